This is an optimization exercise on Yosys and OpenROAD, whose aim is small area, not a production implementation. In this exercise RTL edits were held to simulation tests only and were not proved equivalent to the original. Order is by start time. A run may have started before the one above it ended, and the first run may already hold edits. Some runs may be left out. An edit can pass the tests and still lose a function that they never use.

[design.v]
`timescale 1ns / 1ps
module pe #(
    parameter DATA_WIDTH = 8,
    parameter ACC_WIDTH = 32
)(
    input  logic                    clk,
    input  logic                    reset,
    input  logic                    enable,         
    input  logic signed [DATA_WIDTH-1:0]  in_a,
    input  logic signed [DATA_WIDTH-1:0]  in_b,
    output logic signed [DATA_WIDTH-1:0]  out_a,
    output logic signed [DATA_WIDTH-1:0]  out_b,
    output logic signed [ACC_WIDTH-1:0]   out_c
);
    logic signed [DATA_WIDTH-1:0] a_reg;
    logic signed [DATA_WIDTH-1:0] b_reg;
    logic signed [2*DATA_WIDTH-1:0] mult_result;
    logic signed [ACC_WIDTH-1:0] mult_extended;   
    always_ff @(posedge clk) begin
        if (reset) begin
            a_reg       <= '0;
            b_reg       <= '0;
            mult_result <= '0;
            mult_extended <= '0;
            out_a       <= '0;
            out_b       <= '0;
            out_c       <= '0;
        end else if (enable) begin
            a_reg <= in_a;
            b_reg <= in_b;
            out_a <= a_reg;
            out_b <= b_reg;
            mult_result <= a_reg * b_reg;
            mult_extended <= {{(ACC_WIDTH-2*DATA_WIDTH){mult_result[2*DATA_WIDTH-1]}}, mult_result};
            out_c <= mult_extended;
        end
    end
endmodule
`timescale 1ns / 1ps
module Systolic #(
    parameter ARRAY_SIZE = 4,
    parameter DATA_WIDTH = 8,
    parameter ACC_WIDTH = 32
)(
    input  logic clk,
    input  logic reset,
    input  logic enable,  
    input  logic signed [DATA_WIDTH-1:0] a1, a2, a3, a4,
    input  logic signed [DATA_WIDTH-1:0] b1, b2, b3, b4,
    output logic signed [ACC_WIDTH-1:0]  c1, c2, c3, c4,
    output logic signed [ACC_WIDTH-1:0]  c5, c6, c7, c8,
    output logic signed [ACC_WIDTH-1:0]  c9, c10, c11, c12,
    output logic signed [ACC_WIDTH-1:0]  c13, c14, c15, c16
);
    logic signed [DATA_WIDTH-1:0] a_bus [ARRAY_SIZE-1:0][ARRAY_SIZE-1:0];
    logic signed [DATA_WIDTH-1:0] b_bus [ARRAY_SIZE-1:0][ARRAY_SIZE-1:0];
    logic signed [ACC_WIDTH-1:0]  c_bus [ARRAY_SIZE-1:0][ARRAY_SIZE-1:0];
    logic signed [DATA_WIDTH-1:0] a_input [ARRAY_SIZE-1:0];
    logic signed [DATA_WIDTH-1:0] b_input [ARRAY_SIZE-1:0];
    logic signed [DATA_WIDTH-1:0] a_skew [ARRAY_SIZE-1:0][ARRAY_SIZE-1:0];
    logic signed [DATA_WIDTH-1:0] b_skew [ARRAY_SIZE-1:0][ARRAY_SIZE-1:0];
    logic signed [ACC_WIDTH-1:0] c_output [ARRAY_SIZE-1:0][ARRAY_SIZE-1:0];
    logic reset_sync1, reset_sync2;
    always_ff @(posedge clk) begin
        reset_sync1 <= reset;
        reset_sync2 <= reset_sync1;
    end
    always_ff @(posedge clk) begin
        if (reset_sync2) begin
            for (int i = 0; i < ARRAY_SIZE; i++) begin
                a_input[i] <= '0;
                b_input[i] <= '0;
                for (int k = 0; k < ARRAY_SIZE; k++) begin
                    a_skew[i][k] <= '0;
                    b_skew[i][k] <= '0;
                end
            end
        end else if (enable) begin
            a_input[0] <= a1;
            a_input[1] <= a2;
            a_input[2] <= a3;
            a_input[3] <= a4;
            b_input[0] <= b1;
            b_input[1] <= b2;
            b_input[2] <= b3;
            b_input[3] <= b4;
            for (int i = 0; i < ARRAY_SIZE; i++) begin
                a_skew[i][0] <= a_input[i];
                for (int k = 1; k < ARRAY_SIZE; k++) begin
                    a_skew[i][k] <= a_skew[i][k-1];
                end
            end
            for (int j = 0; j < ARRAY_SIZE; j++) begin
                b_skew[j][0] <= b_input[j];
                for (int k = 1; k < ARRAY_SIZE; k++) begin
                    b_skew[j][k] <= b_skew[j][k-1];
                end
            end
        end
    end
    always_ff @(posedge clk) begin
        if (reset_sync2) begin
            for (int i = 0; i < ARRAY_SIZE; i++)
                for (int k = 0; k < ARRAY_SIZE; k++)
                    c_output[i][k] <= '0;
        end else if (enable) begin
            for (int i = 0; i < ARRAY_SIZE; i++)
                for (int k = 0; k < ARRAY_SIZE; k++)
                    c_output[i][k] <= c_bus[i][k];
        end
    end
    assign c1  = c_output[0][0]; assign c2  = c_output[0][1]; assign c3  = c_output[0][2]; assign c4  = c_output[0][3];
    assign c5  = c_output[1][0]; assign c6  = c_output[1][1]; assign c7  = c_output[1][2]; assign c8  = c_output[1][3];
    assign c9  = c_output[2][0]; assign c10 = c_output[2][1]; assign c11 = c_output[2][2]; assign c12 = c_output[2][3];
    assign c13 = c_output[3][0]; assign c14 = c_output[3][1]; assign c15 = c_output[3][2]; assign c16 = c_output[3][3];
    genvar i, j;
    generate
        for (i = 0; i < ARRAY_SIZE; i = i + 1) begin : ROW
            for (j = 0; j < ARRAY_SIZE; j = j + 1) begin : COL
                logic signed [DATA_WIDTH-1:0] pe_in_a;
                logic signed [DATA_WIDTH-1:0] pe_in_b;
                always_comb begin
                    if (j == 0) begin
                        pe_in_a = a_skew[i][i]; 
                    end else begin
                        pe_in_a = a_bus[i][j-1];
                    end
                    if (i == 0) begin
                        pe_in_b = b_skew[j][j]; 
                    end else begin
                        pe_in_b = b_bus[i-1][j];
                    end
                end
                pe #(
                    .DATA_WIDTH(DATA_WIDTH),
                    .ACC_WIDTH(ACC_WIDTH)
                ) pe_inst (
                    .clk(clk),
                    .reset(reset_sync2),
                    .enable(enable),
                    .in_a(pe_in_a),
                    .in_b(pe_in_b),
                    .out_a(a_bus[i][j]),
                    .out_b(b_bus[i][j]),
                    .out_c(c_bus[i][j])
                );
            end
        end
    endgenerate
endmodule
`timescale 1ns / 1ps
module systolic_top #(
    parameter ARRAY_SIZE = 4,
    parameter DATA_WIDTH = 8,
    parameter ACC_WIDTH = 32
)(
    input  logic                         clk,
    input  logic                         reset,
    input  logic                         enable,         
    input  logic [ARRAY_SIZE*DATA_WIDTH-1:0] a_in,
    input  logic [ARRAY_SIZE*DATA_WIDTH-1:0] b_in,
    output logic [ARRAY_SIZE*ARRAY_SIZE*ACC_WIDTH-1:0] c_out
);
    Systolic #(
        .ARRAY_SIZE(ARRAY_SIZE),
        .DATA_WIDTH(DATA_WIDTH),
        .ACC_WIDTH(ACC_WIDTH)
    ) u_systolic (
        .clk   (clk),
        .reset (reset),
        .enable(enable),
        .a1    (a_in[0*DATA_WIDTH +: DATA_WIDTH]),
        .a2    (a_in[1*DATA_WIDTH +: DATA_WIDTH]),
        .a3    (a_in[2*DATA_WIDTH +: DATA_WIDTH]),
        .a4    (a_in[3*DATA_WIDTH +: DATA_WIDTH]),
        .b1    (b_in[0*DATA_WIDTH +: DATA_WIDTH]),
        .b2    (b_in[1*DATA_WIDTH +: DATA_WIDTH]),
        .b3    (b_in[2*DATA_WIDTH +: DATA_WIDTH]),
        .b4    (b_in[3*DATA_WIDTH +: DATA_WIDTH]),
        .c1    (c_out[0*ACC_WIDTH +: ACC_WIDTH]), .c2  (c_out[1*ACC_WIDTH +: ACC_WIDTH]), .c3  (c_out[2*ACC_WIDTH +: ACC_WIDTH]), .c4  (c_out[3*ACC_WIDTH +: ACC_WIDTH]),
        .c5    (c_out[4*ACC_WIDTH +: ACC_WIDTH]), .c6  (c_out[5*ACC_WIDTH +: ACC_WIDTH]), .c7  (c_out[6*ACC_WIDTH +: ACC_WIDTH]), .c8  (c_out[7*ACC_WIDTH +: ACC_WIDTH]),
        .c9    (c_out[8*ACC_WIDTH +: ACC_WIDTH]), .c10 (c_out[9*ACC_WIDTH +: ACC_WIDTH]), .c11 (c_out[10*ACC_WIDTH +: ACC_WIDTH]), .c12 (c_out[11*ACC_WIDTH +: ACC_WIDTH]),
        .c13   (c_out[12*ACC_WIDTH +: ACC_WIDTH]), .c14 (c_out[13*ACC_WIDTH +: ACC_WIDTH]), .c15 (c_out[14*ACC_WIDTH +: ACC_WIDTH]), .c16 (c_out[15*ACC_WIDTH +: ACC_WIDTH])
    );
endmodule
`timescale 1ns / 1ps
module accumulator_bank #(
    parameter ROWS = 4,
    parameter COLS = 4,
    parameter ACC_WIDTH = 32
)(
    input  logic clk,
    input  logic reset,
    input  logic enable,
    input  logic clear,
    input  logic [ROWS*COLS*ACC_WIDTH-1:0]  partial_sums,
    output logic [ROWS*COLS*ACC_WIDTH-1:0]  accumulated_sums,
    output logic overflow_flag
);
    logic signed [ACC_WIDTH-1:0] accum_regs [ROWS-1:0][COLS-1:0];
    logic signed [ACC_WIDTH:0] accum_temp [ROWS-1:0][COLS-1:0];
    logic overflow_detected [ROWS-1:0][COLS-1:0];
    logic any_overflow;
    always_comb begin
        for (int i = 0; i < ROWS; i++) begin
            for (int j = 0; j < COLS; j++) begin
                accum_temp[i][j] = {partial_sums[(i*COLS+j)*ACC_WIDTH+ACC_WIDTH-1], partial_sums[(i*COLS+j)*ACC_WIDTH +: ACC_WIDTH]} +
                                   {accum_regs[i][j][ACC_WIDTH-1], accum_regs[i][j]};
            end
        end
    end
    always_ff @(posedge clk) begin
        if (reset) begin
            for (int i = 0; i < ROWS; i++)
                for (int j = 0; j < COLS; j++) begin
                    accum_regs[i][j] <= '0;
                    overflow_detected[i][j] <= 1'b0;
                end
        end else if (clear) begin
            for (int i = 0; i < ROWS; i++)
                for (int j = 0; j < COLS; j++) begin
                    accum_regs[i][j] <= '0;
                    overflow_detected[i][j] <= 1'b0;
                end
        end else if (enable) begin
            for (int i = 0; i < ROWS; i++) begin
                for (int j = 0; j < COLS; j++) begin
                    if (accum_temp[i][j][ACC_WIDTH] != accum_temp[i][j][ACC_WIDTH-1]) begin
                        overflow_detected[i][j] <= 1'b1;
                        if (accum_temp[i][j][ACC_WIDTH]) begin
                            accum_regs[i][j] <= {1'b1, {(ACC_WIDTH-1){1'b0}}};
                        end else begin
                            accum_regs[i][j] <= {1'b0, {(ACC_WIDTH-1){1'b1}}};
                        end
                    end else begin
                        accum_regs[i][j] <= accum_temp[i][j][ACC_WIDTH-1:0];
                    end
                end
            end
        end
    end
    always_comb begin
        any_overflow = 1'b0;
        for (int i = 0; i < ROWS; i++) begin
            for (int j = 0; j < COLS; j++) begin
                any_overflow |= overflow_detected[i][j];
            end
        end
    end
    genvar gi, gj;
    generate
        for (gi = 0; gi < ROWS; gi = gi + 1) begin : OUT_ROW
            for (gj = 0; gj < COLS; gj = gj + 1) begin : OUT_COL
                assign accumulated_sums[(gi*COLS+gj)*ACC_WIDTH +: ACC_WIDTH] = accum_regs[gi][gj];
            end
        end
    endgenerate
    assign overflow_flag = any_overflow;
endmodule
`timescale 1ns / 1ps
module systolic_accum4 #(
    parameter ARRAY_SIZE = 4,
    parameter DATA_WIDTH = 8,
    parameter ACC_WIDTH = 32
)(
    input  logic clk,
    input  logic reset,
    input  logic enable,
    input  logic [ARRAY_SIZE*DATA_WIDTH-1:0] a_in,
    input  logic [ARRAY_SIZE*DATA_WIDTH-1:0] b_in,
    input  logic accum_clear,
    input  logic accum_enable,
    output logic [ARRAY_SIZE*ARRAY_SIZE*ACC_WIDTH-1:0] accum_out,
    output logic systolic_valid,
    output logic accum_overflow
);
    logic [ARRAY_SIZE*ARRAY_SIZE*ACC_WIDTH-1:0] systolic_out;
    logic systolic_valid_reg;
    systolic_top #(
        .ARRAY_SIZE(ARRAY_SIZE),
        .DATA_WIDTH(DATA_WIDTH),
        .ACC_WIDTH(ACC_WIDTH)
    ) u_systolic (
        .clk    (clk),
        .reset  (reset),
        .enable (enable),
        .a_in   (a_in),
        .b_in   (b_in),
        .c_out  (systolic_out)
    );
    always_ff @(posedge clk) begin
        if (reset)
            systolic_valid_reg <= 1'b0;
        else
            systolic_valid_reg <= enable;
    end
    assign systolic_valid = systolic_valid_reg;
    accumulator_bank #(
        .ROWS(ARRAY_SIZE),
        .COLS(ARRAY_SIZE),
        .ACC_WIDTH(ACC_WIDTH)
    ) u_accumulator (
        .clk             (clk),
        .reset           (reset),
        .enable          (accum_enable & systolic_valid_reg),
        .clear           (accum_clear),
        .partial_sums    (systolic_out),
        .accumulated_sums(accum_out),
        .overflow_flag   (accum_overflow)
    );
endmodule
[run.sh]
#!/bin/bash
# synth_recipe.tcl (not shown) runs the flow's synth.tcl, then flattens the netlist and writes it again
# the make line also repeats each setting of config.mk as NAME=value (left out here)
make -C /OpenROAD-flow-scripts/flow DESIGN_CONFIG=/design/flow/config.mk WORK_HOME=/design/flow/orfs CLKGATE_MAP_FILE= SYNTH_SCRIPT=/design/flow/synth_recipe.tcl finish
[config.mk]
export PLATFORM = sky130hd
export DESIGN_NAME = systolic_accum4
export DESIGN_NICKNAME = systolic_accum4
export VERILOG_FILES = /design/flow/design.v
export SDC_FILE = /design/flow/constraint.sdc
export NUM_CORES = 4
export LEC_CHECK = 0
export CAP_MARGIN = 20
export CORE_MARGIN = 2
export CORE_UTILIZATION = 40
export SLEW_MARGIN = 20
[constraint.sdc]
create_clock -name core_clock -period 5.5 [get_ports {clk}]
set_input_delay 1.1000 -clock core_clock [delete_from_list [all_inputs] [get_ports {clk}]]
set_output_delay 1.1000 -clock core_clock [all_outputs]
set_load 0.01 [all_outputs]
==> impl_metrics.py, run 1 <==
metrics = {
    "floorplanning": {
        "pin_count": 583,
        "die_area_um2": 366000,
        "initial_core_util": 0.402,
        "rows": 220,
        "die_height_um": 605,
        "die_w_um": 605,
        "coreArea_um2": 359000,
    },
    "cells_and_area": {
        "top_register": "u_accumulator.accum_regs",
        "drive_gt1_frac": 0.0454,
        "final_cell_area_um2": 164000,
        "largest_register_ffs": 512,
        "n_fill_cell": 34600,
        "nets": 18200,
        "syn_to_final_growth_pct": 13.8,
    },
    "synth": {
        "syn_nets": 18000,
        "synth.largest_area_cell": "dfxtp_1",
        "synth-edff-count": 0,
        "synth_area_leaders": "dfxtp_1 31%, fa_1 12%, mux2i_1 11%",
        "ys.flop_type": "dfxtp_1",
        "synth_top_area_frac": 0.309,
        "synth.avg_cell_area_um2": 8.99,
        "ys_async_sr_fraction": 0,
        "yosysWarnings": 20,
        "ys_ff_latch": 2227,
        "syn_inst": 16100,
        "synth.distinct_cells": 117,
        "yosysSeqAreaShare": 0.309,
        "synthesis.area_um2": 144000,
    },
    "global_route": {
        "grt_pass1_wl_mm": 588,
        "antenna_found_initial": 26,
        "grt_usage": 0.198,
        "grt_max_degree": 206,
        "grt_pass1_vias": 104000,
        "grt_overflow": 0,
    },
    "min_path": {
        "timing.hold.worst.class": "flip-flop to flip-flop",
    },
    "sta": {
        "hold_violations": 0,
        "max_freq_ghz": 0.200,
        "skew_ns": 0.0416,
        "setup_viol": 0,
        "fin_crit_ns": 5.00,
        "whs_ns": 0.323,
        "rsz0062_at_grt": "no",
        "period_share": 0.910,
        "tightest_slew_ns": 1.20,
        "drv_slew": 0,
        "max_slew_margin": 0.202,
        "tns_ns": 0,
    },
    "cts": {
        "post_cts_resized": 0,
        "cts_root_buf": "clkbuf_16",
        "h-tree-depth": 5,
        "cts_tree": "yes",
        "cts_setup_buffers": 0,
        "cts.sink_count": 2227,
        "clkSlewWorstSetupHoldPaths_ns": 0.06,
        "clk_latency_ns": 0.90,
        "clock_path_buffers": 4,
        "cts_hold_buf": 0,
        "numCtsBuffers": 275,
    },
    "placed_design": {
        "portBuffers": 582,
        "place.gp.congestion": 0.882,
        "placed_area_um2": 155000,
        "hpwl_mm": 272,
    },
    "detailed_routing": {
        "drcViolationCount": 0,
        "wl_met1_mm": 172,
        "vias": 107000,
        "met2WireLength_mm": 175,
        "firstDrtPassIters": 6,
        "ant_nets": 0,
        "post_drt_wl_per_cell_um": 17.5,
        "route.top_layer_used": "met5",
        "drt_iter0_drc": 6141,
        "wl_met3_mm": 13.4,
        "wl_mm": 371,
        "via_per_inst": 5.06,
    },
    "critical_path": {
        "cp-end-kind": "flip-flop",
        "timing.critical_path.fanout_max": 10,
        "worstSetupPathType": "flip-flop to flip-flop",
        "critPathRequiredTime_ns": 6.29,
        "cp_data_arrival_time_ns": 5.79,
        "worst_setup_path_start_kind": "flip-flop",
    },
    "status": {
        "status": "finished clean",
    },
    "run": {
        "drv_cap": 0,
    },
}
## metrics by stage
stage | setup slack, ns | std cells | utilization
3_5_place_dp | 0.522 | 20700 | 0.431
2_1_floorplan | 0.878 | 16100 | -
4_1_cts | 0.485 | 21200 | 0.457
3_3_place_gp | 0.632 | 20700 | 0.431
5_1_grt | 0.168 | 21200 | 0.457
6_report | 0.496 | 21200 | 0.457
## kinds of logic after synthesis
group           share of synthesized area
xor+xnor                           0.0439
flops                               0.309
fa+ha+maj                           0.220
simple gates                        0.128
compound gates                      0.130
mux                                 0.108
buf+inv                            0.0612
## metal layers
layer / GRT usage / vias to the layer above
met5: 0 / -
met1: 0.266 / 51200
met2: 0.331 / 1616
met3: 0.0256 / 474
li1: - / 54200
met4: 0.0573 / 2
## cells in the final DEF, fill, tap and decap left out, types with 73 or more instances in the layout
cell type,n
a211oi_1,73
a21o_1,312
a21oi_1,1275
and2_1,695
buf_4,128
clkbuf_16,279
clkdlybuf4s50_1,581
dfxtp_1,2226
fa_1,896
ha_1,976
inv_1,1471
maj3_1,167
mux2i_1,1545
nand2_1,552
nand2b_1,90
nand3_1,94
nor2_1,2047
nor2b_1,212
nor3_1,117
o21ai_0,932
o21bai_1,95
xnor2_1,507
xor2_1,196
## synthesized netlist by cell type (13+ instances only)
master / count
clkbuf_1: 667
nor2_1: 2052
mux2i_1: 1545
and3_1: 43
inv_1: 1471
o21bai_1: 95
or3_1: 18
nor4_1: 21
xnor2_1: 509
and2_1: 696
buf_1: 123
a221o_1: 17
nand2_1: 554
o21ai_0: 932
a21boi_0: 17
fa_1: 896
nor3_1: 117
nor3b_1: 13
nand3_1: 94
nor2b_1: 212
nand2b_1: 91
a21oi_1: 1277
a211oi_1: 73
dfxtp_1: 2227
buf_2: 39
a31oi_1: 46
nand4_1: 39
o31ai_1: 20
mux2_2: 16
o31a_1: 21
or2_2: 16
ha_1: 976
xor2_1: 202
o22ai_1: 39
o211ai_1: 28
a21o_1: 312
and4_1: 13
o21ai_1: 61
maj3_1: 167
o21a_1: 69
## worst paths after layout
check / startpoint / to / slack, ns / cells after the start
worst max-delay path: flip-flop / flip-flop / 0.50 / 20
worst min-delay path: u_systolic.u_systolic.reset_sync1 / u_systolic.u_systolic.reset_sync2 / 0.32 / 0
worst max register to register: flip-flop / flip-flop / 0.50 / 20
worst min register to register: u_systolic.u_systolic.reset_sync1 / u_systolic.u_systolic.reset_sync2 / 0.32 / 0
## layout make-up
cell class | instances | area [um^2] | area share
repair buffers | 744 | 7490 | 0.0456
diodes | 11 | 27.5 | 0.000168
multi-input cells | 11500 | 91200 | 0.555
flip-flops and latches | 2227 | 44600 | 0.271
well taps | 4773 | 5970 | 0.0363
clock buffers | 351 | 7660 | 0.0466
clock inverters | 132 | 1810 | 0.0110
inverters | 1474 | 5540 | 0.0337
## worst max-delay path: stages (launching register included)
cell and delay, ns:
dfxtp_1 0.43, and2_1 0.24, fa_1 0.53, inv_1 0.05, fa_1 0.54, inv_1 0.05, fa_1 0.51, inv_1 0.06
fa_1 0.48, inv_1 0.04, ha_1 0.28, inv_1 0.09, o21ai_0 0.09, a21oi_1 0.24, o21bai_1 0.09, a21oi_1 0.22
nor2b_1 0.07, o21a_1 0.18, o41ai_1 0.33, xnor2_1 0.12, a211oi_1 0.25
Power of run 1 is not shown: the default activity estimate is doubtful for this run.
==> run 2: changes to the inputs <==
==> design.v (replaced) <==
`timescale 1ns / 1ps
module systolic_accum4 #(
    parameter ARRAY_SIZE = 4,
    parameter DATA_WIDTH = 8,
    parameter ACC_WIDTH = 32
)(
    input  logic clk,
    input  logic reset,
    input  logic enable,
    input  logic [ARRAY_SIZE*DATA_WIDTH-1:0] a_in,
    input  logic [ARRAY_SIZE*DATA_WIDTH-1:0] b_in,
    input  logic accum_clear,
    input  logic accum_enable,
    output logic [ARRAY_SIZE*ARRAY_SIZE*ACC_WIDTH-1:0] accum_out,
    output logic systolic_valid,
    output logic accum_overflow
);
    logic reset_sync1, reset_sync2;
    logic systolic_valid_reg;
    logic [4:0] step_count;
    always_ff @(posedge clk) begin
        reset_sync1 <= reset;
        reset_sync2 <= reset_sync1;
        systolic_valid_reg <= reset ? 1'b0 : enable;
    end
    always_ff @(posedge clk) begin
        if (reset_sync2)
            step_count <= '0;
        else if (enable && !step_count[4])
            step_count <= step_count + 5'd1;
    end
    assign systolic_valid = systolic_valid_reg;
    wire accum_clr = reset | accum_clear;
    wire accum_go  = accum_enable & systolic_valid_reg;
    logic [15*8-1:0] a_dly [4];
    logic [15*8-1:0] b_dly [4];
    genvar k;
    generate
        for (k = 0; k < 4; k++) begin : LINE
            localparam int LEN = k + 12;
            logic [LEN*8-1:0] a_sr, b_sr;
            always_ff @(posedge clk) begin
                if (enable) begin
                    a_sr <= {a_sr[(LEN-1)*8-1:0], a_in[8*k +: 8]};
                    b_sr <= {b_sr[(LEN-1)*8-1:0], b_in[8*k +: 8]};
                end
            end
            if (LEN < 15) begin : PAD
                assign a_dly[k] = {{(15-LEN)*8{1'b0}}, a_sr};
                assign b_dly[k] = {{(15-LEN)*8{1'b0}}, b_sr};
            end else begin : NOPAD
                assign a_dly[k] = a_sr;
                assign b_dly[k] = b_sr;
            end
        end
    endgenerate
    logic [15:0] ovf_flags;
    genvar i, j;
    generate
        for (i = 0; i < 4; i++) begin : ROW
            for (j = 0; j < 4; j++) begin : COL
                localparam int DA = i + 2*j + 7;
                localparam int DB = j + 2*i + 7;
                localparam int DMAX = (DA > DB) ? DA : DB;
                logic [15:0] prod;
                wire  [15:0] prod_next;
                mul8s u_mul (
                    .a(a_dly[i][8*(DA-2) +: 8]),
                    .b(b_dly[j][8*(DB-2) +: 8]),
                    .p(prod_next)
                );
                always_ff @(posedge clk)
                    prod <= prod_next;
                acc_sat u_acc (
                    .clk  (clk),
                    .clr  (accum_clr),
                    .go   (accum_go & (step_count >= DMAX)),
                    .p    (prod),
                    .acc  (accum_out[32*(4*i+j) +: 32]),
                    .flag (ovf_flags[4*i+j])
                );
            end
        end
    endgenerate
    assign accum_overflow = |ovf_flags;
endmodule
module acc_sat (
    input  logic        clk,
    input  logic        clr,
    input  logic        go,
    input  logic [15:0] p,
    output logic [31:0] acc,
    output logic        flag
);
    wire [15:0] lo_sum;
    wire        c16;
    add16 u_add (.a(acc[15:0]), .b(p), .s(lo_sum), .co(c16));
    logic [15:0] ones_below, zeros_below;
    always_comb begin
        ones_below[0]  = 1'b1;
        zeros_below[0] = 1'b1;
        for (int k = 1; k < 16; k++) begin
            ones_below[k]  = ones_below[k-1]  &  acc[16+k-1];
            zeros_below[k] = zeros_below[k-1] & ~acc[16+k-1];
        end
    end
    wire is_max = ones_below[15]  & ~acc[31];    
    wire is_min = zeros_below[15] &  acc[31];    
    wire inc    = go &  c16 & ~p[15];
    wire dec    = go & ~c16 &  p[15];
    wire ovf_hi = inc & is_max;
    wire ovf_lo = dec & is_min;
    wire inc_ok = inc & ~is_max;
    wire dec_ok = dec & ~is_min;
    logic [31:0] acc_next;
    always_comb begin
        for (int k = 0; k < 16; k++)
            acc_next[k] = ~clr & (((go ? lo_sum[k] : acc[k]) | ovf_hi) & ~ovf_lo);
        for (int k = 0; k < 16; k++)
            acc_next[16+k] = ~clr & (acc[16+k] ^ ((inc_ok & ones_below[k]) | (dec_ok & zeros_below[k])));
    end
    always_ff @(posedge clk) begin
        acc  <= acc_next;
        flag <= ~clr & (flag | ovf_hi | ovf_lo);
    end
endmodule
module mul8s (
    input  logic [7:0]  a,
    input  logic [7:0]  b,
    output logic [15:0] p
);
    wire w0 = (a[0] & b[0]);
    wire w1 = (a[0] & b[1]);
    wire w2 = (a[0] & b[2]);
    wire w3 = (a[0] & b[3]);
    wire w4 = (a[0] & b[4]);
    wire w5 = (a[0] & b[5]);
    wire w6 = (a[0] & b[6]);
    wire w7 = ~(a[0] & b[7]);
    wire w8 = (a[1] & b[0]);
    wire w9 = (a[1] & b[1]);
    wire w10 = (a[1] & b[2]);
    wire w11 = (a[1] & b[3]);
    wire w12 = (a[1] & b[4]);
    wire w13 = (a[1] & b[5]);
    wire w14 = (a[1] & b[6]);
    wire w15 = ~(a[1] & b[7]);
    wire w16 = (a[2] & b[0]);
    wire w17 = (a[2] & b[1]);
    wire w18 = (a[2] & b[2]);
    wire w19 = (a[2] & b[3]);
    wire w20 = (a[2] & b[4]);
    wire w21 = (a[2] & b[5]);
    wire w22 = (a[2] & b[6]);
    wire w23 = ~(a[2] & b[7]);
    wire w24 = (a[3] & b[0]);
    wire w25 = (a[3] & b[1]);
    wire w26 = (a[3] & b[2]);
    wire w27 = (a[3] & b[3]);
    wire w28 = (a[3] & b[4]);
    wire w29 = (a[3] & b[5]);
    wire w30 = (a[3] & b[6]);
    wire w31 = ~(a[3] & b[7]);
    wire w32 = (a[4] & b[0]);
    wire w33 = (a[4] & b[1]);
    wire w34 = (a[4] & b[2]);
    wire w35 = (a[4] & b[3]);
    wire w36 = (a[4] & b[4]);
    wire w37 = (a[4] & b[5]);
    wire w38 = (a[4] & b[6]);
    wire w39 = ~(a[4] & b[7]);
    wire w40 = (a[5] & b[0]);
    wire w41 = (a[5] & b[1]);
    wire w42 = (a[5] & b[2]);
    wire w43 = (a[5] & b[3]);
    wire w44 = (a[5] & b[4]);
    wire w45 = (a[5] & b[5]);
    wire w46 = (a[5] & b[6]);
    wire w47 = ~(a[5] & b[7]);
    wire w48 = (a[6] & b[0]);
    wire w49 = (a[6] & b[1]);
    wire w50 = (a[6] & b[2]);
    wire w51 = (a[6] & b[3]);
    wire w52 = (a[6] & b[4]);
    wire w53 = (a[6] & b[5]);
    wire w54 = (a[6] & b[6]);
    wire w55 = ~(a[6] & b[7]);
    wire w56 = ~(a[7] & b[0]);
    wire w57 = ~(a[7] & b[1]);
    wire w58 = ~(a[7] & b[2]);
    wire w59 = ~(a[7] & b[3]);
    wire w60 = ~(a[7] & b[4]);
    wire w61 = ~(a[7] & b[5]);
    wire w62 = ~(a[7] & b[6]);
    wire w63 = (a[7] & b[7]);
    wire w64 = w16 ^ w2 ^ w9;
    wire w65 = (w16 & w2) | (w16 & w9) | (w2 & w9);
    wire w66 = w10 ^ w17 ^ w24;
    wire w67 = (w10 & w17) | (w10 & w24) | (w17 & w24);
    wire w68 = w3 ^ w65 ^ w66;
    wire w69 = (w3 & w65) | (w3 & w66) | (w65 & w66);
    wire w70 = w11 ^ w18 ^ w25;
    wire w71 = (w11 & w18) | (w11 & w25) | (w18 & w25);
    wire w72 = w32 ^ w4 ^ w67;
    wire w73 = (w32 & w4) | (w32 & w67) | (w4 & w67);
    wire w74 = w70 ^ w69 ^ w72;
    wire w75 = (w70 & w69) | (w70 & w72) | (w69 & w72);
    wire w76 = w12 ^ w19 ^ w26;
    wire w77 = (w12 & w19) | (w12 & w26) | (w19 & w26);
    wire w78 = w33 ^ w40 ^ w5;
    wire w79 = (w33 & w40) | (w33 & w5) | (w40 & w5);
    wire w80 = w71 ^ w76 ^ w78;
    wire w81 = (w71 & w76) | (w71 & w78) | (w76 & w78);
    wire w82 = w73 ^ w80 ^ w75;
    wire w83 = (w73 & w80) | (w73 & w75) | (w80 & w75);
    wire w84 = w13 ^ w20 ^ w27;
    wire w85 = (w13 & w20) | (w13 & w27) | (w20 & w27);
    wire w86 = w34 ^ w41 ^ w48;
    wire w87 = (w34 & w41) | (w34 & w48) | (w41 & w48);
    wire w88 = w6 ^ w77 ^ w79;
    wire w89 = (w6 & w77) | (w6 & w79) | (w77 & w79);
    wire w90 = w84 ^ w86 ^ w81;
    wire w91 = (w84 & w86) | (w84 & w81) | (w86 & w81);
    wire w92 = w88 ^ w90 ^ w83;
    wire w93 = (w88 & w90) | (w88 & w83) | (w90 & w83);
    wire w94 = w14 ^ w21 ^ w28;
    wire w95 = (w14 & w21) | (w14 & w28) | (w21 & w28);
    wire w96 = w35 ^ w42 ^ w49;
    wire w97 = (w35 & w42) | (w35 & w49) | (w42 & w49);
    wire w98 = w56 ^ w7 ^ w85;
    wire w99 = (w56 & w7) | (w56 & w85) | (w7 & w85);
    wire w100 = w87 ^ w94 ^ w96;
    wire w101 = (w87 & w94) | (w87 & w96) | (w94 & w96);
    wire w102 = w89 ^ w98 ^ w100;
    wire w103 = (w89 & w98) | (w89 & w100) | (w98 & w100);
    wire w104 = w91 ^ w102 ^ w93;
    wire w105 = (w91 & w102) | (w91 & w93) | (w102 & w93);
    wire w106 = ~(w15 ^ w22);
    wire w107 = w15 | w22;
    wire w108 = w29 ^ w36 ^ w43;
    wire w109 = (w29 & w36) | (w29 & w43) | (w36 & w43);
    wire w110 = w50 ^ w57 ^ w106;
    wire w111 = (w50 & w57) | (w50 & w106) | (w57 & w106);
    wire w112 = w95 ^ w97 ^ w108;
    wire w113 = (w95 & w97) | (w95 & w108) | (w97 & w108);
    wire w114 = w110 ^ w99 ^ w101;
    wire w115 = (w110 & w99) | (w110 & w101) | (w99 & w101);
    wire w116 = w112 ^ w103 ^ w114;
    wire w117 = (w112 & w103) | (w112 & w114) | (w103 & w114);
    wire w118 = w23 ^ w30 ^ w37;
    wire w119 = (w23 & w30) | (w23 & w37) | (w30 & w37);
    wire w120 = w44 ^ w51 ^ w58;
    wire w121 = (w44 & w51) | (w44 & w58) | (w51 & w58);
    wire w122 = w107 ^ w109 ^ w118;
    wire w123 = (w107 & w109) | (w107 & w118) | (w109 & w118);
    wire w124 = w120 ^ w111 ^ w113;
    wire w125 = (w120 & w111) | (w120 & w113) | (w111 & w113);
    wire w126 = w122 ^ w115 ^ w124;
    wire w127 = (w122 & w115) | (w122 & w124) | (w115 & w124);
    wire w128 = w31 ^ w38 ^ w45;
    wire w129 = (w31 & w38) | (w31 & w45) | (w38 & w45);
    wire w130 = w52 ^ w59 ^ w119;
    wire w131 = (w52 & w59) | (w52 & w119) | (w59 & w119);
    wire w132 = w121 ^ w128 ^ w123;
    wire w133 = (w121 & w128) | (w121 & w123) | (w128 & w123);
    wire w134 = w130 ^ w125 ^ w132;
    wire w135 = (w130 & w125) | (w130 & w132) | (w125 & w132);
    wire w136 = w39 ^ w46 ^ w53;
    wire w137 = (w39 & w46) | (w39 & w53) | (w46 & w53);
    wire w138 = w60 ^ w129 ^ w136;
    wire w139 = (w60 & w129) | (w60 & w136) | (w129 & w136);
    wire w140 = w131 ^ w138 ^ w133;
    wire w141 = (w131 & w138) | (w131 & w133) | (w138 & w133);
    wire w142 = w47 ^ w54 ^ w61;
    wire w143 = (w47 & w54) | (w47 & w61) | (w54 & w61);
    wire w144 = w137 ^ w142 ^ w139;
    wire w145 = (w137 & w142) | (w137 & w139) | (w142 & w139);
    wire w146 = w55 ^ w62 ^ w143;
    wire w147 = (w55 & w62) | (w55 & w143) | (w62 & w143);
    wire w148 = w1 ^ w8;
    wire w149 = w1 & w8;
    wire w150 = w64 ^ w149;
    wire w151 = w64 & w149;
    wire w152 = w68 ^ w151;
    wire w153 = w68 & w151;
    wire w154 = w74 ^ w153;
    wire w155 = w74 & w153;
    wire w156 = w82 ^ w155;
    wire w157 = w82 & w155;
    wire w158 = w92 ^ w157;
    wire w159 = w92 & w157;
    wire w160 = w104 ^ w159;
    wire w161 = w104 & w159;
    wire w162 = w116 ^ w105 ^ w161;
    wire w163 = (w116 & w105) | (w116 & w161) | (w105 & w161);
    wire w164 = w117 ^ w126 ^ w163;
    wire w165 = (w117 & w126) | (w117 & w163) | (w126 & w163);
    wire w166 = w127 ^ w134;
    wire w167 = w127 & w134;
    wire w168 = w166 ^ w165;
    wire w169 = w135 ^ w140 ^ w167;
    wire w170 = (w135 & w140) | (w135 & w167) | (w140 & w167);
    wire w171 = w169 ^ (w165 & w166);
    wire w172 = w166 & w169;
    wire w173 = w144 ^ w141 ^ w170;
    wire w174 = (w144 & w141) | (w144 & w170) | (w141 & w170);
    wire w175 = w173 ^ (w165 & w172);
    wire w176 = w172 & w173;
    wire w177 = w146 ^ w145 ^ w174;
    wire w178 = (w146 & w145) | (w146 & w174) | (w145 & w174);
    wire w179 = w177 ^ (w165 & w176);
    wire w180 = w176 & w177;
    wire w181 = w63 ^ w147 ^ w178;
    wire w182 = (w63 & w147) | (w63 & w178) | (w147 & w178);
    wire w183 = w181 ^ (w165 & w180);
    wire w184 = w180 & w181;
    wire w185 = 1'b1 ^ w182;
    wire w186 = w185 ^ (w165 & w184);
    assign p = {w186, w183, w179, w175, w171, w168, w164, w162, w160, w158, w156, w154, w152, w150, w148, w0};
endmodule
module add16 (
    input  logic [15:0] a,
    input  logic [15:0] b,
    output logic [15:0] s,
    output logic co
);
    wire w0 = a[0] ^ b[0];
    wire w1 = a[0] & b[0];
    wire w2 = a[1] ^ b[1] ^ w1;
    wire w3 = (a[1] & b[1]) | (a[1] & w1) | (b[1] & w1);
    wire w4 = a[2] ^ b[2] ^ w3;
    wire w5 = (a[2] & b[2]) | (a[2] & w3) | (b[2] & w3);
    wire w6 = a[3] ^ b[3] ^ w5;
    wire w7 = (a[3] & b[3]) | (a[3] & w5) | (b[3] & w5);
    wire w8 = a[4] ^ b[4] ^ w7;
    wire w9 = (a[4] & b[4]) | (a[4] & w7) | (b[4] & w7);
    wire w10 = a[5] ^ b[5] ^ w9;
    wire w11 = (a[5] & b[5]) | (a[5] & w9) | (b[5] & w9);
    wire w12 = a[6] ^ b[6];
    wire w13 = a[6] & b[6];
    wire w14 = a[7] ^ b[7] ^ w13;
    wire w15 = (a[7] & b[7]) | (a[7] & w13) | (b[7] & w13);
    wire w16 = a[8] ^ b[8] ^ w15;
    wire w17 = (a[8] & b[8]) | (a[8] & w15) | (b[8] & w15);
    wire w18 = a[9] ^ b[9] ^ w17;
    wire w19 = (a[9] & b[9]) | (a[9] & w17) | (b[9] & w17);
    wire w20 = a[10] ^ b[10] ^ w19;
    wire w21 = (a[10] & b[10]) | (a[10] & w19) | (b[10] & w19);
    wire w22 = w12 ^ w11;
    wire w23 = w14 ^ (w11 & w12);
    wire w24 = w12 & w14;
    wire w25 = w16 ^ (w11 & w24);
    wire w26 = w24 & w16;
    wire w27 = w18 ^ (w11 & w26);
    wire w28 = w26 & w18;
    wire w29 = w20 ^ (w11 & w28);
    wire w30 = w28 & w20;
    wire w31 = w21 | (w11 & w30);
    wire w32 = a[11] ^ b[11];
    wire w33 = a[11] & b[11];
    wire w34 = a[12] ^ b[12] ^ w33;
    wire w35 = (a[12] & b[12]) | (a[12] & w33) | (b[12] & w33);
    wire w36 = a[13] ^ b[13] ^ w35;
    wire w37 = (a[13] & b[13]) | (a[13] & w35) | (b[13] & w35);
    wire w38 = a[14] ^ b[14] ^ w37;
    wire w39 = (a[14] & b[14]) | (a[14] & w37) | (b[14] & w37);
    wire w40 = a[15] ^ b[15] ^ w39;
    wire w41 = (a[15] & b[15]) | (a[15] & w39) | (b[15] & w39);
    wire w42 = w32 ^ w31;
    wire w43 = w34 ^ (w31 & w32);
    wire w44 = w32 & w34;
    wire w45 = w36 ^ (w31 & w44);
    wire w46 = w44 & w36;
    wire w47 = w38 ^ (w31 & w46);
    wire w48 = w46 & w38;
    wire w49 = w40 ^ (w31 & w48);
    wire w50 = w48 & w40;
    wire w51 = w41 | (w31 & w50);
    assign s = {w49, w47, w45, w43, w42, w29, w27, w25, w23, w22, w10, w8, w6, w4, w2, w0};
    assign co = w51;
endmodule
==> run 2 against run 1 <==
  * Still clean
  * Hold slack better by 0.0043 ns
  * Synthesized cell count down 49%
  * Non-clock buffer count is 26 lower
  * Largest cell class unchanged
==> impl_metrics.py, run 2 <==
metrics = {
    "status": {
        "status": "finished clean",
    },
    "cells_and_area": {
        "reg_top3": "ROW.COL.u_acc.acc: 512 flops, LINE.a_sr: 432 flops, LINE.b_sr: 432 flops",
        "top_register": "ROW.COL.u_acc.acc",
        "syn_to_final_growth_pct": 18.0,
        "nets": 10200,
        "largest_register_ffs": 512,
        "finalNonFillerCells": 12200,
        "drive_gt1_frac": 0.0610,
        "final_cell_mix": "1097 x inv_1, 1007 x nand2_1, 960 x fa_1, 864 x edfxtp_1, 792 x dfxtp_1",
        "final_common_cell": "inv_1",
    },
    "cts": {
        "h-tree-depth": 4,
        "cts_tree": "yes",
        "cts_setup_buffers": 0,
        "clock_path_buffers": 3,
        "numCtsBuffers": 189,
        "cts_hold_buf": 0,
        "cts.sink_count": 1656,
        "clkSlewWorstSetupHoldPaths_ns": 0.07,
        "post_cts_resized": 0,
        "clk_latency_ns": 0.86,
        "cts_root_buf": "clkbuf_16",
    },
    "global_route": {
        "grt_overflow": 0,
        "grt_max_degree": 138,
        "antenna_found_initial": 7,
        "grt_pass1_wl_mm": 390,
        "grt_usage": 0.216,
        "grt_pass1_vias": 63600,
    },
    "critical_path": {
        "reg2reg_slack_ns": 0.36,
        "crit_top_cell": "fa_1",
        "worstSetupPathType": "flip-flop to flip-flop",
        "path_cells": "nand2_1 > fa_1 > inv_1 > fa_1 > fa_1 > fa_1 > inv_1 > fa_1 > inv_1 > fa_1 > ha_1 > fa_1 > fa_1 > nand3_1 > or2_2 > nor2_1 > nand2_1 > xor2_1",
        "slowest_delay_ns": 0.55,
        "slowest_stage": "fa_1",
        "cp-end-kind": "flip-flop",
        "cp_data_arrival_time_ns": 5.92,
        "timing.critical_path.fanout_max": 9,
        "critPathRequiredTime_ns": 6.28,
        "worst_setup_path_start_kind": "flip-flop",
        "critPathTopFamily": "adder cells",
        "crit_buf_inv": 3,
    },
    "sta": {
        "max_slew_margin": 0.256,
        "hold_violations": 0,
        "max_freq_ghz": 0.195,
        "fin_crit_ns": 5.14,
        "drv_slew": 0,
        "skew_ns": 0.0679,
        "period_share": 0.935,
        "tns_ns": 0,
        "setup_viol": 0,
        "tightest_slew_ns": 1.10,
        "rsz0062_at_grt": "no",
    },
    "synth": {
        "synth.avg_cell_area_um2": 11.2,
        "ys_ff_latch": 1656,
        "synth.largest_area_cell": "edfxtp_1",
        "yosysSeqAreaShare": 0.449,
        "synth.distinct_cells": 93,
        "post-synth-top-count-cell": "inv_1",
        "syn_inst": 8269,
        "synth_top_area_frac": 0.279,
        "synth_area_leaders": "edfxtp_1 28%, fa_1 21%, dfxtp_1 17%",
        "netlist_top_cells_count": "1097 x inv_1, 1008 x nand2_1, 960 x fa_1",
        "ys_async_sr_fraction": 0,
        "synthesis.area_um2": 93000,
        "ys.flop_type": "edfxtp_1",
        "syn_nets": 9542,
        "yosysWarnings": 6,
        "synth-edff-count": 864,
    },
    "floorplanning": {
        "die_area_um2": 236000,
        "die_w_um": 486,
        "initial_core_util": 0.401,
        "pin_count": 583,
        "die_height_um": 486,
        "rows": 177,
        "coreArea_um2": 232000,
    },
    "detailed_routing": {
        "drcViolationCount": 0,
        "firstDrtPassIters": 6,
        "ant_nets": 0,
        "via_per_inst": 5.18,
        "vias": 63000,
        "wl_mm": 256,
        "drt_iter0_drc": 4306,
        "post_drt_wl_per_cell_um": 21.0,
    },
    "placed_design": {
        "place_inst": 11800,
        "hpwl_mm": 196,
        "portBuffers": 582,
        "place.gp.congestion": 0.885,
    },
    "run": {
        "drv_cap": 0,
    },
    "min_path": {
        "timing.hold.worst.class": "flip-flop to flip-flop",
    },
}
run 2: layout make-up:
| class | count | area, um^2 |
|---|---|---|
| inverters | 1097 | 4120 |
| clock inverters | 104 | 1320 |
| flip-flops and latches | 1656 | 41800 |
| fillers | 20900 | 122000 |
| well taps | 3043 | 3810 |
| multi-input cells | 5301 | 46400 |
| diodes | 3 | 7.51 |
| repair buffers | 718 | 6960 |
| clock buffers | 255 | 5310 |
run 2: through the flow:
| stage | utilization | hold slack, ns | area, um^2 | setup WS (ns) |
|---|---|---|---|---|
| 2_1_floorplan | - | 0.310 | 93000 | 0.731 |
| 3_3_place_gp | 0.445 | 0.314 | 103000 | 0.408 |
| 3_5_place_dp | 0.445 | 0.313 | 103000 | 0.335 |
| 4_1_cts | 0.473 | 0.327 | 110000 | 0.350 |
| 5_1_grt | 0.473 | 0.346 | 110000 | 0.0412 |
| 6_report | 0.473 | 0.327 | 110000 | 0.360 |
run 2: kinds of logic after synthesis:
family / Yosys count / share of synthesized area
AOI/OAI and AO/OA: 872 / 0.0602
xor gates and xnor gates: 177 / 0.0167
adders and majority gates: 1204 / 0.239
buffers and inverters: 1312 / 0.0535
DFF: 1656 / 0.449
muxes: 194 / 0.0209
and+or+nand+nor: 2854 / 0.160
run 2: final timing paths:
check                            to  depth (start not counted)              from
max          ROW[1].COL[1].prod[15]                         18  LINE[1].b_sr[64]
min                     reset_sync2                          0       reset_sync1
max reg2reg  ROW[1].COL[1].prod[15]                         18  LINE[1].b_sr[64]
min reg2reg             reset_sync2                          0       reset_sync1
run 2: layer usage:
metal / vias to the layer above / wire [um] / GRT usage
li1: 29300 / - / -
met1: 31600 / 107000 / 0.278
met2: 1783 / 119000 / 0.348
met3: 433 / 16200 / 0.0442
met4: 8 / 13100 / 0.101
met5: - / 54 / 0
Power of run 2 is not shown: the default activity estimate is doubtful for this run.
==> run 3: changes to the inputs <==
--- a/design.v
+++ b/design.v
@@ -195,121 +195,121 @@
     wire w63 = (a[7] & b[7]);
-    wire w64 = w16 ^ w2 ^ w9;
-    wire w65 = (w16 & w2) | (w16 & w9) | (w2 & w9);
-    wire w66 = w10 ^ w17 ^ w24;
-    wire w67 = (w10 & w17) | (w10 & w24) | (w17 & w24);
-    wire w68 = w3 ^ w65 ^ w66;
-    wire w69 = (w3 & w65) | (w3 & w66) | (w65 & w66);
-    wire w70 = w11 ^ w18 ^ w25;
-    wire w71 = (w11 & w18) | (w11 & w25) | (w18 & w25);
-    wire w72 = w32 ^ w4 ^ w67;
-    wire w73 = (w32 & w4) | (w32 & w67) | (w4 & w67);
-    wire w74 = w70 ^ w69 ^ w72;
-    wire w75 = (w70 & w69) | (w70 & w72) | (w69 & w72);
-    wire w76 = w12 ^ w19 ^ w26;
-    wire w77 = (w12 & w19) | (w12 & w26) | (w19 & w26);
-    wire w78 = w33 ^ w40 ^ w5;
-    wire w79 = (w33 & w40) | (w33 & w5) | (w40 & w5);
-    wire w80 = w71 ^ w76 ^ w78;
-    wire w81 = (w71 & w76) | (w71 & w78) | (w76 & w78);
-    wire w82 = w73 ^ w80 ^ w75;
-    wire w83 = (w73 & w80) | (w73 & w75) | (w80 & w75);
-    wire w84 = w13 ^ w20 ^ w27;
-    wire w85 = (w13 & w20) | (w13 & w27) | (w20 & w27);
-    wire w86 = w34 ^ w41 ^ w48;
-    wire w87 = (w34 & w41) | (w34 & w48) | (w41 & w48);
-    wire w88 = w6 ^ w77 ^ w79;
-    wire w89 = (w6 & w77) | (w6 & w79) | (w77 & w79);
-    wire w90 = w84 ^ w86 ^ w81;
-    wire w91 = (w84 & w86) | (w84 & w81) | (w86 & w81);
-    wire w92 = w88 ^ w90 ^ w83;
-    wire w93 = (w88 & w90) | (w88 & w83) | (w90 & w83);
-    wire w94 = w14 ^ w21 ^ w28;
-    wire w95 = (w14 & w21) | (w14 & w28) | (w21 & w28);
-    wire w96 = w35 ^ w42 ^ w49;
-    wire w97 = (w35 & w42) | (w35 & w49) | (w42 & w49);
-    wire w98 = w56 ^ w7 ^ w85;
-    wire w99 = (w56 & w7) | (w56 & w85) | (w7 & w85);
-    wire w100 = w87 ^ w94 ^ w96;
-    wire w101 = (w87 & w94) | (w87 & w96) | (w94 & w96);
-    wire w102 = w89 ^ w98 ^ w100;
-    wire w103 = (w89 & w98) | (w89 & w100) | (w98 & w100);
-    wire w104 = w91 ^ w102 ^ w93;
-    wire w105 = (w91 & w102) | (w91 & w93) | (w102 & w93);
+    wire w64, w65;
+    fa_cell u_w64 (.a(w16), .b(w2), .c(w9), .s(w64), .co(w65));
+    wire w66, w67;
+    fa_cell u_w66 (.a(w10), .b(w17), .c(w24), .s(w66), .co(w67));
+    wire w68, w69;
+    fa_cell u_w68 (.a(w3), .b(w65), .c(w66), .s(w68), .co(w69));
+    wire w70, w71;
+    fa_cell u_w70 (.a(w11), .b(w18), .c(w25), .s(w70), .co(w71));
+    wire w72, w73;
+    fa_cell u_w72 (.a(w32), .b(w4), .c(w67), .s(w72), .co(w73));
+    wire w74, w75;
+    fa_cell u_w74 (.a(w70), .b(w69), .c(w72), .s(w74), .co(w75));
+    wire w76, w77;
+    fa_cell u_w76 (.a(w12), .b(w19), .c(w26), .s(w76), .co(w77));
+    wire w78, w79;
+    fa_cell u_w78 (.a(w33), .b(w40), .c(w5), .s(w78), .co(w79));
+    wire w80, w81;
+    fa_cell u_w80 (.a(w71), .b(w76), .c(w78), .s(w80), .co(w81));
+    wire w82, w83;
+    fa_cell u_w82 (.a(w73), .b(w80), .c(w75), .s(w82), .co(w83));
+    wire w84, w85;
+    fa_cell u_w84 (.a(w13), .b(w20), .c(w27), .s(w84), .co(w85));
+    wire w86, w87;
+    fa_cell u_w86 (.a(w34), .b(w41), .c(w48), .s(w86), .co(w87));
+    wire w88, w89;
+    fa_cell u_w88 (.a(w6), .b(w77), .c(w79), .s(w88), .co(w89));
+    wire w90, w91;
+    fa_cell u_w90 (.a(w84), .b(w86), .c(w81), .s(w90), .co(w91));
+    wire w92, w93;
+    fa_cell u_w92 (.a(w88), .b(w90), .c(w83), .s(w92), .co(w93));
+    wire w94, w95;
+    fa_cell u_w94 (.a(w14), .b(w21), .c(w28), .s(w94), .co(w95));
+    wire w96, w97;
+    fa_cell u_w96 (.a(w35), .b(w42), .c(w49), .s(w96), .co(w97));
+    wire w98, w99;
+    fa_cell u_w98 (.a(w56), .b(w7), .c(w85), .s(w98), .co(w99));
+    wire w100, w101;
+    fa_cell u_w100 (.a(w87), .b(w94), .c(w96), .s(w100), .co(w101));
+    wire w102, w103;
+    fa_cell u_w102 (.a(w89), .b(w98), .c(w100), .s(w102), .co(w103));
+    wire w104, w105;
+    fa_cell u_w104 (.a(w91), .b(w102), .c(w93), .s(w104), .co(w105));
     wire w106 = ~(w15 ^ w22);
     wire w107 = w15 | w22;
-    wire w108 = w29 ^ w36 ^ w43;
-    wire w109 = (w29 & w36) | (w29 & w43) | (w36 & w43);
-    wire w110 = w50 ^ w57 ^ w106;
-    wire w111 = (w50 & w57) | (w50 & w106) | (w57 & w106);
-    wire w112 = w95 ^ w97 ^ w108;
-    wire w113 = (w95 & w97) | (w95 & w108) | (w97 & w108);
-    wire w114 = w110 ^ w99 ^ w101;
-    wire w115 = (w110 & w99) | (w110 & w101) | (w99 & w101);
-    wire w116 = w112 ^ w103 ^ w114;
-    wire w117 = (w112 & w103) | (w112 & w114) | (w103 & w114);
-    wire w118 = w23 ^ w30 ^ w37;
-    wire w119 = (w23 & w30) | (w23 & w37) | (w30 & w37);
-    wire w120 = w44 ^ w51 ^ w58;
-    wire w121 = (w44 & w51) | (w44 & w58) | (w51 & w58);
-    wire w122 = w107 ^ w109 ^ w118;
-    wire w123 = (w107 & w109) | (w107 & w118) | (w109 & w118);
-    wire w124 = w120 ^ w111 ^ w113;
-    wire w125 = (w120 & w111) | (w120 & w113) | (w111 & w113);
-    wire w126 = w122 ^ w115 ^ w124;
-    wire w127 = (w122 & w115) | (w122 & w124) | (w115 & w124);
-    wire w128 = w31 ^ w38 ^ w45;
-    wire w129 = (w31 & w38) | (w31 & w45) | (w38 & w45);
-    wire w130 = w52 ^ w59 ^ w119;
-    wire w131 = (w52 & w59) | (w52 & w119) | (w59 & w119);
-    wire w132 = w121 ^ w128 ^ w123;
-    wire w133 = (w121 & w128) | (w121 & w123) | (w128 & w123);
-    wire w134 = w130 ^ w125 ^ w132;
-    wire w135 = (w130 & w125) | (w130 & w132) | (w125 & w132);
-    wire w136 = w39 ^ w46 ^ w53;
-    wire w137 = (w39 & w46) | (w39 & w53) | (w46 & w53);
-    wire w138 = w60 ^ w129 ^ w136;
-    wire w139 = (w60 & w129) | (w60 & w136) | (w129 & w136);
-    wire w140 = w131 ^ w138 ^ w133;
-    wire w141 = (w131 & w138) | (w131 & w133) | (w138 & w133);
-    wire w142 = w47 ^ w54 ^ w61;
-    wire w143 = (w47 & w54) | (w47 & w61) | (w54 & w61);
-    wire w144 = w137 ^ w142 ^ w139;
-    wire w145 = (w137 & w142) | (w137 & w139) | (w142 & w139);
-    wire w146 = w55 ^ w62 ^ w143;
-    wire w147 = (w55 & w62) | (w55 & w143) | (w62 & w143);
-    wire w148 = w1 ^ w8;
-    wire w149 = w1 & w8;
-    wire w150 = w64 ^ w149;
-    wire w151 = w64 & w149;
-    wire w152 = w68 ^ w151;
-    wire w153 = w68 & w151;
-    wire w154 = w74 ^ w153;
-    wire w155 = w74 & w153;
-    wire w156 = w82 ^ w155;
-    wire w157 = w82 & w155;
-    wire w158 = w92 ^ w157;
-    wire w159 = w92 & w157;
-    wire w160 = w104 ^ w159;
-    wire w161 = w104 & w159;
-    wire w162 = w116 ^ w105 ^ w161;
-    wire w163 = (w116 & w105) | (w116 & w161) | (w105 & w161);
-    wire w164 = w117 ^ w126 ^ w163;
-    wire w165 = (w117 & w126) | (w117 & w163) | (w126 & w163);
-    wire w166 = w127 ^ w134;
-    wire w167 = w127 & w134;
+    wire w108, w109;
+    fa_cell u_w108 (.a(w29), .b(w36), .c(w43), .s(w108), .co(w109));
+    wire w110, w111;
+    fa_cell u_w110 (.a(w50), .b(w57), .c(w106), .s(w110), .co(w111));
+    wire w112, w113;
+    fa_cell u_w112 (.a(w95), .b(w97), .c(w108), .s(w112), .co(w113));
+    wire w114, w115;
+    fa_cell u_w114 (.a(w110), .b(w99), .c(w101), .s(w114), .co(w115));
+    wire w116, w117;
+    fa_cell u_w116 (.a(w112), .b(w103), .c(w114), .s(w116), .co(w117));
+    wire w118, w119;
+    fa_cell u_w118 (.a(w23), .b(w30), .c(w37), .s(w118), .co(w119));
+    wire w120, w121;
+    fa_cell u_w120 (.a(w44), .b(w51), .c(w58), .s(w120), .co(w121));
+    wire w122, w123;
+    fa_cell u_w122 (.a(w107), .b(w109), .c(w118), .s(w122), .co(w123));
+    wire w124, w125;
+    fa_cell u_w124 (.a(w120), .b(w111), .c(w113), .s(w124), .co(w125));
+    wire w126, w127;
+    fa_cell u_w126 (.a(w122), .b(w115), .c(w124), .s(w126), .co(w127));
+    wire w128, w129;
+    fa_cell u_w128 (.a(w31), .b(w38), .c(w45), .s(w128), .co(w129));
+    wire w130, w131;
+    fa_cell u_w130 (.a(w52), .b(w59), .c(w119), .s(w130), .co(w131));
+    wire w132, w133;
+    fa_cell u_w132 (.a(w121), .b(w128), .c(w123), .s(w132), .co(w133));
+    wire w134, w135;
+    fa_cell u_w134 (.a(w130), .b(w125), .c(w132), .s(w134), .co(w135));
+    wire w136, w137;
+    fa_cell u_w136 (.a(w39), .b(w46), .c(w53), .s(w136), .co(w137));
+    wire w138, w139;
+    fa_cell u_w138 (.a(w60), .b(w129), .c(w136), .s(w138), .co(w139));
+    wire w140, w141;
+    fa_cell u_w140 (.a(w131), .b(w138), .c(w133), .s(w140), .co(w141));
+    wire w142, w143;
+    fa_cell u_w142 (.a(w47), .b(w54), .c(w61), .s(w142), .co(w143));
+    wire w144, w145;
+    fa_cell u_w144 (.a(w137), .b(w142), .c(w139), .s(w144), .co(w145));
+    wire w146, w147;
+    fa_cell u_w146 (.a(w55), .b(w62), .c(w143), .s(w146), .co(w147));
+    wire w148, w149;
+    ha_cell u_w148 (.a(w1), .b(w8), .s(w148), .co(w149));
+    wire w150, w151;
+    ha_cell u_w150 (.a(w64), .b(w149), .s(w150), .co(w151));
+    wire w152, w153;
+    ha_cell u_w152 (.a(w68), .b(w151), .s(w152), .co(w153));
+    wire w154, w155;
+    ha_cell u_w154 (.a(w74), .b(w153), .s(w154), .co(w155));
+    wire w156, w157;
+    ha_cell u_w156 (.a(w82), .b(w155), .s(w156), .co(w157));
+    wire w158, w159;
+    ha_cell u_w158 (.a(w92), .b(w157), .s(w158), .co(w159));
+    wire w160, w161;
+    ha_cell u_w160 (.a(w104), .b(w159), .s(w160), .co(w161));
+    wire w162, w163;
+    fa_cell u_w162 (.a(w116), .b(w105), .c(w161), .s(w162), .co(w163));
+    wire w164, w165;
+    fa_cell u_w164 (.a(w117), .b(w126), .c(w163), .s(w164), .co(w165));
+    wire w166, w167;
+    ha_cell u_w166 (.a(w127), .b(w134), .s(w166), .co(w167));
     wire w168 = w166 ^ w165;
-    wire w169 = w135 ^ w140 ^ w167;
-    wire w170 = (w135 & w140) | (w135 & w167) | (w140 & w167);
+    wire w169, w170;
+    fa_cell u_w169 (.a(w135), .b(w140), .c(w167), .s(w169), .co(w170));
     wire w171 = w169 ^ (w165 & w166);
     wire w172 = w166 & w169;
-    wire w173 = w144 ^ w141 ^ w170;
-    wire w174 = (w144 & w141) | (w144 & w170) | (w141 & w170);
+    wire w173, w174;
+    fa_cell u_w173 (.a(w144), .b(w141), .c(w170), .s(w173), .co(w174));
     wire w175 = w173 ^ (w165 & w172);
     wire w176 = w172 & w173;
-    wire w177 = w146 ^ w145 ^ w174;
-    wire w178 = (w146 & w145) | (w146 & w174) | (w145 & w174);
+    wire w177, w178;
+    fa_cell u_w177 (.a(w146), .b(w145), .c(w174), .s(w177), .co(w178));
     wire w179 = w177 ^ (w165 & w176);
     wire w180 = w176 & w177;
-    wire w181 = w63 ^ w147 ^ w178;
-    wire w182 = (w63 & w147) | (w63 & w178) | (w147 & w178);
+    wire w181, w182;
+    fa_cell u_w181 (.a(w63), .b(w147), .c(w178), .s(w181), .co(w182));
     wire w183 = w181 ^ (w165 & w180);
@@ -326,24 +326,24 @@
 );
-    wire w0 = a[0] ^ b[0];
-    wire w1 = a[0] & b[0];
-    wire w2 = a[1] ^ b[1] ^ w1;
-    wire w3 = (a[1] & b[1]) | (a[1] & w1) | (b[1] & w1);
-    wire w4 = a[2] ^ b[2] ^ w3;
-    wire w5 = (a[2] & b[2]) | (a[2] & w3) | (b[2] & w3);
-    wire w6 = a[3] ^ b[3] ^ w5;
-    wire w7 = (a[3] & b[3]) | (a[3] & w5) | (b[3] & w5);
-    wire w8 = a[4] ^ b[4] ^ w7;
-    wire w9 = (a[4] & b[4]) | (a[4] & w7) | (b[4] & w7);
-    wire w10 = a[5] ^ b[5] ^ w9;
-    wire w11 = (a[5] & b[5]) | (a[5] & w9) | (b[5] & w9);
-    wire w12 = a[6] ^ b[6];
-    wire w13 = a[6] & b[6];
-    wire w14 = a[7] ^ b[7] ^ w13;
-    wire w15 = (a[7] & b[7]) | (a[7] & w13) | (b[7] & w13);
-    wire w16 = a[8] ^ b[8] ^ w15;
-    wire w17 = (a[8] & b[8]) | (a[8] & w15) | (b[8] & w15);
-    wire w18 = a[9] ^ b[9] ^ w17;
-    wire w19 = (a[9] & b[9]) | (a[9] & w17) | (b[9] & w17);
-    wire w20 = a[10] ^ b[10] ^ w19;
-    wire w21 = (a[10] & b[10]) | (a[10] & w19) | (b[10] & w19);
+    wire w0, w1;
+    ha_cell u_w0 (.a(a[0]), .b(b[0]), .s(w0), .co(w1));
+    wire w2, w3;
+    fa_cell u_w2 (.a(a[1]), .b(b[1]), .c(w1), .s(w2), .co(w3));
+    wire w4, w5;
+    fa_cell u_w4 (.a(a[2]), .b(b[2]), .c(w3), .s(w4), .co(w5));
+    wire w6, w7;
+    fa_cell u_w6 (.a(a[3]), .b(b[3]), .c(w5), .s(w6), .co(w7));
+    wire w8, w9;
+    fa_cell u_w8 (.a(a[4]), .b(b[4]), .c(w7), .s(w8), .co(w9));
+    wire w10, w11;
+    fa_cell u_w10 (.a(a[5]), .b(b[5]), .c(w9), .s(w10), .co(w11));
+    wire w12, w13;
+    ha_cell u_w12 (.a(a[6]), .b(b[6]), .s(w12), .co(w13));
+    wire w14, w15;
+    fa_cell u_w14 (.a(a[7]), .b(b[7]), .c(w13), .s(w14), .co(w15));
+    wire w16, w17;
+    fa_cell u_w16 (.a(a[8]), .b(b[8]), .c(w15), .s(w16), .co(w17));
+    wire w18, w19;
+    fa_cell u_w18 (.a(a[9]), .b(b[9]), .c(w17), .s(w18), .co(w19));
+    wire w20, w21;
+    fa_cell u_w20 (.a(a[10]), .b(b[10]), .c(w19), .s(w20), .co(w21));
     wire w22 = w12 ^ w11;
@@ -358,12 +358,12 @@
     wire w31 = w21 | (w11 & w30);
-    wire w32 = a[11] ^ b[11];
-    wire w33 = a[11] & b[11];
-    wire w34 = a[12] ^ b[12] ^ w33;
-    wire w35 = (a[12] & b[12]) | (a[12] & w33) | (b[12] & w33);
-    wire w36 = a[13] ^ b[13] ^ w35;
-    wire w37 = (a[13] & b[13]) | (a[13] & w35) | (b[13] & w35);
-    wire w38 = a[14] ^ b[14] ^ w37;
-    wire w39 = (a[14] & b[14]) | (a[14] & w37) | (b[14] & w37);
-    wire w40 = a[15] ^ b[15] ^ w39;
-    wire w41 = (a[15] & b[15]) | (a[15] & w39) | (b[15] & w39);
+    wire w32, w33;
+    ha_cell u_w32 (.a(a[11]), .b(b[11]), .s(w32), .co(w33));
+    wire w34, w35;
+    fa_cell u_w34 (.a(a[12]), .b(b[12]), .c(w33), .s(w34), .co(w35));
+    wire w36, w37;
+    fa_cell u_w36 (.a(a[13]), .b(b[13]), .c(w35), .s(w36), .co(w37));
+    wire w38, w39;
+    fa_cell u_w38 (.a(a[14]), .b(b[14]), .c(w37), .s(w38), .co(w39));
+    wire w40, w41;
+    fa_cell u_w40 (.a(a[15]), .b(b[15]), .c(w39), .s(w40), .co(w41));
     wire w42 = w32 ^ w31;
@@ -381 +381,9 @@
 endmodule
+module fa_cell (input logic a, input logic b, input logic c, output logic s, output logic co);
+    assign s  = a ^ b ^ c;
+    assign co = (a & b) | (a & c) | (b & c);
+endmodule
+module ha_cell (input logic a, input logic b, output logic s, output logic co);
+    assign s  = a ^ b;
+    assign co = a & b;
+endmodule
--- a/config.mk
+++ b/config.mk
@@ -11 +11,3 @@
 export SLEW_MARGIN = 20
+export SYNTH_HIERARCHICAL = 1
+export SYNTH_MINIMUM_KEEP_SIZE = 0
==> run 3 against run 2 <==
  * Still clean on timing, DRC and antenna
  * Register-to-register slack better by 0.19 ns
  * Synthesized cell count down 7.7%
  * Setup slack better by 0.19 ns
  * First-iteration DRC count down 28%
  * Global-route usage down 3.7 points
==> impl_metrics.py, run 3 <==
metrics = {
    "status": {
        "status": "finished clean",
    },
    "critical_path": {
        "worstSetupPathType": "flip-flop to flip-flop",
        "critPathRequiredTime_ns": 6.16,
        "worst_setup_path_start_kind": "flip-flop",
        "crit_top_cell": "fa_1",
        "cp_data_arrival_time_ns": 5.61,
        "path_cells": "ha_1 > fa_1 > fa_1 > fa_1 > fa_1 > fa_1 > nand4_2 > o31a_1 > o21bai_1 > and3b_1 > nand3_1 > nor2_1 > a21o_1 > a21oi_1",
        "timing.critical_path.fanout_max": 16,
        "critPathTopFamily": "adder cells",
        "crit_buf_inv": 0,
        "cp-end-kind": "flip-flop",
        "slowest_stage": "a21o_1",
        "slowest_delay_ns": 0.58,
    },
    "synth": {
        "synthesis.area_um2": 95100,
        "synth_area_leaders": "edfxtp_1 27%, fa_1 20%, dfxtp_1 17%",
        "ys.flop_type": "edfxtp_1",
        "post-synth-top-count-cell": "fa_1",
        "netlist_top_cells_count": "960 x fa_1, 864 x edfxtp_1, 816 x and2_1",
        "yosysSeqAreaShare": 0.439,
        "yosysWarnings": 12,
        "ys_async_sr_fraction": 0,
        "synth_top_area_frac": 0.273,
        "ys_ff_latch": 1656,
        "synth-edff-count": 864,
        "synth.avg_cell_area_um2": 12.5,
        "synth.distinct_cells": 57,
        "syn_nets": 8902,
        "syn_inst": 7629,
        "synth.largest_area_cell": "edfxtp_1",
    },
    "sta": {
        "hold_violations": 0,
        "drv_slew": 0,
        "rsz0062_at_grt": "no",
        "max_slew_margin": 0.394,
        "setup_viol": 0,
        "max_freq_ghz": 0.202,
        "period_share": 0.900,
        "tightest_slew_ns": 0.906,
        "fin_crit_ns": 4.95,
        "tns_ns": 0,
        "skew_ns": 0.0598,
    },
    "floorplanning": {
        "coreArea_um2": 237000,
        "die_height_um": 492,
        "pin_count": 583,
        "die_area_um2": 242000,
        "rows": 179,
        "initial_core_util": 0.401,
        "die_w_um": 492,
    },
    "detailed_routing": {
        "via_per_inst": 5.12,
        "post_drt_wl_per_cell_um": 19.4,
        "vias": 57000,
        "ant_nets": 0,
        "drt_iter0_drc": 3086,
        "drcViolationCount": 0,
        "wl_mm": 216,
        "firstDrtPassIters": 6,
    },
    "cts": {
        "cts_hold_buf": 0,
        "clkSlewWorstSetupHoldPaths_ns": 0.06,
        "post_cts_resized": 0,
        "clock_path_buffers": 3,
        "h-tree-depth": 4,
        "cts_tree": "yes",
        "cts.sink_count": 1656,
        "clk_latency_ns": 0.87,
        "cts_setup_buffers": 0,
        "numCtsBuffers": 185,
        "cts_root_buf": "clkbuf_16",
    },
    "global_route": {
        "antenna_found_initial": 5,
        "grt_overflow": 0,
        "use_met2": 0.298,
        "grt_pass1_wl_mm": 341,
        "busiest_layer": "met2",
        "gr-usage-met1": 0.227,
        "grt_usage": 0.178,
        "grtUsageMet3": 0.0337,
        "grt_max_degree": 136,
        "grt_pass1_vias": 59300,
    },
    "min_path": {
        "timing.hold.worst.class": "flip-flop to flip-flop",
    },
    "placed_design": {
        "portBuffers": 582,
        "place_inst": 10800,
        "hpwl_mm": 164,
        "place.gp.congestion": 0.867,
    },
    "run": {
        "drv_cap": 0,
    },
    "cells_and_area": {
        "syn_to_final_growth_pct": 12.8,
        "final_common_cell": "fa_1",
        "finalNonFillerCells": 11100,
        "reg_top3": "ROW.COL.u_acc.acc: 512 flops, LINE.a_sr: 432 flops, LINE.b_sr: 432 flops",
        "largest_register_ffs": 512,
        "top_register": "ROW.COL.u_acc.acc",
        "n_fill_cell": 21300,
        "nets": 9073,
        "multiInputGateArea_um2": 48200,
        "final_cell_mix": "960 x fa_1, 864 x edfxtp_1, 816 x and2_1, 792 x dfxtp_1, 581 x clkdlybuf4s50_1",
        "seq_area_um2": 41800,
        "drive_gt1_frac": 0.0762,
    },
}
==> run 3: cell type report <==
cell class | instances | area share
diodes | 2 | 0.0000466
clock buffers | 255 | 0.0487
clock inverters | 93 | 0.0109
inverters | 147 | 0.00514
multi-input cells | 5167 | 0.449
flip-flops and latches | 1656 | 0.389
well taps | 3167 | 0.0369
repair buffers | 643 | 0.0599
==> run 3: path summary, 6_finish.rpt <==
| check | cells after the start | slack, ns | end | startpoint |
|---|---|---|---|---|
| setup / recovery | 14 | 0.55 | ROW[2].COL[0].u_acc.acc[13] | ROW[2].COL[0].u_acc.acc[0] |
| hold / removal | 0 | 0.32 | reset_sync2 | reset_sync1 |
| setup reg to reg | 14 | 0.55 | ROW[2].COL[0].u_acc.acc[13] | ROW[2].COL[0].u_acc.acc[0] |
| hold reg to reg | 0 | 0.32 | reset_sync2 | reset_sync1 |
==> run 3: routing by layer <==
metal	vias to the layer above	part of all wire	wire length, um
met1	28700	0.43	92100
met4	6	0.041	8970
li1	26700	-	-
met3	326	0.045	9740
met2	1212	0.49	105000
met5	-	0.00019	41
==> run 3: kinds of logic (layout without fill, tap and decap cells) <==
logic type,Yosys count,after routing,synth area share
simple gates,2539,2539,0.157
flops,1656,1656,0.439
compound gates,877,877,0.0596
xor+xnor,226,226,0.0208
buf+inv,806,1138,0.0548
mux,321,321,0.0344
other cells,0,2,0
fa+ha+maj,1204,1204,0.234
==> run 3: through the flow <==
stage / instance area (um^2) / hold slack, ns / setup WS, ns / utilization
after floorplan: 95100 / 0.310 / 0.816 / -
after global placement: 101000 / 0.313 / 0.610 / 0.426
after global routing: 107000 / 0.328 / 0.246 / 0.452
final: 107000 / 0.321 / 0.551 / 0.452
after CTS: 107000 / 0.321 / 0.522 / 0.452
after detailed placement: 101000 / 0.312 / 0.565 / 0.426
==> run 3: modules after synthesis, one instance, submodules excluded <==
module,flops+latches,cells,area [um^2]
fa_cell,0,1,20.0
add16,0,47,342
ha_cell,0,1,12.5
systolic_accum4,1128,1181,31600
mul8s,0,93,592
acc_sat,33,192,1700
Power of run 3 is not shown: the default activity estimate is doubtful for this run.
==> run 4: changes to the inputs <==
--- a/design.v
+++ b/design.v
@@ -56,3 +56,4 @@
     endgenerate
-    logic [15:0] ovf_flags;
+    logic [15:0] ovf_now;
+    logic [3:0]  ovf_flags;
     genvar i, j;
@@ -79,5 +80,7 @@
                     .acc  (accum_out[32*(4*i+j) +: 32]),
-                    .flag (ovf_flags[4*i+j])
+                    .ovf  (ovf_now[4*i+j])
                 );
             end
+            always_ff @(posedge clk)
+                ovf_flags[i] <= ~accum_clr & (ovf_flags[i] | (|ovf_now[4*i +: 4]));
         end
@@ -92,3 +95,3 @@
     output logic [31:0] acc,
-    output logic        flag
+    output logic        ovf      
 );
@@ -121,6 +124,5 @@
     end
-    always_ff @(posedge clk) begin
-        acc  <= acc_next;
-        flag <= ~clr & (flag | ovf_hi | ovf_lo);
-    end
+    assign ovf = ovf_hi | ovf_lo;
+    always_ff @(posedge clk)
+        acc <= acc_next;
 endmodule
@@ -339,5 +341,5 @@
     wire w12, w13;
-    ha_cell u_w12 (.a(a[6]), .b(b[6]), .s(w12), .co(w13));
+    fa_cell u_w12 (.a(a[6]), .b(b[6]), .c(w11), .s(w12), .co(w13));
     wire w14, w15;
-    fa_cell u_w14 (.a(a[7]), .b(b[7]), .c(w13), .s(w14), .co(w15));
+    ha_cell u_w14 (.a(a[7]), .b(b[7]), .s(w14), .co(w15));
     wire w16, w17;
@@ -348,16 +350,16 @@
     fa_cell u_w20 (.a(a[10]), .b(b[10]), .c(w19), .s(w20), .co(w21));
-    wire w22 = w12 ^ w11;
-    wire w23 = w14 ^ (w11 & w12);
-    wire w24 = w12 & w14;
-    wire w25 = w16 ^ (w11 & w24);
-    wire w26 = w24 & w16;
-    wire w27 = w18 ^ (w11 & w26);
+    wire w22, w23;
+    fa_cell u_w22 (.a(a[11]), .b(b[11]), .c(w21), .s(w22), .co(w23));
+    wire w24 = w14 ^ w13;
+    wire w25 = w16 ^ (w13 & w14);
+    wire w26 = w14 & w16;
+    wire w27 = w18 ^ (w13 & w26);
     wire w28 = w26 & w18;
-    wire w29 = w20 ^ (w11 & w28);
+    wire w29 = w20 ^ (w13 & w28);
     wire w30 = w28 & w20;
-    wire w31 = w21 | (w11 & w30);
-    wire w32, w33;
-    ha_cell u_w32 (.a(a[11]), .b(b[11]), .s(w32), .co(w33));
+    wire w31 = w22 ^ (w13 & w30);
+    wire w32 = w30 & w22;
+    wire w33 = w23 | (w13 & w32);
     wire w34, w35;
-    fa_cell u_w34 (.a(a[12]), .b(b[12]), .c(w33), .s(w34), .co(w35));
+    ha_cell u_w34 (.a(a[12]), .b(b[12]), .s(w34), .co(w35));
     wire w36, w37;
@@ -368,14 +370,12 @@
     fa_cell u_w40 (.a(a[15]), .b(b[15]), .c(w39), .s(w40), .co(w41));
-    wire w42 = w32 ^ w31;
-    wire w43 = w34 ^ (w31 & w32);
-    wire w44 = w32 & w34;
-    wire w45 = w36 ^ (w31 & w44);
-    wire w46 = w44 & w36;
-    wire w47 = w38 ^ (w31 & w46);
-    wire w48 = w46 & w38;
-    wire w49 = w40 ^ (w31 & w48);
-    wire w50 = w48 & w40;
-    wire w51 = w41 | (w31 & w50);
-    assign s = {w49, w47, w45, w43, w42, w29, w27, w25, w23, w22, w10, w8, w6, w4, w2, w0};
-    assign co = w51;
+    wire w42 = w34 ^ w33;
+    wire w43 = w36 ^ (w33 & w34);
+    wire w44 = w34 & w36;
+    wire w45 = w38 ^ (w33 & w44);
+    wire w46 = w44 & w38;
+    wire w47 = w40 ^ (w33 & w46);
+    wire w48 = w46 & w40;
+    wire w49 = w41 | (w33 & w48);
+    assign s = {w47, w45, w43, w42, w31, w29, w27, w25, w24, w12, w10, w8, w6, w4, w2, w0};
+    assign co = w49;
 endmodule
--- a/config.mk
+++ b/config.mk
@@ -9,3 +9,6 @@
 export CORE_MARGIN = 2
-export CORE_UTILIZATION = 40
+export CORE_UTILIZATION = 60
+export CTS_CLUSTER_DIAMETER = 100
+export CTS_CLUSTER_SIZE = 25
+export PLACE_DENSITY = 0.75
 export SLEW_MARGIN = 20
==> run 4 against run 3 <==
  * Still clean on timing, DRC and antenna
  * Clock skew fell by 0.018 ns
  * Wire length down 6.0%
  * Maximum frequency shrank 3.6%
  * Final area decreased by 5.5%
  * Critical path type unchanged
  * Largest cell class unchanged
  * Highest routed layer unchanged
==> impl_metrics.py, run 4 <==
metrics = {
    "status": {
        "status": "finished clean",
    },
    "detailed_routing": {
        "wl_mm": 203,
        "ant_nets": 0,
        "drt_iter0_drc": 4347,
        "firstDrtPassIters": 7,
        "vias": 56900,
        "post_drt_wl_per_cell_um": 20.9,
        "drcViolationCount": 0,
        "via_per_inst": 5.86,
    },
    "cts": {
        "post_cts_resized": 0,
        "clk_latency_ns": 0.75,
        "cts_hold_buf": 0,
        "h-tree-depth": 3,
        "cts_tree": "yes",
        "numCtsBuffers": 77,
        "clkSlewWorstSetupHoldPaths_ns": 0.11,
        "cts_setup_buffers": 0,
        "clock_path_buffers": 3,
        "cts.sink_count": 1644,
        "cts_root_buf": "clkbuf_16",
    },
    "critical_path": {
        "rr_startpoint": "ROW[2].COL[0].u_acc.acc[0]",
        "crit_end": "ROW[2].COL[0].u_acc.acc[3]",
        "cp-startpoint": "ROW[2].COL[0].u_acc.acc[0]",
        "cp_data_arrival_time_ns": 5.72,
        "ff2ff_path_depth": 15,
        "worstSetupPathType": "flip-flop to flip-flop",
        "cp-end-kind": "flip-flop",
        "timing.critical_path.fanout_max": 16,
        "regToRegEndpoint": "ROW[2].COL[0].u_acc.acc[3]",
        "worst_setup_path_start_kind": "flip-flop",
        "critPathRequiredTime_ns": 6.08,
        "reg2reg_slack_ns": 0.37,
    },
    "floorplanning": {
        "die_height_um": 402,
        "die_area_um2": 162000,
        "pin_count": 583,
        "rows": 146,
        "die_w_um": 402,
        "initial_core_util": 0.603,
        "coreArea_um2": 158000,
    },
    "placed_design": {
        "place.gp.congestion": 0.921,
        "pre_cts_ws_ns": 0.379,
        "portBuffers": 582,
        "hpwl_mm": 155,
    },
    "sta": {
        "fin_crit_ns": 5.13,
        "max_slew_margin": 0.328,
        "max_freq_ghz": 0.195,
        "skew_ns": 0.0416,
        "setup_viol": 0,
        "tns_ns": 0,
        "final.setup.worst_slack_ns": 0.366,
        "period_share": 0.933,
        "tightest_slew_ns": 1.01,
        "rsz0062_at_grt": "no",
        "drv_slew": 0,
        "hold_violations": 0,
    },
    "synth": {
        "synth-edff-count": 864,
        "synth_top_area_frac": 0.273,
        "synth_top_family_by_area": "adder cells",
        "synth_xor_area_frac": 0.0208,
        "ys_async_sr_fraction": 0,
        "synth_compound_area_frac": 0.0593,
        "synth.area.mux_share": 0.0362,
        "synth.avg_cell_area_um2": 12.6,
        "yosysWarnings": 12,
        "synth_area_leaders": "edfxtp_1 27%, fa_1 20%, dfxtp_1 16%",
        "synth.distinct_cells": 64,
        "netlist_top_cells_count": "960 x fa_1, 864 x edfxtp_1, 800 x and2_1",
        "post-synth-top-count-cell": "fa_1",
        "syn_nets": 8849,
        "synth-simple-area-share": 0.155,
        "ys.flop_type": "edfxtp_1",
        "yosysSeqAreaShare": 0.437,
        "syn_inst": 7576,
        "synth.largest_area_cell": "edfxtp_1",
        "synthAdderAreaFrac": 0.234,
        "ys_ff_latch": 1644,
        "synthesis.area_um2": 95100,
    },
    "global_route": {
        "grt_pass1_wl_mm": 324,
        "grt_usage": 0.252,
        "antenna_found_initial": 3,
        "grt_pass1_vias": 58500,
        "grt_max_degree": 137,
        "grt_overflow": 0,
    },
    "cells_and_area": {
        "largest_register_ffs": 512,
        "drive_gt1_frac": 0.0594,
        "multiInputGateArea_um2": 48100,
        "top_register": "ROW.COL.u_acc.acc",
        "n_fill_cell": 11900,
        "final_cell_mix": "960 x fa_1, 864 x edfxtp_1, 800 x and2_1, 780 x dfxtp_1, 581 x clkdlybuf4s50_1",
        "fin_util": 0.643,
        "syn_to_final_growth_pct": 6.66,
        "seq_area_um2": 41600,
        "nets": 8842,
        "reg_top3": "ROW.COL.u_acc.acc: 512 flops, LINE.a_sr: 432 flops, LINE.b_sr: 432 flops",
        "final_common_cell": "fa_1",
    },
    "min_path": {
        "worstHoldPathCells": 0,
        "hp-start": "reset_sync1",
        "timing.hold.worst.class": "flip-flop to flip-flop",
    },
    "run": {
        "drv_cap": 0,
    },
}
==> run 4: cell types whose count changed after synthesis, moves of 33 or more <==
| cell | previous run | this run |
|---|---|---|
| nor3_1 | 369 | 262 |
| nand3_1 | 193 | 96 |
| a31o_2 | 0 | 48 |
| a32oi_1 | 0 | 48 |
| nor2b_1 | 51 | 97 |
| a311oi_1 | 0 | 33 |
| clkbuf_2 | 0 | 33 |
==> run 4: Yosys stat by module, one instance, submodules excluded <==
module / cell area, um^2 / flip-flops and latches / cells
systolic_accum4: 31700 / 1132 / 1192
acc_sat: 1740 / 32 / 197
mul8s: 592 / 0 / 93
add16: 293 / 0 / 38
fa_cell: 20.0 / 0 / 1
ha_cell: 12.5 / 0 / 1
==> run 4: worst max-delay path, cell delays in order, from the launching register on <==
cell and delay (ns):
dfxtp_1 0.34, ha_1 0.21, fa_1 0.39, fa_1 0.40, fa_1 0.40, fa_1 0.38
fa_1 0.38, fa_1 0.44, nand4_1 0.17, o21ai_2 0.11, a31o_2 0.29, nor4bb_1 0.34
nand4_1 0.18, or2_2 0.37, nand2b_1 0.48, a21oi_1 0.09
==> run 4: metrics by stage <==
stage               area [um^2]  hold WS [ns]  std cells
floorplan                 95100         0.310       7576
global placement          99000         0.358       9562
detailed placement        99000         0.363       9562
CTS                      101000         0.387       9704
global route             101000         0.384       9705
finish                   101000         0.384       9705
==> run 4: area by class of cell <==
type / count / area share
Timing Repair Buffer: 638 / 0.0622
Sequential cell: 1644 / 0.410
Clock buffer: 126 / 0.0209
Tap cell: 2072 / 0.0256
Multi-Input combinational cell: 5092 / 0.475
Inverter: 116 / 0.00429
Clock inverter: 16 / 0.00265
Antenna cell: 1 / 0.0000247
==> run 4: worst min path at each step <==
| stage | slack, ns | end |
|---|---|---|
| floorplan | 0.31 | reset_sync2 |
| global placement | 0.36 | reset_sync2 |
| detailed placement | 0.36 | reset_sync2 |
| CTS | 0.39 | reset_sync2 |
| global route | 0.38 | reset_sync2 |
| finish | 0.38 | reset_sync2 |
==> run 4: layer usage <==
layer / track usage / wire, um
met5: 0 / 26
met3: 0.0454 / 11200
met1: 0.327 / 82800
met4: 0.0858 / 7690
met2: 0.429 / 101000
==> run 4: logic make-up (layout without fill, tap and decap cells) <==
family | count (synthesis) | in the layout
AOI/OAI and AO/OA | 849 | 849
xor gates and xnor gates | 226 | 226
adders and majority gates | 1204 | 1204
buffers and inverters | 840 | 896
DFF | 1644 | 1644
muxes | 336 | 336
other | 0 | 1
and+or+nand+nor | 2477 | 2477
Power of run 4 is not shown: the default activity estimate is doubtful for this run.
==> run 5: changes to the inputs <==
==> flow/run.sh (new file) <==
#!/bin/bash
set -o pipefail
export BUFFER_PORTS_ARGS="-buffer_cell sky130_fd_sc_hd__buf_1"
bash standard.sh > standard.log 2>&1
==> standard.sh (new file) <==
#!/bin/bash
# synth_recipe.tcl (not shown) runs the flow's synth.tcl, then flattens the netlist and writes it again
# the make line also repeats each setting of config.mk as NAME=value (left out here)
make -C /OpenROAD-flow-scripts/flow DESIGN_CONFIG=/design/flow/config.mk WORK_HOME=/design/flow/orfs CLKGATE_MAP_FILE= SYNTH_SCRIPT=/design/flow/synth_recipe.tcl "${@:-finish}"
removed: run.sh
==> run 5 against run 4 <==
  * First-iteration DRC count rose by 2.2%
  * Synthesized area did not move
  * Final cell count barely moved
  * Largest cell class unchanged
  * Register-to-register slack barely moved
  * Die area did not move
  * Critical path type unchanged
  * Via count fell by 0.65%
  * Flip-flop and latch count did not move
  * Final area fell by 3.6%
  * Clock-buffer cell count rose by 1
  * Critical endpoint is now ROW[1].COL[1].u_acc.acc[6]
==> impl_metrics.py, run 5 <==
metrics = {
    "status": {
        "status": "finished clean",
    },
    "cts": {
        "cts_hold_buf": 0,
        "h-tree-depth": 3,
        "numCtsBuffers": 78,
        "cts_root_buf": "clkbuf_16",
        "clk_latency_ns": 0.73,
        "post_cts_resized": 0,
        "cts_tree": "yes",
        "clkSlewWorstSetupHoldPaths_ns": 0.10,
        "cts_setup_buffers": 0,
        "cts.sink_count": 1644,
        "clock_path_buffers": 3,
    },
    "synth": {
        "synth_area_leaders": "edfxtp_1 27%, fa_1 20%, dfxtp_1 16%",
        "ys_ff_latch": 1644,
        "ys.flop_type": "edfxtp_1",
        "synth.distinct_cells": 64,
        "synth.largest_area_cell": "edfxtp_1",
        "synthesis.area_um2": 95100,
        "yosysWarnings": 12,
        "synth.avg_cell_area_um2": 12.6,
        "synth_top_area_frac": 0.273,
        "synth-edff-count": 864,
        "netlist_top_cells_count": "960 x fa_1, 864 x edfxtp_1, 800 x and2_1",
        "syn_nets": 8849,
        "yosysSeqAreaShare": 0.437,
        "syn_inst": 7576,
        "post-synth-top-count-cell": "fa_1",
        "ys_async_sr_fraction": 0,
    },
    "detailed_routing": {
        "wl_met1_mm": 81.5,
        "vias": 56500,
        "wl_mm": 201,
        "wl_met3_mm": 12.4,
        "drcViolationCount": 0,
        "met2WireLength_mm": 99.4,
        "ant_nets": 0,
        "post_drt_wl_per_cell_um": 20.7,
        "drt_iter0_drc": 4444,
        "via_per_inst": 5.83,
        "firstDrtPassIters": 6,
        "route.top_layer_used": "met5",
    },
    "global_route": {
        "grt_usage": 0.250,
        "grt_pass1_vias": 57700,
        "grt_overflow": 0,
        "antenna_found_initial": 3,
        "grt_max_degree": 127,
        "grt_pass1_wl_mm": 322,
    },
    "cells_and_area": {
        "seq_area_um2": 41600,
        "final_cell_mix": "960 x fa_1, 864 x edfxtp_1, 800 x and2_1, 780 x dfxtp_1, 581 x buf_1",
        "drive_gt1_frac": 0.0591,
        "final_cell_area_um2": 97800,
        "largest_register_ffs": 512,
        "final_common_cell": "fa_1",
        "reg_top3": "ROW.COL.u_acc.acc: 512 flops, LINE.a_sr: 432 flops, LINE.b_sr: 432 flops",
        "nets": 8839,
        "syn_to_final_growth_pct": 2.87,
        "multiInputGateArea_um2": 48100,
        "top_register": "ROW.COL.u_acc.acc",
        "n_fill_cell": 12200,
    },
    "floorplanning": {
        "pin_count": 583,
        "rows": 146,
        "coreArea_um2": 158000,
        "initial_core_util": 0.603,
        "die_w_um": 402,
        "die_area_um2": 162000,
        "die_height_um": 402,
    },
    "sta": {
        "hold_violations": 0,
        "tns_ns": 0,
        "rsz0062_at_grt": "no",
        "max_slew_margin": 0.287,
        "setup_viol": 0,
        "fin_crit_ns": 5.14,
        "period_share": 0.935,
        "max_freq_ghz": 0.194,
        "final.setup.worst_slack_ns": 0.356,
        "tightest_slew_ns": 1.07,
        "drv_slew": 0,
        "skew_ns": 0.0437,
    },
    "placed_design": {
        "portBuffers": 582,
        "hpwl_mm": 154,
        "place.gp.congestion": 0.932,
        "placed_area_um2": 95400,
        "pre_cts_ws_ns": 0.357,
    },
    "critical_path": {
        "ff2ff_path_depth": 15,
        "cp-startpoint": "ROW[1].COL[1].u_acc.acc[0]",
        "slowest_delay_ns": 0.55,
        "cp-end-kind": "flip-flop",
        "worst_setup_path_start_kind": "flip-flop",
        "crit_end": "ROW[1].COL[1].u_acc.acc[6]",
        "slowest_stage": "nand2b_1",
        "rr_startpoint": "ROW[1].COL[1].u_acc.acc[0]",
        "path_cells": "ha_1 > fa_1 > fa_1 > fa_1 > fa_1 > fa_1 > fa_1 > nand4_1 > o21ai_2 > a31o_2 > nor4bb_1 > nand4_1 > or2_2 > nand2b_1 > a21oi_1",
        "worstSetupPathType": "flip-flop to flip-flop",
        "critPathRequiredTime_ns": 6.06,
        "timing.critical_path.fanout_max": 16,
        "crit_top_cell": "fa_1",
        "cp_data_arrival_time_ns": 5.70,
        "regToRegEndpoint": "ROW[1].COL[1].u_acc.acc[6]",
        "reg2reg_slack_ns": 0.36,
    },
    "min_path": {
        "timing.hold.worst.class": "flip-flop to flip-flop",
    },
    "run": {
        "drv_cap": 0,
    },
}
==> run 5: cell counts after synthesis <==
Identical to the previous run, type by type.
==> run 5: cell families after synthesis <==
family | synth area share
AOI/OAI and AO/OA | 0.0593
xor gates and xnor gates | 0.0208
adders and majority gates | 0.234
buffers and inverters | 0.0575
DFF | 0.437
muxes | 0.0362
and+or+nand+nor | 0.155
==> run 5: worst min-delay path by stage <==
stage          slack [ns]         from     endpoint  cells past startpoint
2_1_floorplan        0.31  reset_sync1  reset_sync2                      0
3_3_place_gp         0.31  reset_sync1  reset_sync2                      0
3_5_place_dp         0.31  reset_sync1  reset_sync2                      0
4_1_cts              0.34  reset_sync1  reset_sync2                      0
5_1_grt              0.36  reset_sync1  reset_sync2                      0
6_report             0.34  reset_sync1  reset_sync2                      0
==> run 5: modules after synthesis (local to each module, per instance) <==
module | cells | area [um^2]
mul8s | 93 | 592
acc_sat | 197 | 1740
systolic_accum4 | 1192 | 31700
fa_cell | 1 | 20.0
add16 | 38 | 293
ha_cell | 1 | 12.5
==> run 5: metrics by stage <==
step / cells / hold WS (ns) / utilization
2_1_floorplan: 7576 / 0.310 / -
3_3_place_gp: 9558 / 0.313 / 0.605
3_5_place_dp: 9558 / 0.314 / 0.605
4_1_cts: 9701 / 0.340 / 0.620
5_1_grt: 9702 / 0.356 / 0.620
6_report: 9702 / 0.338 / 0.620
==> run 5: final cells by class <==
| type | instances | share of cell area |
|---|---|---|
| clock buffers | 127 | 0.0223 |
| well taps | 2072 | 0.0265 |
| repair buffers | 634 | 0.0278 |
| inverters | 116 | 0.00445 |
| clock inverters | 16 | 0.00215 |
| multi-input cells | 5092 | 0.492 |
| flip-flops and latches | 1644 | 0.425 |
| diodes | 1 | 0.0000256 |
==> run 5: routing by layer <==
layer	vias to the layer above	global-route usage
met5	-	0
met2	1498	0.421
met4	4	0.0921
met3	307	0.0495
met1	28700	0.323
li1	26100	-
==> run 5: critical path: cells and delay by family, from the launching register on <==
family	cells	cell delay (ns)
and+or+nand+nor	5	1.55
adders and majority gates	7	2.59
AOI/OAI and AO/OA	3	0.51
DFF	1	0.35
Power of run 5 is not shown: the default activity estimate is doubtful for this run.
==> run 6: changes to the inputs <==
==> flow/run.sh (replaced) <==
#!/bin/bash
set -o pipefail
export BUFFER_PORTS_ARGS="-buffer_cell sky130_fd_sc_hd__buf_1"
export RECOVER_POWER=100
bash standard.sh > standard.log 2>&1
==> run 6 against run 5 <==
  * Now fails the layout checks on capacitance limit, slew limit
  * Critical path depth grew 1
  * Clock-buffer cell count is the same
  * Synthesized cell count is the same
  * Flip-flop and latch count is the same
  * Global-route usage is the same
  * Utilization shrank 0.22 points
  * Clock skew shrank 0.0037 ns
  * Sequential share of layout area grew 0.15 points
  * Largest cell class unchanged
==> impl_metrics.py, run 6 <==
metrics = {
    "cells_and_area": {
        "nets": 8839,
        "reg_top3": "ROW.COL.u_acc.acc: 512 flops, LINE.a_sr: 432 flops, LINE.b_sr: 432 flops",
        "final_cell_area_um2": 97500,
        "final_cell_mix": "960 x fa_1, 864 x edfxtp_1, 780 x dfxtp_1, 745 x and2_1, 470 x buf_1",
        "drive_gt1_frac": 0.0515,
        "n_fill_cell": 12300,
        "final_common_cell": "fa_1",
        "finalNonFillerCells": 9702,
        "top_register": "ROW.COL.u_acc.acc",
        "largest_register_ffs": 512,
        "syn_to_final_growth_pct": 2.51,
    },
    "detailed_routing": {
        "via_per_inst": 5.83,
        "ant_nets": 0,
        "drcViolationCount": 0,
        "firstDrtPassIters": 9,
        "post_drt_wl_per_cell_um": 20.8,
        "wl_mm": 201,
        "vias": 56600,
        "drt_iter0_drc": 4404,
    },
    "synth": {
        "syn_inst": 7576,
        "ys_async_sr_fraction": 0,
        "post-synth-top-count-cell": "fa_1",
        "synthesis.area_um2": 95100,
        "ys_ff_latch": 1644,
        "synth.largest_area_cell": "edfxtp_1",
        "syn_nets": 8849,
        "synth.avg_cell_area_um2": 12.6,
        "yosysSeqAreaShare": 0.437,
        "synth_area_leaders": "edfxtp_1 27%, fa_1 20%, dfxtp_1 16%",
        "synth.distinct_cells": 64,
        "yosysWarnings": 12,
        "ys.flop_type": "edfxtp_1",
        "netlist_top_cells_count": "960 x fa_1, 864 x edfxtp_1, 800 x and2_1",
        "synth_top_area_frac": 0.273,
        "synth-edff-count": 864,
    },
    "placed_design": {
        "place.gp.congestion": 0.932,
        "hpwl_mm": 154,
        "portBuffers": 582,
        "placed_area_um2": 95400,
        "place_inst": 9558,
    },
    "cts": {
        "cts_hold_buf": 0,
        "numCtsBuffers": 78,
        "clock_path_buffers": 3,
        "cts_root_buf": "clkbuf_16",
        "cts_tree": "yes",
        "clk_latency_ns": 0.73,
        "post_cts_resized": 0,
        "h-tree-depth": 3,
        "clkSlewWorstSetupHoldPaths_ns": 0.10,
        "cts.sink_count": 1644,
        "cts_setup_buffers": 0,
    },
    "min_path": {
        "worstHoldPathCells": 0,
        "timing.hold.worst.class": "flip-flop to flip-flop",
    },
    "global_route": {
        "grt_pass1_wl_mm": 322,
        "antenna_found_initial": 3,
        "grt_max_degree": 127,
        "grt_pass1_vias": 57700,
        "grt_usage": 0.250,
        "grt_overflow": 0,
    },
    "sta": {
        "skew_ns": 0.0400,
        "drv_slew": 571,
        "period_share": 0.955,
        "rsz0062_at_grt": "no",
        "fin_crit_ns": 5.25,
        "max_slew_margin": -1.13,
        "tns_ns": 0,
        "max_freq_ghz": 0.190,
        "setup_viol": 0,
        "hold_violations": 0,
        "tightest_slew_ns": 3.20,
    },
    "status": {
        "status": "finished with violations",
        "violations": "capacitance limit, slew limit",
    },
    "critical_path": {
        "worst_setup_path_start_kind": "flip-flop",
        "cp_data_arrival_time_ns": 5.83,
        "timing.critical_path.fanout_max": 16,
        "critPathRequiredTime_ns": 6.07,
        "ff2ff_path_depth": 16,
        "worstSetupPathType": "flip-flop to flip-flop",
        "cp-end-kind": "flip-flop",
    },
    "floorplanning": {
        "initial_core_util": 0.603,
        "die_area_um2": 162000,
        "die_height_um": 402,
        "coreArea_um2": 158000,
        "pin_count": 583,
        "rows": 146,
        "die_w_um": 402,
    },
    "run": {
        "drv_cap": 7,
    },
}
run 6: cell counts after synthesis:
No cell type changed its count.
run 6: stage by stage:
step	setup slack (ns)	hold slack [ns]	utilization
2_1_floorplan	0.816	0.310	-
3_3_place_gp	0.478	0.313	0.605
3_5_place_dp	0.357	0.314	0.605
4_1_cts	0.345	0.340	0.620
5_1_grt	0.0374	0.356	0.618
6_report	0.249	0.337	0.618
run 6: cells by family (layout without fill, tap and decap cells):
kind of cell / count (synthesis) / count (layout) / synth area share
simple gates: 2477 / 2477 / 0.155
flops: 1644 / 1644 / 0.437
fa+ha+maj: 1204 / 1204 / 0.234
compound gates: 849 / 849 / 0.0593
buf+inv: 840 / 893 / 0.0575
mux: 336 / 336 / 0.0362
xor+xnor: 226 / 226 / 0.0208
other cells: 0 / 1 / 0
run 6: routing by layer:
metal	global-route usage	vias to the layer above	wire length (um)
met4	0.0921	4	7740
met1	0.323	28800	82000
met5	0	-	26
met3	0.0495	297	12100
met2	0.421	1445	99500
li1	-	26100	-
run 6: final cells by class:
class	count	area, um^2	share of cell area
multi-input cells	5092	48000	0.492
flip-flops and latches	1644	41600	0.426
well taps	2072	2590	0.0266
repair buffers	634	2530	0.0259
clock buffers	127	2180	0.0223
inverters	116	435	0.00447
clock inverters	16	210	0.00216
diodes	1	2.50	0.0000257
run 6: Yosys stat by module, one instance, submodules excluded:
module           flip-flops and latches  cells  cell area, um^2  copies in the design
fa_cell                               0      1             20.0                   960
acc_sat                              32    197             1740                    16
mul8s                                 0     93              592                    16
ha_cell                               0      1             12.5                   176
add16                                 0     38              293                    16
systolic_accum4                    1132   1192            31700                     1
run 6: path summary, 6_finish.rpt:
check	from	endpoint	slack [ns]
worst max-delay path	ROW[1].COL[3].u_acc.acc[0]	ROW[1].COL[3].u_acc.acc[10]	0.25
worst min-delay path	reset_sync1	reset_sync2	0.34
worst max register to register	ROW[1].COL[3].u_acc.acc[0]	ROW[1].COL[3].u_acc.acc[10]	0.25
worst min register to register	reset_sync1	reset_sync2	0.34
run 6: critical path, stage by stage (launching register included):
cell and delay, ns:
dfxtp_1 0.34, ha_1 0.22, fa_1 0.39, fa_1 0.40
fa_1 0.40, fa_1 0.40, fa_1 0.41, fa_1 0.44
nand4_1 0.15, o21ai_0 0.21, a31o_1 0.38, nor4bb_1 0.32
nand4_1 0.18, or2_2 0.39, nand2b_1 0.08, clkbuf_2 0.34
a21oi_1 0.09
Power of run 6 is not shown: the default activity estimate is doubtful for this run.
==> run 7: changes to the inputs <==
==> flow/run.sh (replaced) <==
#!/bin/bash
set -o pipefail
export BUFFER_PORTS_ARGS="-buffer_cell sky130_fd_sc_hd__buf_1"
bash standard.sh > standard.log 2>&1
--- a/config.mk
+++ b/config.mk
@@ -9,6 +9,6 @@
 export CORE_MARGIN = 2
-export CORE_UTILIZATION = 60
+export CORE_UTILIZATION = 70
 export CTS_CLUSTER_DIAMETER = 100
 export CTS_CLUSTER_SIZE = 25
-export PLACE_DENSITY = 0.75
+export PLACE_DENSITY = 0.82
 export SLEW_MARGIN = 20
==> run 7 against run 6 <==
  * Now clean on timing, DRC and antenna
  * Via count grew 0.93%
  * Hold slack gained 0.0035 ns
  * Clock-buffer cell count is the same
  * Sequential share of layout area grew 0.060 points
==> impl_metrics.py, run 7 <==
metrics = {
    "cts": {
        "cts_hold_buf": 0,
        "numCtsBuffers": 76,
        "clk_latency_ns": 0.74,
        "post_cts_resized": 0,
        "cts_setup_buffers": 0,
        "clock_path_buffers": 3,
        "cts.sink_count": 1644,
        "clkSlewWorstSetupHoldPaths_ns": 0.10,
        "cts_tree": "yes",
        "cts_root_buf": "clkbuf_16",
        "h-tree-depth": 3,
    },
    "critical_path": {
        "worstSetupPathType": "flip-flop to flip-flop",
        "crit_top_cell": "fa_1",
        "slowest_stage": "nand2_1",
        "critPathTopFamily": "adder cells",
        "timing.critical_path.fanout_max": 5,
        "critPathRequiredTime_ns": 6.15,
        "regToRegEndpoint": "ovf_flags[2]",
        "crit_buf_inv": 0,
        "path_cells": "ha_1 > fa_1 > fa_1 > fa_1 > fa_1 > fa_1 > fa_1 > nand4_1 > o21ai_2 > a31o_2 > nor4bb_1 > nand4_1 > or2_2 > nand2_1 > nor3_1 > a21oi_1",
        "worst_setup_path_start_kind": "flip-flop",
        "reg2reg_slack_ns": 0.23,
        "slowest_delay_ns": 0.52,
        "cp-end-kind": "flip-flop",
        "rr_startpoint": "ROW[2].COL[0].u_acc.acc[0]",
        "cp_data_arrival_time_ns": 5.92,
        "ff2ff_path_depth": 16,
    },
    "synth": {
        "post-synth-top-count-cell": "fa_1",
        "synth_top_area_frac": 0.273,
        "synth.avg_cell_area_um2": 12.6,
        "synth_area_leaders": "edfxtp_1 27%, fa_1 20%, dfxtp_1 16%",
        "ys_ff_latch": 1644,
        "yosysSeqAreaShare": 0.437,
        "synthesis.area_um2": 95100,
        "ys_async_sr_fraction": 0,
        "synth.distinct_cells": 64,
        "syn_nets": 8849,
        "ys.flop_type": "edfxtp_1",
        "netlist_top_cells_count": "960 x fa_1, 864 x edfxtp_1, 800 x and2_1",
        "synth-edff-count": 864,
        "yosysWarnings": 12,
        "syn_inst": 7576,
        "synth.largest_area_cell": "edfxtp_1",
    },
    "cells_and_area": {
        "largest_register_ffs": 512,
        "final_common_cell": "fa_1",
        "reg_top3": "ROW.COL.u_acc.acc: 512 flops, LINE.a_sr: 432 flops, LINE.b_sr: 432 flops",
        "final_cell_mix": "960 x fa_1, 864 x edfxtp_1, 800 x and2_1, 780 x dfxtp_1, 581 x buf_1",
        "syn_to_final_growth_pct": 2.37,
        "drive_gt1_frac": 0.0584,
        "nets": 8838,
        "top_register": "ROW.COL.u_acc.acc",
    },
    "sta": {
        "skew_ns": 0.0342,
        "max_freq_ghz": 0.190,
        "tightest_slew_ns": 0.981,
        "drv_slew": 0,
        "rsz0062_at_grt": "no",
        "setup_viol": 0,
        "max_slew_margin": 0.346,
        "hold_violations": 0,
        "period_share": 0.958,
        "fin_crit_ns": 5.27,
        "tns_ns": 0,
    },
    "floorplanning": {
        "pin_count": 583,
        "die_area_um2": 139000,
        "die_height_um": 373,
        "rows": 135,
        "die_w_um": 373,
        "coreArea_um2": 135000,
        "initial_core_util": 0.704,
    },
    "detailed_routing": {
        "via_per_inst": 6.07,
        "drt_iter0_drc": 4487,
        "ant_nets": 0,
        "wl_mm": 202,
        "firstDrtPassIters": 5,
        "vias": 57100,
        "drcViolationCount": 0,
        "post_drt_wl_per_cell_um": 21.5,
    },
    "global_route": {
        "use_met2": 0.488,
        "grt_max_degree": 142,
        "grtUsageMet3": 0.0663,
        "busiest_layer": "met2",
        "grt_usage": 0.294,
        "gr-usage-met1": 0.376,
        "grt_pass1_vias": 58100,
        "antenna_found_initial": 4,
        "grt_pass1_wl_mm": 319,
        "grt_overflow": 0,
    },
    "min_path": {
        "hp-start": "reset_sync1",
        "min_to": "reset_sync2",
        "timing.hold.worst.class": "flip-flop to flip-flop",
        "worstHoldPathCells": 0,
    },
    "placed_design": {
        "hpwl_mm": 154,
        "place.gp.congestion": 0.958,
        "portBuffers": 582,
    },
    "status": {
        "status": "finished clean",
    },
    "run": {
        "drv_cap": 0,
    },
}
## run 7: worst max-delay path by stage
stage	start	end	cells after the start
finish	ROW[2].COL[0].u_acc.acc[0]	ovf_flags[2]	16
global route	ROW[2].COL[0].u_acc.acc[0]	ovf_flags[2]	16
CTS	ROW[2].COL[0].u_acc.acc[0]	ovf_flags[2]	16
detailed placement	ROW[2].COL[0].u_acc.acc[0]	ovf_flags[2]	16
global placement	ROW[2].COL[0].u_acc.acc[0]	ovf_flags[2]	16
floorplan	LINE[0].a_sr[41]	ROW[0].COL[0].prod[11]	13
## run 7: layout make-up
class / instances / area [um^2]
antenna: 2 / 5.00
clock buffer: 127 / 2130
clock inverter: 11 / 173
fill: 9043 / 37800
inverter: 116 / 435
multi-input combinational: 5092 / 48100
sequential: 1644 / 41600
tap: 1781 / 2230
timing repair buffer: 635 / 2690
## run 7: stage by stage
step | std cells | hold slack (ns) | utilization | area (um^2) | setup slack (ns)
6_report | 9408 | 0.341 | 0.720 | 97300 | 0.231
5_1_grt | 9408 | 0.363 | 0.720 | 97300 | 0.0450
4_1_cts | 9406 | 0.345 | 0.720 | 97300 | 0.248
3_5_place_dp | 9268 | 0.322 | 0.703 | 95000 | 0.294
3_3_place_gp | 9268 | 0.316 | 0.703 | 95000 | 0.411
2_1_floorplan | 7576 | 0.310 | - | 95100 | 0.816
## run 7: logic make-up after synthesis
family / synth area share
flip-flops: 0.437
AND/OR/NAND/NOR: 0.155
buffers and inverters: 0.0575
AO/OA/AOI/OAI: 0.0593
adder cells (fa/ha/maj): 0.234
XOR/XNOR: 0.0208
multiplexers: 0.0362
## run 7: routing by layer
metal	part of all wire	vias to the layer above
met2	0.49	1742
met3	0.070	364
met4	0.045	2
met5	0.000035	-
li1	-	26100
met1	0.39	28900
## run 7: Yosys stat by module (local to each module, per instance)
module | cell area [um^2] | cells | copies in the design | flops+latches
acc_sat | 1740 | 197 | 16 | 32
add16 | 293 | 38 | 16 | 0
fa_cell | 20.0 | 1 | 960 | 0
ha_cell | 12.5 | 1 | 176 | 0
mul8s | 592 | 93 | 16 | 0
systolic_accum4 | 31700 | 1192 | 1 | 1132
Power of run 7 is not shown: the default activity estimate is doubtful for this run.
==> run 8: changes to the inputs <==
==> flow/run.sh (replaced) <==
#!/bin/bash
set -o pipefail
export BUFFER_PORTS_ARGS="-buffer_cell sky130_fd_sc_hd__buf_1"
export CTS_ARGS="-sink_clustering_enable -repair_clock_nets -sink_clustering_size 25 -sink_clustering_max_diameter 100 -dont_use_dummy_load"
bash standard.sh > standard.log 2>&1
--- a/config.mk
+++ b/config.mk
@@ -9,6 +9,6 @@
 export CORE_MARGIN = 2
-export CORE_UTILIZATION = 70
+export CORE_UTILIZATION = 60
 export CTS_CLUSTER_DIAMETER = 100
 export CTS_CLUSTER_SIZE = 25
-export PLACE_DENSITY = 0.82
+export PLACE_DENSITY = 0.75
 export SLEW_MARGIN = 20
==> run 8 against run 7 <==
  * Die area is 16% higher
  * Via count is 1.2% lower
  * Register-to-register slack better by 0.12 ns
  * Non-clock buffer count is 1 lower
  * Critical path depth is 1 lower
  * Synthesized cell count stayed put
  * First-iteration DRC count is 3.1% lower
==> impl_metrics.py, run 8 <==
metrics = {
    "status": {
        "status": "finished clean",
    },
    "synth": {
        "synth.avg_cell_area_um2": 12.6,
        "ys.flop_type": "edfxtp_1",
        "ys_ff_latch": 1644,
        "synthesis.area_um2": 95100,
        "yosysSeqAreaShare": 0.437,
        "ys_async_sr_fraction": 0,
        "netlist_top_cells_count": "960 x fa_1, 864 x edfxtp_1, 800 x and2_1",
        "yosysWarnings": 12,
        "synth_area_leaders": "edfxtp_1 27%, fa_1 20%, dfxtp_1 16%",
        "synth.distinct_cells": 64,
        "post-synth-top-count-cell": "fa_1",
        "synth_top_area_frac": 0.273,
        "synth-edff-count": 864,
        "synth.largest_area_cell": "edfxtp_1",
        "syn_nets": 8849,
        "syn_inst": 7576,
    },
    "cells_and_area": {
        "nets": 8839,
        "largest_register_ffs": 512,
        "final_common_cell": "fa_1",
        "drive_gt1_frac": 0.0571,
        "syn_to_final_growth_pct": 2.41,
        "final_cell_mix": "960 x fa_1, 864 x edfxtp_1, 800 x and2_1, 780 x dfxtp_1, 581 x buf_1",
        "top_register": "ROW.COL.u_acc.acc",
        "reg_top3": "ROW.COL.u_acc.acc: 512 flops, LINE.a_sr: 432 flops, LINE.b_sr: 432 flops",
    },
    "detailed_routing": {
        "route.top_layer_used": "met5",
        "post_drt_wl_per_cell_um": 20.8,
        "drt_iter0_drc": 4348,
        "via_per_inst": 5.86,
        "vias": 56400,
        "wl_met1_mm": 81.0,
        "drcViolationCount": 0,
        "met2WireLength_mm": 99.0,
        "firstDrtPassIters": 8,
        "wl_mm": 201,
        "wl_met3_mm": 12.4,
        "ant_nets": 0,
    },
    "cts": {
        "clk_latency_ns": 0.72,
        "clock_path_buffers": 3,
        "cts_tree": "yes",
        "h-tree-depth": 3,
        "cts_setup_buffers": 0,
        "cts_hold_buf": 0,
        "cts.sink_count": 1644,
        "post_cts_resized": 0,
        "cts_root_buf": "clkbuf_16",
        "numCtsBuffers": 78,
        "clkSlewWorstSetupHoldPaths_ns": 0.10,
    },
    "floorplanning": {
        "rows": 146,
        "die_w_um": 402,
        "die_height_um": 402,
        "initial_core_util": 0.603,
        "pin_count": 583,
        "die_area_um2": 162000,
        "coreArea_um2": 158000,
    },
    "critical_path": {
        "slowest_stage": "nand2b_1",
        "critPathTopFamily": "adder cells",
        "timing.critical_path.fanout_max": 16,
        "reg2reg_slack_ns": 0.35,
        "crit_buf_inv": 0,
        "regToRegEndpoint": "ROW[1].COL[1].u_acc.acc[0]",
        "path_cells": "ha_1 > fa_1 > fa_1 > fa_1 > fa_1 > fa_1 > fa_1 > nand4_1 > o21ai_2 > a31o_2 > nor4bb_1 > nand4_1 > or2_2 > nand2b_1 > a21oi_1",
        "rr_startpoint": "ROW[1].COL[1].u_acc.acc[0]",
        "worstSetupPathType": "flip-flop to flip-flop",
        "crit_top_cell": "fa_1",
        "ff2ff_path_depth": 15,
        "slowest_delay_ns": 0.54,
        "cp-end-kind": "flip-flop",
        "critPathRequiredTime_ns": 6.06,
        "cp_data_arrival_time_ns": 5.71,
        "worst_setup_path_start_kind": "flip-flop",
    },
    "global_route": {
        "grt_usage": 0.250,
        "grt_overflow": 0,
        "grt_pass1_vias": 57600,
        "grt_pass1_wl_mm": 321,
        "grt_max_degree": 127,
        "antenna_found_initial": 3,
    },
    "sta": {
        "max_freq_ghz": 0.194,
        "setup_viol": 0,
        "period_share": 0.936,
        "drv_slew": 0,
        "final.setup.worst_slack_ns": 0.352,
        "max_slew_margin": 0.285,
        "tns_ns": 0,
        "hold_violations": 0,
        "fin_crit_ns": 5.15,
        "rsz0062_at_grt": "no",
        "skew_ns": 0.0592,
        "tightest_slew_ns": 1.07,
    },
    "run": {
        "drv_cap": 0,
    },
    "placed_design": {
        "portBuffers": 582,
        "pre_cts_ws_ns": 0.357,
        "place.gp.congestion": 0.932,
        "hpwl_mm": 154,
    },
    "min_path": {
        "timing.hold.worst.class": "flip-flop to flip-flop",
        "hp-start": "reset_sync1",
        "worstHoldPathCells": 0,
        "min_to": "reset_sync2",
    },
}
[run 8: cell count changes in the layout (fill, tap and decap cells not counted), moves of 2 or more]
cell      delta
inv_16       -4
clkbuf_1    -48
buf_4        -4
clkbuf_8     -2
buf_12       +3
inv_6        -2
[run 8: area by class of cell]
type                    instances  area, um^2
inverters                     116         435
multi-input cells            5092       48100
repair buffers                634        2720
diodes                          1        2.50
flip-flops and latches       1644       41600
clock buffers                  78        1950
fillers                     12200       60400
well taps                    2072        2590
[run 8: worst reg2reg max path, cell delays in order (launching register included)]
cell,delay (ns)
dfxtp_1,0.34
ha_1,0.21
fa_1,0.37
fa_1,0.38
fa_1,0.39
fa_1,0.40
fa_1,0.39
fa_1,0.44
nand4_1,0.16
o21ai_2,0.10
a31o_2,0.31
nor4bb_1,0.34
nand4_1,0.16
or2_2,0.36
nand2b_1,0.54
a21oi_1,0.11
[run 8: cells by family after synthesis]
family / synth area share
and+or+nand+nor: 0.155
buffers and inverters: 0.0575
DFF: 0.437
xor gates and xnor gates: 0.0208
AOI/OAI and AO/OA: 0.0593
muxes: 0.0362
adders and majority gates: 0.234
[run 8: Yosys stat by module, one instance, submodules excluded]
module	area [um^2]	cells	copies in the design	flops+latches
acc_sat	1740	197	16	32
add16	293	38	16	0
fa_cell	20.0	1	960	0
ha_cell	12.5	1	176	0
mul8s	592	93	16	0
systolic_accum4	31700	1192	1	1132
[run 8: worst max-delay path by stage]
stage,start,end,slack [ns],depth (start not counted)
global route,ROW[1].COL[1].u_acc.acc[0],ROW[1].COL[1].u_acc.acc[6],0.07,15
CTS,ROW[1].COL[1].u_acc.acc[0],ROW[1].COL[1].u_acc.acc[6],0.36,15
detailed placement,ROW[1].COL[1].u_acc.acc[0],ROW[1].COL[1].u_acc.acc[0],0.36,15
floorplan,LINE[0].a_sr[41],ROW[0].COL[0].prod[11],0.82,13
finish,ROW[1].COL[1].u_acc.acc[0],ROW[1].COL[1].u_acc.acc[0],0.35,15
global placement,ROW[1].COL[1].u_acc.acc[0],ROW[1].COL[1].u_acc.acc[1],0.48,15
[run 8: through the flow]
stage	area (um^2)	hold WS [ns]	cells	util
floorplan	95100	0.310	7576	-
global placement	95400	0.313	9558	0.605
detailed placement	95400	0.314	9558	0.605
CTS	97400	0.339	9636	0.617
global route	97400	0.356	9637	0.617
finish	97400	0.337	9637	0.617
[run 8: metal layers]
layer  vias up  track usage
met1     28600        0.321
met2      1517        0.418
met3       301       0.0502
li1      26000            -
met4         4       0.0964
met5         -            0
Power of run 8 is not shown: the default activity estimate is doubtful for this run.
==> run 9: changes to the inputs <==
--- a/design.v
+++ b/design.v
@@ -111,8 +111,8 @@
     wire is_min = zeros_below[15] &  acc[31];    
-    wire inc    = go &  c16 & ~p[15];
-    wire dec    = go & ~c16 &  p[15];
-    wire ovf_hi = inc & is_max;
-    wire ovf_lo = dec & is_min;
-    wire inc_ok = inc & ~is_max;
-    wire dec_ok = dec & ~is_min;
+    wire sgn    = p[15];
+    wire step   = go & (c16 ^ sgn);              
+    wire at_end = sgn ? is_min : is_max;         
+    wire ovf_hi = step & ~sgn & is_max;
+    wire ovf_lo = step &  sgn & is_min;
+    wire move   = step & ~at_end;
     logic [31:0] acc_next;
@@ -122,3 +122,3 @@
         for (int k = 0; k < 16; k++)
-            acc_next[16+k] = ~clr & (acc[16+k] ^ ((inc_ok & ones_below[k]) | (dec_ok & zeros_below[k])));
+            acc_next[16+k] = ~clr & (acc[16+k] ^ (move & (sgn ? zeros_below[k] : ones_below[k])));
     end
==> flow/run.sh (replaced) <==
#!/bin/bash
set -o pipefail
export BUFFER_PORTS_ARGS="-buffer_cell sky130_fd_sc_hd__buf_1"
bash standard.sh > standard.log 2>&1
==> run 9 against run 8 <==
  * Final cell count fell by 1.5%
  * Critical path depth did not move
  * Synthesized cell count shrank 2.3%
  * Hold slack improved by 0.013 ns
  * Via count shrank 0.87%
  * Wire length decreased by 2.6%
==> impl_metrics.py, run 9 <==
metrics = {
    "synth": {
        "post-synth-top-count-cell": "fa_1",
        "netlist_top_cells_count": "960 x fa_1, 864 x edfxtp_1, 832 x and2_1",
        "syn_nets": 8675,
        "synth_top_area_frac": 0.275,
        "ys.flop_type": "edfxtp_1",
        "ys_async_sr_fraction": 0,
        "synth.avg_cell_area_um2": 12.7,
        "synth-edff-count": 864,
        "syn_inst": 7402,
        "yosysWarnings": 12,
        "synth_area_leaders": "edfxtp_1 28%, fa_1 20%, dfxtp_1 17%",
        "synth.distinct_cells": 56,
        "ys_ff_latch": 1644,
        "yosysSeqAreaShare": 0.441,
        "synth.largest_area_cell": "edfxtp_1",
        "synthesis.area_um2": 94200,
    },
    "global_route": {
        "grt_pass1_wl_mm": 312,
        "grt_overflow": 0,
        "grt_pass1_vias": 57000,
        "antenna_found_initial": 6,
        "grt_max_degree": 109,
        "grt_usage": 0.244,
    },
    "sta": {
        "skew_ns": 0.0259,
        "setup_viol": 0,
        "rsz0062_at_grt": "no",
        "max_freq_ghz": 0.193,
        "tightest_slew_ns": 1.08,
        "fin_crit_ns": 5.18,
        "tns_ns": 0,
        "max_slew_margin": 0.276,
        "hold_violations": 0,
        "drv_slew": 0,
        "period_share": 0.942,
    },
    "critical_path": {
        "slowest_delay_ns": 0.57,
        "cp_data_arrival_time_ns": 5.76,
        "worstSetupPathType": "flip-flop to flip-flop",
        "path_cells": "ha_1 > fa_1 > fa_1 > fa_1 > fa_1 > fa_1 > fa_1 > nand4_1 > o21ai_2 > a31o_2 > xor2_1 > nand2_1 > or4_4 > o21bai_4 > a21oi_1",
        "cp-end-kind": "flip-flop",
        "critPathTopFamily": "adder cells",
        "critPathRequiredTime_ns": 6.07,
        "slowest_stage": "or4_4",
        "timing.critical_path.fanout_max": 18,
        "crit_top_cell": "fa_1",
        "worst_setup_path_start_kind": "flip-flop",
        "crit_buf_inv": 0,
    },
    "placed_design": {
        "portBuffers": 582,
        "hpwl_mm": 147,
        "placed_area_um2": 94600,
        "place_inst": 9345,
        "place.gp.congestion": 0.905,
    },
    "cts": {
        "cts_tree": "yes",
        "clk_latency_ns": 0.71,
        "cts_hold_buf": 0,
        "clkSlewWorstSetupHoldPaths_ns": 0.10,
        "h-tree-depth": 3,
        "clock_path_buffers": 3,
        "cts_root_buf": "clkbuf_16",
        "cts.sink_count": 1644,
        "numCtsBuffers": 78,
        "cts_setup_buffers": 0,
        "post_cts_resized": 0,
    },
    "floorplanning": {
        "pin_count": 583,
        "coreArea_um2": 156000,
        "initial_core_util": 0.604,
        "rows": 145,
        "die_height_um": 400,
        "die_w_um": 400,
        "die_area_um2": 160000,
    },
    "detailed_routing": {
        "ant_nets": 0,
        "via_per_inst": 5.89,
        "vias": 55900,
        "drt_iter0_drc": 4078,
        "firstDrtPassIters": 6,
        "wl_mm": 195,
        "drcViolationCount": 0,
        "post_drt_wl_per_cell_um": 20.6,
    },
    "cells_and_area": {
        "final_cell_mix": "960 x fa_1, 864 x edfxtp_1, 832 x and2_1, 780 x dfxtp_1, 581 x buf_1",
        "reg_top3": "ROW.COL.u_acc.acc: 512 flops, LINE.a_sr: 432 flops, LINE.b_sr: 432 flops",
        "syn_to_final_growth_pct": 2.97,
        "top_register": "ROW.COL.u_acc.acc",
        "largest_register_ffs": 512,
        "final_cell_area_um2": 97000,
        "drive_gt1_frac": 0.0655,
        "finalNonFillerCells": 9492,
        "n_fill_cell": 12000,
        "final_common_cell": "fa_1",
        "nets": 8641,
    },
    "min_path": {
        "timing.hold.worst.class": "flip-flop to flip-flop",
    },
    "status": {
        "status": "finished clean",
    },
    "run": {
        "drv_cap": 0,
    },
}
run 9: cell types whose count changed after synthesis, moves of 65 or more:
cell	change
or4_1	+176
a21oi_1	+196
clkbuf_1	+65
o31ai_1	+192
o21ai_0	-65
nor3_1	-225
run 9: cells by family after synthesis:
group,Yosys count,share of synthesized area
DFF,1644,0.441
buffers and inverters,871,0.0590
and+or+nand+nor,2175,0.143
adders and majority gates,1204,0.236
AOI/OAI and AO/OA,993,0.0675
xor gates and xnor gates,210,0.0195
muxes,305,0.0331
run 9: area by class of cell:
type	count	area (um^2)	share of cell area
timing repair buffer	658	2890	0.0298
antenna	4	10.0	0.000103
sequential	1644	41600	0.428
clock inverter	19	215	0.00222
inverter	99	372	0.00383
tap	2058	2570	0.0265
multi-input combinational	4887	47300	0.487
clock buffer	123	2140	0.0221
run 9: final timing paths:
path                                   start                     endpoint  slack [ns]  cells past startpoint
setup reg to reg  ROW[2].COL[3].u_acc.acc[0]  ROW[2].COL[3].u_acc.acc[13]        0.32                     15
hold reg to reg                  reset_sync1                  reset_sync2        0.35                      0
hold / removal                   reset_sync1                  reset_sync2        0.35                      0
setup / recovery  ROW[2].COL[3].u_acc.acc[0]  ROW[2].COL[3].u_acc.acc[13]        0.32                     15
run 9: per-layer routing:
layer,vias up,global-route usage,share of wire
li1,25600,-,-
met1,28400,0.309,0.40
met2,1494,0.415,0.50
met3,375,0.0355,0.048
met4,0,0.112,0.052
met5,-,0,0
run 9: per-stage QoR:
stage           util  setup WS [ns]  hold slack, ns
2_1_floorplan      -          0.816           0.310
4_1_cts        0.622          0.317           0.353
3_3_place_gp   0.607          0.531           0.315
3_5_place_dp   0.607          0.362           0.313
6_report       0.622          0.317           0.351
5_1_grt        0.622         0.0737           0.357
run 9: per-module statistics from Yosys, one instance, submodules excluded:
module	cells	cell area, um^2
systolic_accum4	1194	31700
fa_cell	1	20.0
mul8s	93	592
acc_sat	186	1690
ha_cell	1	12.5
add16	38	293
Power of run 9 is not shown: the default activity estimate is doubtful for this run.
==> run 10: changes to the inputs <==
--- a/design.v
+++ b/design.v
@@ -100,18 +100,13 @@
     add16 u_add (.a(acc[15:0]), .b(p), .s(lo_sum), .co(c16));
-    logic [15:0] ones_below, zeros_below;
+    logic [15:0] same_below;
     always_comb begin
-        ones_below[0]  = 1'b1;
-        zeros_below[0] = 1'b1;
-        for (int k = 1; k < 16; k++) begin
-            ones_below[k]  = ones_below[k-1]  &  acc[16+k-1];
-            zeros_below[k] = zeros_below[k-1] & ~acc[16+k-1];
-        end
+        same_below[0] = 1'b1;
+        for (int k = 1; k < 16; k++)
+            same_below[k] = same_below[k-1] & (acc[16+k-1] ^ p[15]);
     end
-    wire is_max = ones_below[15]  & ~acc[31];    
-    wire is_min = zeros_below[15] &  acc[31];    
     wire sgn    = p[15];
     wire step   = go & (c16 ^ sgn);              
-    wire at_end = sgn ? is_min : is_max;         
-    wire ovf_hi = step & ~sgn & is_max;
-    wire ovf_lo = step &  sgn & is_min;
+    wire at_end = same_below[15] & (acc[31] == sgn);   
+    wire ovf_hi = step & ~sgn & at_end;
+    wire ovf_lo = step &  sgn & at_end;
     wire move   = step & ~at_end;
@@ -122,3 +117,3 @@
         for (int k = 0; k < 16; k++)
-            acc_next[16+k] = ~clr & (acc[16+k] ^ (move & (sgn ? zeros_below[k] : ones_below[k])));
+            acc_next[16+k] = ~clr & (acc[16+k] ^ (move & same_below[k]));
     end
==> flow/run.sh (replaced) <==
#!/bin/bash
set -o pipefail
export BUFFER_PORTS_ARGS="-buffer_cell sky130_fd_sc_hd__buf_1"
export CTS_ARGS="-sink_clustering_enable -repair_clock_nets -sink_clustering_size 25 -sink_clustering_max_diameter 100 -dont_use_dummy_load"
bash standard.sh > standard.log 2>&1
==> run 10 against run 9 <==
  * Hold slack worse by 0.0088 ns
  * First-iteration DRC count down 24%
  * Critical path type unchanged
  * Still clean
  * Clock-buffer cell count down 45
  * Highest routed layer is now met5
  * Largest cell class unchanged
==> impl_metrics.py, run 10 <==
metrics = {
    "sta": {
        "setup_viol": 0,
        "skew_ns": 0.0638,
        "rsz0062_at_grt": "no",
        "hold_violations": 0,
        "whs_ns": 0.342,
        "tns_ns": 0,
        "period_share": 0.943,
        "max_slew_margin": 0.354,
        "drv_slew": 0,
        "max_freq_ghz": 0.193,
        "fin_crit_ns": 5.18,
        "tightest_slew_ns": 0.968,
    },
    "cts": {
        "cts_tree": "yes",
        "clock_path_buffers": 3,
        "cts_setup_buffers": 0,
        "h-tree-depth": 3,
        "cts_root_buf": "clkbuf_16",
        "cts.sink_count": 1644,
        "clkSlewWorstSetupHoldPaths_ns": 0.10,
        "clk_latency_ns": 0.69,
        "numCtsBuffers": 78,
    },
    "global_route": {
        "grt_pass1_vias": 53700,
        "use_met2": 0.398,
        "grt_pass1_wl_mm": 293,
        "grtUsageMet3": 0.0405,
        "busiest_layer": "met2",
        "grt_usage": 0.233,
        "grt_max_degree": 155,
        "antenna_found_initial": 1,
        "gr-usage-met1": 0.304,
        "grt_overflow": 0,
    },
    "floorplanning": {
        "die_w_um": 398,
        "coreArea_um2": 154000,
        "die_height_um": 398,
        "die_area_um2": 159000,
        "pin_count": 583,
        "rows": 144,
        "initial_core_util": 0.605,
    },
    "synth": {
        "synth-simple-area-share": 0.130,
        "synth-edff-count": 864,
        "syn_nets": 8419,
        "synthAdderAreaFrac": 0.239,
        "synth.avg_cell_area_um2": 13.1,
        "synth_compound_area_frac": 0.0613,
        "yosysSeqAreaShare": 0.446,
        "synthesis.area_um2": 93300,
        "synth_xor_area_frac": 0.0287,
        "ys_ff_latch": 1644,
        "synth_top_area_frac": 0.278,
        "ys.flop_type": "edfxtp_1",
        "synth_area_leaders": "edfxtp_1 28%, fa_1 21%, dfxtp_1 17%",
        "synth_top_family_by_area": "adder cells",
        "synth.distinct_cells": 55,
        "ys_async_sr_fraction": 0,
        "post-synth-top-count-cell": "fa_1",
        "synth.area.mux_share": 0.0416,
        "yosysWarnings": 12,
        "netlist_top_cells_count": "960 x fa_1, 864 x edfxtp_1, 816 x and2_1",
        "syn_inst": 7146,
        "synth.largest_area_cell": "edfxtp_1",
    },
    "cells_and_area": {
        "fin_util": 0.621,
        "syn_to_final_growth_pct": 2.76,
        "final_common_cell": "fa_1",
        "largest_register_ffs": 512,
        "nets": 8477,
        "top_register": "ROW.COL.u_acc.acc",
        "finalNonFillerCells": 9246,
        "antennaDiodeCount": 0,
        "reg_top3": "ROW.COL.u_acc.acc: 512 flops, LINE.a_sr: 432 flops, LINE.b_sr: 432 flops",
        "drive_gt1_frac": 0.0626,
        "final_cell_mix": "960 x fa_1, 864 x edfxtp_1, 816 x and2_1, 780 x dfxtp_1, 581 x buf_1",
    },
    "critical_path": {
        "timing.critical_path.fanout_max": 17,
        "critPathRequiredTime_ns": 6.12,
        "regToRegEndpoint": "ovf_flags[3]",
        "cp_data_arrival_time_ns": 5.80,
        "worstSetupPathType": "flip-flop to flip-flop",
        "ff2ff_path_depth": 17,
        "rr_startpoint": "ROW[3].COL[3].u_acc.acc[0]",
        "reg2reg_slack_ns": 0.32,
        "worst_setup_path_start_kind": "flip-flop",
        "cp-end-kind": "flip-flop",
    },
    "placed_design": {
        "place.gp.congestion": 0.889,
        "hpwl_mm": 138,
        "place_inst": 9168,
        "portBuffers": 582,
    },
    "status": {
        "status": "finished clean",
    },
    "detailed_routing": {
        "vias": 52100,
        "drcViolationCount": 0,
        "drt_iter0_drc": 3094,
        "ant_nets": 0,
        "via_per_inst": 5.64,
        "wl_mm": 183,
        "post_drt_wl_per_cell_um": 19.7,
        "firstDrtPassIters": 6,
    },
    "min_path": {
        "hp-start": "reset_sync1",
        "timing.hold.worst.class": "flip-flop to flip-flop",
        "worstHoldPathCells": 0,
        "min_to": "reset_sync2",
    },
    "run": {
        "drv_cap": 0,
    },
}
## run 10: area by class of cell
type | count | area [um^2]
Clock buffer | 78 | 1950
Sequential cell | 1644 | 41600
Tap cell | 2044 | 2560
Fill cell | 12000 | 58400
Multi-Input combinational cell | 4759 | 46700
Timing Repair Buffer | 637 | 2710
Inverter | 84 | 315
## run 10: kinds of logic (layout without fill, tap and decap cells)
group,Yosys count,after routing
and+or+nand+nor,1999,1999
adders and majority gates,1204,1204
DFF,1644,1644
AOI/OAI and AO/OA,882,882
xor gates and xnor gates,306,306
muxes,368,368
buffers and inverters,743,799
## run 10: metal layers
| metal | wire length, um | vias to the layer above | part of all wire |
|---|---|---|---|
| li1 | - | 24300 | - |
| met1 | 75200 | 26500 | 0.41 |
| met2 | 92200 | 1095 | 0.51 |
| met3 | 8880 | 272 | 0.049 |
| met4 | 6270 | 2 | 0.034 |
| met5 | 12 | - | 0.000066 |
## run 10: what timing repair did
action,4_1_cts,5_1_grt
setup endpoints to repair,0,1
gates resized for setup,0,1
hold buffers,0,0
## run 10: how the worst max path moves through the flow
stage | start | end | slack (ns) | cells after the start
after floorplan | ROW[0].COL[1].u_acc.acc[0] | ovf_flags[0] | 0.80 | 19
after detailed placement | ROW[3].COL[2].u_acc.acc[0] | ovf_flags[3] | 0.22 | 17
after global placement | ROW[3].COL[2].u_acc.acc[0] | ovf_flags[3] | 0.30 | 17
final | ROW[3].COL[3].u_acc.acc[0] | ovf_flags[3] | 0.32 | 17
after global routing | ROW[3].COL[3].u_acc.acc[0] | ovf_flags[3] | 0.05 | 17
after CTS | ROW[3].COL[2].u_acc.acc[0] | ovf_flags[3] | 0.21 | 17
## run 10: through the flow
stage	setup WS, ns	area, um^2
2_1_floorplan	0.804	93300
3_3_place_gp	0.302	93900
3_5_place_dp	0.220	93900
4_1_cts	0.207	95800
5_1_grt	0.0500	95800
6_report	0.315	95800
## run 10: worst max-delay path, stage by stage, from the launching register on
cell,delay [ns]
dfxtp_1,0.34
ha_1,0.21
fa_1,0.41
fa_1,0.40
fa_1,0.39
fa_1,0.39
fa_1,0.40
fa_1,0.44
nand4_1,0.18
o21ai_2,0.11
a31o_2,0.25
xor2_1,0.18
and2_1,0.38
nand4b_4,0.20
or2_1,0.49
inv_1,0.13
nor3_1,0.05
a21oi_1,0.16
## run 10: per-module statistics from Yosys, one instance, submodules excluded
| module | area, um^2 | cells | times used |
|---|---|---|---|
| acc_sat | 1630 | 170 | 16 |
| add16 | 293 | 38 | 16 |
| fa_cell | 20.0 | 1 | 960 |
| ha_cell | 12.5 | 1 | 176 |
| mul8s | 592 | 93 | 16 |
| systolic_accum4 | 31700 | 1194 | 1 |
Power of run 10 is not shown: the default activity estimate is doubtful for this run.

==> static timing again, ports no longer ideal <==
In the flow no input, the clock included, has a driving cell. The finished layouts below were timed again as built, in two steps.
Step 1: set_driving_cell puts a clkbuf_16 on clk and a buf_2 on each other input, an assumption about the parent block.
Step 2, shift: input delay + t, output delay - t, t = (earliest + latest rising clock arrival at the registers) / 2. This alone moves slack from input paths to output paths.
Slacks: ideal / step 1 / step 2; pairs: ideal / step 1.
run	shift t [ns]	setup slack, ns	worst setup path at the end	worst slew at a driven data input, ns
run 1	0.999	0.496 / 0.496 / 0.496	register to register	0.22
run 2	0.918	0.360 / 0.360 / 0.360	register to register	0.14
run 3	0.929	0.551 / 0.551 / 0.551	register to register	0.10
run 4	0.811	0.366 / 0.366 / 0.366	register to register	0.09
run 5	0.784	0.356 / 0.356 / 0.356	register to register	0.11
run 6	0.784	0.249 / 0.249 / -0.037	input to register	0.11
run 7	0.790	0.231 / 0.231 / 0.231	register to register	0.09
run 8	0.766	0.352 / 0.352 / 0.352	register to register	0.11
run 9	0.784	0.317 / 0.317 / 0.317	register to register	0.16
run 10	0.761	0.315 / 0.315 / 0.315	register to register	0.06
For run 6, which loses most, drivers alone change the setup slack by 0.000 ns; drivers and shift together by -0.286 ns.
